Source: an optimization exercise on an open RTL-to-GDS flow (aim: small area). Production flows keep margins and buffers that such runs may drop.
RTL that was checked went through simulation tests only; none was proved equivalent to the original.
Runs are listed by start time; runs that overlapped did not see each other's results, and the first one shown may already differ from the original design.
Some runs may be left out. An edit can pass the tests and still lose a function that they never use.
Function not checked in run 6: the RTL went through the layout flow alone.

$ cat design/flow/design.v
`timescale 1ns / 1ps
`default_nettype none
module pwm_module(cclk, rstb, duty_cycle, tick, pwm_out);
	input  wire cclk, rstb;
	input  wire [7:0] duty_cycle;
	input  wire tick;
	output wire pwm_out;
	reg [7:0] cycle_count;
	assign pwm_out = (cycle_count < duty_cycle);
	always @(posedge cclk) begin
		if (~rstb)
			cycle_count <= 8'd0;
		else if (tick)
			cycle_count <= cycle_count + 8'd1;
	end
endmodule
`default_nettype wire
`timescale 1ns / 1ps
`default_nettype none
module CharDraw(input wire [5:0] e, input wire [3:0] spix, output wire on);
	localparam [1023:0] ROM = 1024'h00000000000000000000003ff5aeffaa0000002b767896bc0000002b75adfffe0000003fc1eced9600000000129202000000002a25e7fdfe0000003fe0ebe5320000001bf71d4b660000003be0eff9fe0000003ce7e7ad1600000000101022000000003b93eff9fe0000003fe7ffafea0000003f741f82fe0000003fe7ffbbfe;
	assign on = ROM[{spix, e}];
endmodule
`default_nettype wire
`timescale 1ns / 1ps
`default_nettype none
`default_nettype wire
`timescale 1ns / 1ps
`default_nettype none
module CharReceiver(cclk, rstb, inputCharBit, slots);
	input  wire cclk;
	input  wire rstb;
	input  wire inputCharBit;
	output reg  [155:0] slots;
	reg [5:0]  counter;    
	reg [6:0]  currChar;   
	reg [13:0] clkCounter;
	localparam [77:0] ROWINIT = {6'd37, 6'd36, 6'd35, 6'd34, 6'd33, 6'd32, 6'd31,
	                             6'd27, 6'd4, 6'd3, 6'd2, 6'd1, 6'd0};
	wire [5:0] enc = (currChar != 7'd0 && currChar <= 7'd37) ? currChar[5:0] : 6'd0;
	wire [161:0] ext = {enc, slots};   
	wire shift = (clkCounter != 14'd1) && counter >= 6'd8 && counter < 6'd34 && inputCharBit;
	integer i;
	always @(posedge cclk) begin
		if (~rstb) begin
			slots <= {ROWINIT, ROWINIT};
			counter <= 6'd9;
			currChar <= 7'd27;
			clkCounter <= 14'd0;
		end
		else begin
			if (clkCounter == 14'd1) begin
				if (inputCharBit == 1'b0 && counter == 6'd34)
					counter <= 6'd0;
				else if (counter < 6'd8) begin
					if (counter != 6'd7) currChar[counter[2:0]] <= inputCharBit;
					counter <= counter + 6'd1;
				end
			end
			else if (shift) begin
				for (i = 0; i < 26; i = i + 1)
					if (counter == i + 8) slots[6*i +: 6] <= ext[6*(i+1) +: 6];
				counter <= counter + 6'd1;
			end
			if (clkCounter == (10417) - 1)
				clkCounter <= 14'd0;
			else
				clkCounter <= clkCounter + 14'd1;
		end
	end
endmodule
`default_nettype wire
`timescale 1ns / 1ps
`default_nettype none
module ScreenMux(cclk, rstb, x, y, slots, bg_red, bg_green, bg_blue, tft_red, tft_green, tft_blue);
	input  wire cclk, rstb;
	input  wire [9:0] x;
	input  wire [8:0] y;
	input  wire [155:0] slots;
	input  wire [7:0] bg_red, bg_green, bg_blue;
	output wire [7:0] tft_red, tft_green, tft_blue;
	integer i, s;
	reg [3:0] k;    
	reg [1:0] sc;   
	reg       cin;  
	always @* begin
		cin = 1'b0; k = 4'd0; sc = 2'd0;
		for (i = 0; i < 13; i = i + 1)
			for (s = 0; s < 3; s = s + 1)
				if (x >= 5 + 35*i + 10*s && x < 15 + 35*i + 10*s) begin
					cin = 1'b1; k = i; sc = s;
				end
	end
	wire r1 = (y >= 9'd5)  && (y < 9'd55);
	wire r2 = (y >= 9'd60) && (y < 9'd110);
	reg [2:0] sr;   
	always @* begin
		sr = 3'd0;
		for (i = 0; i < 5; i = i + 1)
			if ((y >= 5 + 10*i && y < 15 + 10*i) || (y >= 60 + 10*i && y < 70 + 10*i))
				sr = i;
	end
	wire [4:0] slot = r2 ? k + 5'd13 : {1'b0, k};
	wire [5:0] e = slots[6*slot +: 6];
	wire glyph_on;
	CharDraw rom(.e(e), .spix(sr * 3 + sc), .on(glyph_on));
	wire char_on = (r1 | r2) & cin & glyph_on;
	wire       lrow = (y >= 9'd184) && (y < 9'd224);
	wire [2:0] lsr  = y[5:3] - 3'd7;    
	reg  [4:0] lmask;
	always @* begin
		lmask = 5'd0;
		if (x >= 10'd7 && x < 10'd15) lmask = 5'b10111;
		if (x >= 10'd15 && x < 10'd23) lmask = 5'b10101;
		if (x >= 10'd23 && x < 10'd31) lmask = 5'b11101;
		if (x >= 10'd36 && x < 10'd44) lmask = 5'b11111;
		if (x >= 10'd44 && x < 10'd52) lmask = 5'b00101;
		if (x >= 10'd52 && x < 10'd60) lmask = 5'b00111;
		if (x >= 10'd65 && x < 10'd73) lmask = 5'b11111;
		if (x >= 10'd73 && x < 10'd81) lmask = 5'b00101;
		if (x >= 10'd81 && x < 10'd89) lmask = 5'b11111;
		if (x >= 10'd94 && x < 10'd102) lmask = 5'b11111;
		if (x >= 10'd102 && x < 10'd110) lmask = 5'b10001;
		if (x >= 10'd110 && x < 10'd118) lmask = 5'b10001;
		if (x >= 10'd123 && x < 10'd131) lmask = 5'b11111;
		if (x >= 10'd131 && x < 10'd139) lmask = 5'b10101;
		if (x >= 10'd139 && x < 10'd147) lmask = 5'b10101;
		if (x >= 10'd196 && x < 10'd204) lmask = 5'b00001;
		if (x >= 10'd204 && x < 10'd212) lmask = 5'b11111;
		if (x >= 10'd212 && x < 10'd220) lmask = 5'b00001;
		if (x >= 10'd225 && x < 10'd233) lmask = 5'b11111;
		if (x >= 10'd233 && x < 10'd241) lmask = 5'b00101;
		if (x >= 10'd241 && x < 10'd249) lmask = 5'b11111;
		if (x >= 10'd254 && x < 10'd262) lmask = 5'b11111;
		if (x >= 10'd262 && x < 10'd270) lmask = 5'b00101;
		if (x >= 10'd270 && x < 10'd278) lmask = 5'b00111;
		if (x >= 10'd342 && x < 10'd350) lmask = 5'b10111;
		if (x >= 10'd350 && x < 10'd358) lmask = 5'b10101;
		if (x >= 10'd358 && x < 10'd366) lmask = 5'b11101;
		if (x >= 10'd371 && x < 10'd379) lmask = 5'b11111;
		if (x >= 10'd379 && x < 10'd387) lmask = 5'b10101;
		if (x >= 10'd387 && x < 10'd395) lmask = 5'b10101;
		if (x >= 10'd400 && x < 10'd408) lmask = 5'b11110;
		if (x >= 10'd408 && x < 10'd416) lmask = 5'b00100;
		if (x >= 10'd416 && x < 10'd424) lmask = 5'b11100;
		if (x >= 10'd429 && x < 10'd437) lmask = 5'b11111;
		if (x >= 10'd437 && x < 10'd445) lmask = 5'b10001;
		if (x >= 10'd445 && x < 10'd453) lmask = 5'b01110;
	end
	wire label_on = lrow & lmask[lsr];
	wire morse_on = (y >= 9'd120) && (y < 9'd130) &&
	                ((x >= 10'd255 && x < 10'd275) || (x >= 10'd280 && x < 10'd300));
	reg pix;
	always @(posedge cclk) begin
		if (~rstb) pix <= 1'b0;
		else       pix <= char_on | label_on | morse_on;
	end
	wire in_box  = ((y >= 9'd5)   && (y < 9'd115) && (x >= 10'd5)   && (x < 10'd460)) ||
	               ((y >= 9'd120) && (y < 9'd130) && (x >= 10'd180) && (x < 10'd305)) ||
	               (lrow && ((x >= 10'd7   && x < 10'd152) ||
	                         (x >= 10'd196 && x < 10'd283) ||
	                         (x >= 10'd342 && x < 10'd458)));
	wire in_line = (y == 9'd136) ||
	               ((x == 10'd160 || x == 10'd320) && y >= 9'd136 && y < 9'd272);
	wire fg      = in_box | in_line;
	wire fgval   = in_box ? pix : 1'b1;
	assign tft_red   = fg ? {8{fgval}} : bg_red;
	assign tft_green = fg ? {8{fgval}} : bg_green;
	assign tft_blue  = fg ? {8{fgval}} : bg_blue;
endmodule
`default_nettype wire
`timescale 1ns / 1ps
`default_nettype none
module tft_driver(
	input wire cclk, rstb,
	input wire inputCharBit,
	input wire [7:0] switch,
	output wire tft_backlight, tft_data_ena,
	output wire tft_display, tft_vdd,
	output wire [7:0] tft_red, tft_green, tft_blue,
	input wire [7:0] bg_red, bg_green, bg_blue,
	output reg [(10-1):0] x,
	output reg [(9-1):0] y,
	output wire new_frame
);
wire [155:0] slots;
reg on;   
pwm_module PWM (.cclk(cclk), .rstb(rstb), .duty_cycle(switch), .tick(x[0]), .pwm_out(tft_backlight));
CharReceiver receiver(.cclk(cclk), .rstb(rstb), .inputCharBit(inputCharBit), .slots(slots));
ScreenMux screenMux(.cclk(cclk), .rstb(rstb), .x(x), .y(y), .slots(slots),
                    .bg_red(bg_red), .bg_green(bg_green), .bg_blue(bg_blue),
                    .tft_red(tft_red), .tft_green(tft_green), .tft_blue(tft_blue));
assign tft_data_ena = (x > 480 || y > 272) ? 0 : 1;
assign new_frame = (x == 0 && y == 0) ? 1 : 0;
assign tft_vdd = on;
assign tft_display = on;
always @(posedge cclk) begin
  if(~rstb) begin
    x <= 0;
    y <= 0;
    on <= 0;
  end
  else begin
    on <= 1;
    if (x == (480 + 45)) begin
      x <= 0;
      if (y == (272 + 16))
        y <= 0;
      else
        y <= y + 1;
    end
    else
      x <= x + 1;
  end
end
endmodule
`default_nettype wire
$ cat design/flow/run.sh
#!/bin/bash
# synth_recipe.tcl (not shown) runs the flow's synth.tcl, then flattens the netlist and writes it again
# the make line also repeats each setting of config.mk as NAME=value (left out here)
make -C /OpenROAD-flow-scripts/flow DESIGN_CONFIG=/design/flow/config.mk WORK_HOME=/design/flow/orfs CLKGATE_MAP_FILE= SYNTH_SCRIPT=/design/flow/synth_recipe.tcl finish
$ cat design/flow/config.mk
export PLATFORM = sky130hd
export DESIGN_NAME = tft_driver
export DESIGN_NICKNAME = tft_driver
export VERILOG_FILES = /design/flow/design.v
export SDC_FILE = /design/flow/constraint.sdc
export NUM_CORES = 4
export LEC_CHECK = 0
export CAP_MARGIN = 20
export CORE_MARGIN = 2
export CORE_UTILIZATION = 40
export PLACE_DENSITY = 0.6
export SLEW_MARGIN = 20
$ cat design/flow/constraint.sdc
create_clock -name core_clock -period 10.0 [get_ports {cclk}]
set_input_delay 2.0000 -clock core_clock [delete_from_list [all_inputs] [get_ports {cclk}]]
set_output_delay 2.0000 -clock core_clock [all_outputs]
set_load 0.01 [all_outputs]
==> results of run 1 <==
==> critical path, delay by kind of cell (launching register included) <==
family / cells / cell delay [ns]
flip-flops: 1 / 0.58
buffers and inverters: 2 / 0.98
AO/OA/AOI/OAI: 8 / 2.15
adder cells (fa/ha/maj): 2 / 0.75
AND/OR/NAND/NOR: 9 / 3.38
==> logic make-up after synthesis <==
kind of cell	share of synthesized area, %
DFF	28.1
AOI/OAI and AO/OA	20.5
muxes	9.60
buffers and inverters	5.58
and+or+nand+nor	30.3
adders and majority gates	3.49
xor gates and xnor gates	2.32
==> per-stage QoR <==
stage	worst slack (ns)	area, µm²	hold WS, ns
after floorplan	3.78	15100	0.451
after global placement	1.95	16100	0.467
after detailed placement	2.06	16100	0.477
after CTS	1.98	17000	0.482
after global routing	1.53	17000	0.502
final	2.02	17000	0.478
==> routing by layer <==
layer  share of wire, %  GRT usage (%)
met3                7.6           3.56
met2                 45           42.2
met1                 43           35.7
met5                  0              0
met4                4.2           10.9
==> sequential cells by signal (all words and copies together) (netlist names) <==
signal and cells:
PWM.cycle_count 8, on 1, receiver.clkCounter 14, receiver.counter 6, receiver.currChar 7, receiver.slots 156
screenMux.pix 1, x 10, y 9
==> worst max-delay path by stage <==
stage               startpoint       endpoint  cells past startpoint
global placement          x[7]  screenMux.pix                     21
CTS                       x[7]  screenMux.pix                     21
floorplan                 x[1]  screenMux.pix                     27
finish                    x[3]  screenMux.pix                     21
detailed placement        x[7]  screenMux.pix                     21
global route              x[1]  screenMux.pix                     23
==> cell usage after synthesis, types with 7 or more instances <==
| master | count | share of area [%] |
|---|---|---|
| nand2_1 | 277 | 6.9 |
| dfxtp_1 | 212 | 28 |
| nor2_1 | 160 | 4.0 |
| nand3_1 | 138 | 4.6 |
| mux2i_1 | 130 | 8.6 |
| nor2b_1 | 98 | 4.1 |
| clkbuf_1 | 84 | 2.1 |
| o21ai_0 | 72 | 2.4 |
| a21oi_1 | 60 | 2.0 |
| ha_1 | 38 | 3.2 |
| inv_1 | 38 | 0.95 |
| buf_2 | 34 | 1.1 |
| a211oi_1 | 30 | 1.5 |
| nand4_1 | 29 | 1.2 |
| a21boi_0 | 28 | 1.4 |
| nor3_1 | 28 | 0.93 |
| and3_1 | 27 | 1.1 |
| a311oi_1 | 26 | 1.5 |
| xnor2_1 | 22 | 1.3 |
| a2111oi_0 | 18 | 1.0 |
| nor4_1 | 18 | 0.75 |
| xor2_1 | 18 | 1.0 |
| a31oi_1 | 17 | 0.71 |
| a32oi_1 | 16 | 0.93 |
| nand2b_1 | 16 | 0.66 |
| o211ai_1 | 16 | 0.80 |
| and2_1 | 15 | 0.62 |
| nor4b_1 | 14 | 0.81 |
| buf_4 | 13 | 0.65 |
| o22ai_1 | 13 | 0.54 |
| or3_1 | 11 | 0.46 |
| buf_1 | 10 | 0.25 |
| o21ai_1 | 9 | 0.30 |
| o31ai_1 | 9 | 0.45 |
| or4_1 | 9 | 0.45 |
| a21o_1 | 8 | 0.40 |
| a211o_1 | 7 | 0.41 |
| a22oi_1 | 7 | 0.35 |
| and4_1 | 7 | 0.41 |
| nor3b_1 | 7 | 0.35 |
| o21a_1 | 7 | 0.35 |
==> cell type report <==
class | instances | area [µm²] | share of cell area, %
sequential | 212 | 4240 | 25.0
tap | 511 | 639 | 3.76
timing repair buffer | 113 | 1060 | 6.23
inverter | 41 | 154 | 0.906
multi-input combinational | 1540 | 10000 | 59.0
clock buffer | 33 | 738 | 4.34
clock inverter | 12 | 129 | 0.758
==> flow_summary.ini, run 1 <==
[setup_path]
critPathCaptureType = flop
arrival_ns = 8.38
crit_fanout = 41
path_cells = buf_4 > nand2_1 > and3_1 > nor3_1 > and4_1 > nand2_1 > ha_1 > nand2b_1 > o31a_1 > nor3_1 > a32oi_1 > a21oi_1 > or4_1 > inv_2 > ha_1 > o311a_1 > nor3_1 > a211oi_1 > a21oi_1 > a2111oi_1 > a311oi_2
worst-endpoint-required_ns = 10.40
worst-setup-path-type = reg2reg
critical_path_max_stage_delay_ns = 0.86
rr_endpoint = screenMux.pix
worst-r2r-setup-slack_ns = 2.02
rr_startpoint = x[3]
worst_setup_path_start_kind = flop
worst-r2r-cell-count = 21
worst_path_most_repeated_cell = nor3_1
crit_slowest_cell = or4_1

[clocking]
numCtsBuffers = 26
cts_tree = yes
ctsResizeCount = 0
cts_max_path_buffers = 3
h_tree_lvl_count = 1
clk_latency_ns = 0.54
clock_tree_root_driver_cell = clkbuf_16
cts.sink_count = 212
post_cts_hold_buffer_count = 0
setup_repair_bufs_after_cts = 0
clk_pin_slew_worst_paths_ns = 0.05

[floorplanning]
core-area_um2 = 37400
pin_count = 83
design.die.area_um2 = 39300
chipHeight_um = 198
initial_utilization_pct = 40.3
num_rows = 71
die_w_um = 198

[route]
drt-vias-per-instance = 6.14
post_drt_wl_per_cell_um = 21.3
drtAntennaViolNets = 0
detail_route.iter0.violations = 1532
routed-via-count = 15127
post-route-drc-count = 0
routed_wl_um = 52300
dr.pass1.iters = 5

[synth]
synth_edf_count = 0
dominantRegCellSynth = dfxtp_1
synth.yosys.seq_area_share_pct = 28.1
synth_nets = 2015
synth_seq_cells = 212
netlist_area_um2 = 15100
ys_async_sr_fraction_pct = 0
ys_warn_count = 5
synth_cell_type_count = 107
syn-mean-instance-area_um2 = 7.77
post_synth_inst_count = 1940

[sta]
drv_slew = 0
report.final.hold_viol_count = 0
slew_headroom_pct = 30.5
timing_worst_slew_pin_value_ns = 1.03
max_freq_ghz = 0.125
timing.clock.skew_ns = 0.0177
finalCritPeriodShare_pct = 79.8
rsz0062_at_grt = no
report.final.setup_viol = 0
final.min_clock_period_ns = 7.98
tns_ns = 0

[hold_path]
hold_path_startpoint = receiver.slots[146]
worstHoldEndpoint = receiver.slots[146]
worst_hold_path.num_cells = 2
hold_path_class = reg2reg

[grt]
global_route.overflow_total = 0
grt_first_pass_wirelength_um = 82400
antenna_violations_before_repair = 0
groute.usage.overall_pct = 26.4
grt_max_degree = 135
first_global_vias = 14069

[place]
post-place-cells = 2416
gp_congestion = 1.00
port_buffers = 82
hpwl_um = 37500

[cells_and_area]
layout_commonest_cell = nand2_1
finalNetCount = 2009
layout.filler_cells = 3763
flow.area_growth_from_synthesis_pct = 12.7
instances_no_fill = 2462
antenna_cells_inserted = 0
mostFrequentLayoutCells = nand2_1 (277), dfxtp_1 (212), nor2_1 (160)
layout-drive-gt1-share_pct = 7.12
postLayoutCoreUtil_pct = 45.4

[status]
run_status = complete, no violations

[flow_run]
drv_cap = 0
Power of run 1 is not shown: the default activity estimate is doubtful for this run.
==> inputs of run 2 (changes only) <==
==> design/flow/design.v (replaced) <==
`timescale 1ns / 1ps
`default_nettype none
module pwm_module(cclk, rstb, duty_cycle, tick, pwm_out);
	input  wire cclk, rstb;
	input  wire [7:0] duty_cycle;
	input  wire tick;
	output wire pwm_out;
	reg [7:0] cycle_count;
	assign pwm_out = (cycle_count < duty_cycle);
	always @(posedge cclk) begin
		if (~rstb)
			cycle_count <= 8'd0;
		else if (tick)
			cycle_count <= cycle_count + 8'd1;
	end
endmodule
`default_nettype wire
`timescale 1ns / 1ps
`default_nettype none
module CharDraw(input wire [5:0] e, input wire [3:0] spix, output wire on);
	localparam [1023:0] ROM = 1024'h00000000000000000000003ff5aeffaa0000002b767896bc0000002b75adfffe0000003fc1eced9600000000129202000000002a25e7fdfe0000003fe0ebe5320000001bf71d4b660000003be0eff9fe0000003ce7e7ad1600000000101022000000003b93eff9fe0000003fe7ffafea0000003f741f82fe0000003fe7ffbbfe;
	assign on = ROM[{spix, e}];
endmodule
`default_nettype wire
`timescale 1ns / 1ps
`default_nettype none
`default_nettype wire
`timescale 1ns / 1ps
`default_nettype none
module CharReceiver(cclk, rstb, inputCharBit, slots);
	input  wire cclk;
	input  wire rstb;
	input  wire inputCharBit;
	output reg  [155:0] slots;
	reg [5:0]  counter;    
	reg [6:0]  currChar;   
	reg [13:0] clkCounter;
	localparam [77:0] ROWINIT = {6'd37, 6'd36, 6'd35, 6'd34, 6'd33, 6'd32, 6'd31,
	                             6'd27, 6'd4, 6'd3, 6'd2, 6'd1, 6'd0};
	wire [5:0] enc = (currChar != 7'd0 && currChar <= 7'd37) ? currChar[5:0] : 6'd0;
	wire [161:0] ext = {enc, slots};   
	wire shift = (clkCounter != 14'd1) && counter >= 6'd8 && counter < 6'd34 && inputCharBit;
	localparam [155:0] INIT = {ROWINIT, ROWINIT};
	reg  [155:0] slots_d;
	integer i, b;
	always @* begin
		for (i = 0; i < 26; i = i + 1) begin : slot
			reg en, ld, hold;
			en   = shift && counter == i + 8;
			ld   = en & rstb;       
			hold = ~en & rstb;      
			for (b = 0; b < 6; b = b + 1)
				if (INIT[6*i+b])
					slots_d[6*i+b] = (~hold | slots[6*i+b]) & (~ld | ext[6*(i+1)+b]);
				else
					slots_d[6*i+b] = (ld & ext[6*(i+1)+b]) | (hold & slots[6*i+b]);
		end
	end
	always @(posedge cclk) slots <= slots_d;
	always @(posedge cclk) begin
		if (~rstb) begin
			counter <= 6'd9;
			currChar <= 7'd27;
			clkCounter <= 14'd0;
		end
		else begin
			if (clkCounter == 14'd1) begin
				if (inputCharBit == 1'b0 && counter == 6'd34)
					counter <= 6'd0;
				else if (counter < 6'd8) begin
					if (counter != 6'd7) currChar[counter[2:0]] <= inputCharBit;
					counter <= counter + 6'd1;
				end
			end
			else if (shift)
				counter <= counter + 6'd1;
			if (clkCounter == (10417) - 1)
				clkCounter <= 14'd0;
			else
				clkCounter <= clkCounter + 14'd1;
		end
	end
endmodule
`default_nettype wire
`timescale 1ns / 1ps
`default_nettype none
module ScreenMux(cclk, rstb, x, y, slots, bg_red, bg_green, bg_blue, tft_red, tft_green, tft_blue);
	input  wire cclk, rstb;
	input  wire [9:0] x;
	input  wire [8:0] y;
	input  wire [155:0] slots;
	input  wire [7:0] bg_red, bg_green, bg_blue;
	output wire [7:0] tft_red, tft_green, tft_blue;
	wire lmode = (y >= 9'd184);        
	reg [3:0] k;
	reg [1:0] sc;
	reg [3:0] sub;
	wire idle    = (sc == 2'd3) && (sub == 4'd5);
	wire colend  = (sc == 2'd3) ? (sub == 4'd4) : (sub == (lmode ? 4'd7 : 4'd9));
	wire last    = lmode ? (k == 4'd4 || k == 4'd7 || k == 4'd11 || k == 4'd12) : (k == 4'd12);
	wire load    = lmode ? (x == 10'd6 || x == 10'd195 || x == 10'd341) : (x == 10'd4);
	wire [3:0] k0 = x[8] ? 4'd8 : x[7] ? 4'd5 : 4'd0;
	always @(posedge cclk) begin
		if (~rstb) begin
			k <= 4'd12; sc <= 2'd3; sub <= 4'd5;
		end
		else if (load) begin
			k <= (lmode ? k0 : 4'd0); sc <= 2'd0; sub <= 4'd0;
		end
		else if (!idle) begin
			if (!colend)
				sub <= sub + 4'd1;
			else if (sc != 2'd3) begin
				sub <= 4'd0; sc <= sc + 2'd1;
			end
			else if (last)
				sub <= 4'd5;
			else begin
				sub <= 4'd0; sc <= 2'd0; k <= k + 4'd1;
			end
		end
	end
	wire r1 = (y >= 9'd5)  && (y < 9'd55);
	wire r2 = (y >= 9'd60) && (y < 9'd110);
	reg [2:0] csr;
	integer i;
	always @* begin
		csr = 3'd0;
		for (i = 0; i < 5; i = i + 1)
			if ((y >= 5 + 10*i && y < 15 + 10*i) || (y >= 60 + 10*i && y < 70 + 10*i))
				csr = i;
	end
	wire       lrow = (y >= 9'd184) && (y < 9'd224);
	wire [2:0] lsr  = y[5:3] - 3'd7;    
	reg [5:0] lcode;
	always @* begin
		case (k)
			4'd0: lcode = 6'd19;  4'd1: lcode = 6'd16;  4'd2: lcode = 6'd1;    
			4'd3: lcode = 6'd3;   4'd4: lcode = 6'd5;                          
			4'd5: lcode = 6'd20;  4'd6: lcode = 6'd1;   4'd7: lcode = 6'd16;   
			4'd8: lcode = 6'd19;  4'd9: lcode = 6'd5;   4'd10: lcode = 6'd14;  
			default: lcode = 6'd4;                                             
		endcase
	end
	reg [5:0] code;
	integer j;
	always @* begin
		code = 6'd0;
		for (j = 0; j < 26; j = j + 1)
			code = code | ({6{k == j % 13 && r2 == (j >= 13)}} & slots[6*j +: 6]);
	end
	wire [5:0] e    = lmode ? lcode : code;
	wire [2:0] sr   = lmode ? lsr : csr;
	wire glyph_on;
	CharDraw rom(.e(e), .spix(sr * 4'd3 + sc), .on(glyph_on));
	wire obj_on = (lmode ? lrow : (r1 | r2)) && sc != 2'd3 && glyph_on;
	wire mrow     = (y >= 9'd120) && (y < 9'd130);
	wire morse_on = mrow && ((x >= 10'd255 && x < 10'd275) || (x >= 10'd280 && x < 10'd300));
	reg pix;
	always @(posedge cclk) begin
		if (~rstb) pix <= 1'b0;
		else       pix <= obj_on | morse_on;
	end
	wire in_box  = (((y >= 9'd5) && (y < 9'd115)) || lrow) && !idle ||
	               (mrow && (x >= 10'd180) && (x < 10'd305));
	wire in_line = (y == 9'd136) ||
	               ((x == 10'd160 || x == 10'd320) && y >= 9'd136 && y < 9'd272);
	wire fg      = in_box | in_line;
	wire fgval   = in_box ? pix : 1'b1;
	assign tft_red   = fg ? {8{fgval}} : bg_red;
	assign tft_green = fg ? {8{fgval}} : bg_green;
	assign tft_blue  = fg ? {8{fgval}} : bg_blue;
endmodule
`default_nettype wire
`timescale 1ns / 1ps
`default_nettype none
module tft_driver(
	input wire cclk, rstb,
	input wire inputCharBit,
	input wire [7:0] switch,
	output wire tft_backlight, tft_data_ena,
	output wire tft_display, tft_vdd,
	output wire [7:0] tft_red, tft_green, tft_blue,
	input wire [7:0] bg_red, bg_green, bg_blue,
	output reg [(10-1):0] x,
	output reg [(9-1):0] y,
	output wire new_frame
);
wire [155:0] slots;
reg on;   
pwm_module PWM (.cclk(cclk), .rstb(rstb), .duty_cycle(switch), .tick(x[0]), .pwm_out(tft_backlight));
CharReceiver receiver(.cclk(cclk), .rstb(rstb), .inputCharBit(inputCharBit), .slots(slots));
ScreenMux screenMux(.cclk(cclk), .rstb(rstb), .x(x), .y(y), .slots(slots),
                    .bg_red(bg_red), .bg_green(bg_green), .bg_blue(bg_blue),
                    .tft_red(tft_red), .tft_green(tft_green), .tft_blue(tft_blue));
assign tft_data_ena = (x > 480 || y > 272) ? 0 : 1;
assign new_frame = (x == 0 && y == 0) ? 1 : 0;
assign tft_vdd = on;
assign tft_display = on;
always @(posedge cclk) begin
  if(~rstb) begin
    x <= 0;
    y <= 0;
    on <= 0;
  end
  else begin
    on <= 1;
    if (x == (480 + 45)) begin
      x <= 0;
      if (y == (272 + 16))
        y <= 0;
      else
        y <= y + 1;
    end
    else
      x <= x + 1;
  end
end
endmodule
`default_nettype wire
--- a/design/flow/config.mk
+++ b/design/flow/config.mk
@@ -5,6 +5,7 @@
 export SDC_FILE = /design/flow/constraint.sdc
 export NUM_CORES = 4
 export LEC_CHECK = 0
+export ABC_AREA = 1
 export CAP_MARGIN = 20
 export CORE_MARGIN = 2
 export CORE_UTILIZATION = 40
==> run 2 against run 1 <==
  * Still clean on timing, DRC and antenna
  * Flip-flop and latch count up 15
  * Sequential share of layout area up 5.5 points
  * Core utilization up 0.79 points
  * Via count down 13%
  * Synthesized cell count up 0.26%
  * Die area down 13%
==> flow_summary.ini, run 2 <==
[synth]
netlist_area_um2 = 13000
ys_async_sr_fraction_pct = 0
synth_common_cells = nand2_1 (349), inv_1 (328), nand3_1 (248), dfxtp_1 (227), nor2_1 (171)
ys_warn_count = 4
synth_top_area_cell = dfxtp_1
synthXorXnorAreaFrac_pct = 0.673
synth.yosys.seq_area_share_pct = 34.9
synth_top_family_by_area = simple AND/OR/NAND/NOR gates
muxShareOfSynthArea_pct = 0
syn-mean-instance-area_um2 = 6.69
synth_nets = 2031
post_synth_inst_count = 1945
synth-simple-area-share_pct = 31.4
synth_fa_ha_area_share_pct = 5.02
synth-compound-area-share_pct = 15.5
synth_cell_type_count = 53
synth_most_common_cell = nand2_1
yosys-top-cells-area = dfxtp_1 (35%), nand2_1 (10%), nand3_1 (9.5%)
synth_seq_cells = 227
synth_edf_count = 0
dominantRegCellSynth = dfxtp_1
post-synth-top-area-fraction_pct = 34.9

[sta]
fin_hold_ws_ns = 0.462
timing.clock.skew_ns = 0.0391
timing_worst_slew_pin_value_ns = 1.20
report.final.setup_viol = 0
report.final.hold_viol_count = 0
slew_headroom_pct = 19.8
tns_ns = 0
final.min_clock_period_ns = 6.19
drv_slew = 0
max_freq_ghz = 0.162
rsz0062_at_grt = no
finalCritPeriodShare_pct = 61.9
timing.final.ws_setup_ns = 3.81

[clocking]
setup_repair_bufs_after_cts = 0
cts.sink_count = 227
cts_tree = yes
post_cts_hold_buffer_count = 0
h_tree_lvl_count = 1
ctsResizeCount = 0
clk_pin_slew_worst_paths_ns = 0.06
cts_max_path_buffers = 3
numCtsBuffers = 26
clock_tree_root_driver_cell = clkbuf_16
clk_latency_ns = 0.56

[cells_and_area]
finalNetCount = 2083
layout-drive-gt1-share_pct = 4.42
antenna_cells_inserted = 0
layout_commonest_cell = nand2_1
largest_register_ff_count = 156
instances_no_fill = 2456
mostFrequentLayoutCells = nand2_1 (349), inv_1 (328), nand3_1 (248)
biggestRegsByFlops = receiver.slots: 156 flops, receiver.clkCounter: 14 flops, x: 10 flops
regMostFlops = receiver.slots
flow.area_growth_from_synthesis_pct = 14.7

[place]
port_buffers = 82
post-place-cells = 2411
preCtsSetupSlack_ns = 3.81
hpwl_um = 31700
gp_congestion = 0.960

[floorplanning]
initial_utilization_pct = 40.3
chipHeight_um = 184
core-area_um2 = 32300
design.die.area_um2 = 34000
die_w_um = 184
num_rows = 66
pin_count = 83

[setup_path]
critPathCaptureType = output pin
arrival_ns = 4.19
worst_setup_path_start_kind = primary input
worst-r2r-cell-count = 29
worst-r2r-setup-slack_ns = 4.63
worst-setup-path-type = in2out
critical_path_max_stage_delay_ns = 0.54
crit_fanout = 1
crit_slowest_cell = clkdlybuf4s50_1
rr_endpoint = screenMux.pix
path_cells = clkdlybuf4s50_1 > inv_1 > ha_1 > a21boi_0 > o211ai_1 > nand2_1 > a21oi_1 > nor2_1 > o21ai_0 > nand2_1 > a21oi_1 > clkdlybuf4s50_1
worst-endpoint-required_ns = 8.00
rr_startpoint = y[3]

[grt]
grt_max_degree = 93
groute.usage.overall_pct = 24.5
antenna_violations_before_repair = 0
first_global_vias = 12354
global_route.overflow_total = 0
grt_first_pass_wirelength_um = 66600

[route]
maxUsedRoutingLayer = met4
post_drt_wl_per_cell_um = 17.1
routed_wl_um = 42000
drt-vias-per-instance = 5.37
total_routed_wire_length_on_the_met1_layer_um = 18500
dr.pass1.iters = 5
post-route-drc-count = 0
wl_met3_um = 2500
drtAntennaViolNets = 0
detail_route.iter0.violations = 1164
wl_met2_um = 19100
routed-via-count = 13191

[hold_path]
worst_hold_path.num_cells = 1
hold_path_startpoint = PWM.cycle_count[7]
worstHoldEndpoint = PWM.cycle_count[7]
hold_path_class = reg2reg

[flow_run]
drv_cap = 0

[status]
run_status = complete, no violations
[run 2: cell count changes in the layout (fill, tap and decap cells not counted), moves of 24 or more]
cell,previous run,this run
a211oi_1,30,1
a21boi_0,28,3
a311oi_1,26,2
and3_1,27,0
buf_4,30,6
inv_1,38,328
mux2i_1,130,0
nand2_1,277,349
nand3_1,138,248
nand4_1,29,53
nor2b_1,98,0
o21ai_0,72,114
o22ai_1,13,118
[run 2: worst max-delay path by stage]
stage                   start            end  slack [ns]  cells after the start
finish              switch[1]  tft_backlight        3.81                     12
global route        switch[1]  tft_backlight        3.62                     12
CTS                      y[1]     tft_red[7]        3.77                     13
detailed placement  switch[1]  tft_backlight        3.81                     12
global placement    switch[1]  tft_backlight        3.77                     12
floorplan           switch[1]  tft_backlight        4.84                     10
[run 2: cell type report]
| type | count | area (µm²) |
|---|---|---|
| Inverter | 338 | 1270 |
| Timing Repair Buffer | 87 | 856 |
| Clock buffer | 34 | 691 |
| Fill cell | 3328 | 17400 |
| Tap cell | 442 | 553 |
| Multi-Input combinational cell | 1317 | 6870 |
| Sequential cell | 227 | 4540 |
| Clock inverter | 11 | 140 |
[run 2: kinds of logic (layout without fill, tap and decap cells)]
group	count (synthesis)	after routing
buf+inv	401	470
fa+ha+maj	51	51
xor+xnor	10	10
simple gates	911	911
flops	227	227
compound gates	345	345
[run 2: per-layer routing]
layer,vias up,global-route usage (%)
li1,6580,-
met1,6041,32.4
met2,482,40.3
met3,88,2.53
met4,0,10.7
met5,-,0
[run 2: worst max-delay path: cells and delay by family]
kind                       cells  cell delay (ns)
adders and majority gates      1             0.27
and+or+nand+nor                3             0.19
buffers and inverters          3             1.03
AOI/OAI and AO/OA              5             0.69
[run 2: per-stage QoR]
| stage | utilization [%] | cell area (µm²) |
|---|---|---|
| 6_report | 46.2 | 14900 |
| 5_1_grt | 46.2 | 14900 |
| 4_1_cts | 46.2 | 14900 |
| 3_5_place_dp | 43.6 | 14100 |
| 3_3_place_gp | 43.6 | 14100 |
| 2_1_floorplan | - | 13000 |
Power of run 2 is not shown: the default activity estimate is doubtful for this run.
==> inputs of run 3 (changes only) <==
==> design/flow/flow/run.sh (new file) <==
#!/bin/bash
# Standard layout, unchanged.
bash standard.sh > standard.log 2>&1
==> design/flow/standard.sh (new file) <==
#!/bin/bash
# synth_recipe.tcl (not shown) runs the flow's synth.tcl, then flattens the netlist and writes it again
# the make line also repeats each setting of config.mk as NAME=value (left out here)
make -C /OpenROAD-flow-scripts/flow DESIGN_CONFIG=/design/flow/config.mk WORK_HOME=/design/flow/orfs CLKGATE_MAP_FILE= SYNTH_SCRIPT=/design/flow/synth_recipe.tcl "${@:-finish}"
removed: design/flow/run.sh
==> run 3 against run 2 <==
  * Design area did not move
  * Clock skew did not move
  * Register-to-register slack barely moved
  * Critical path depth did not move
  * Flip-flop and latch count did not move
  * Largest cell class unchanged
  * Highest routed layer unchanged
==> flow_summary.ini, run 3 <==
[synth]
post_synth_inst_count = 1945
synth_edf_count = 0
synth_nets = 2031
ys_async_sr_fraction_pct = 0
synth_seq_cells = 227
netlist_area_um2 = 13000
synth.yosys.seq_area_share_pct = 34.9
post-synth-top-area-fraction_pct = 34.9
synth_common_cells = nand2_1 (349), inv_1 (328), nand3_1 (248), dfxtp_1 (227), nor2_1 (171)
synth_top_area_cell = dfxtp_1
synth_most_common_cell = nand2_1
yosys-top-cells-area = dfxtp_1 (35%), nand2_1 (10%), nand3_1 (9.5%)
syn-mean-instance-area_um2 = 6.69
ys_warn_count = 4
synth_cell_type_count = 53
dominantRegCellSynth = dfxtp_1

[hold_path]
hold_path_startpoint = PWM.cycle_count[7]
hold_path_class = reg2reg

[cells_and_area]
mostFrequentLayoutCells = nand2_1 (349), inv_1 (328), nand3_1 (248)
multiInputGateArea_um2 = 6870
layout_commonest_cell = nand2_1
biggestRegsByFlops = receiver.slots: 156 flops, receiver.clkCounter: 14 flops, x: 10 flops
antenna_cells_inserted = 0
final-seq-area_um2 = 4540
layout.filler_cells = 3328
layout-drive-gt1-share_pct = 4.42
flow.area_growth_from_synthesis_pct = 14.7
finalNetCount = 2083
regMostFlops = receiver.slots
largest_register_ff_count = 156

[clocking]
cts_tree = yes
cts_max_path_buffers = 3
ctsResizeCount = 0
clk_pin_slew_worst_paths_ns = 0.06
h_tree_lvl_count = 1
clk_latency_ns = 0.56
clock_tree_root_driver_cell = clkbuf_16
setup_repair_bufs_after_cts = 0
post_cts_hold_buffer_count = 0
cts.sink_count = 227
numCtsBuffers = 26

[grt]
met1_usage_pct = 32.4
globalRoute.busiestLayer = met2
routing_usage_on_met3_pct = 2.53
grt_first_pass_wirelength_um = 66600
antenna_violations_before_repair = 0
grt_max_degree = 93
groute.usage.overall_pct = 24.5
grt_use_met2_pct = 40.3
first_global_vias = 12354
global_route.overflow_total = 0

[floorplanning]
chipHeight_um = 184
die_w_um = 184
pin_count = 83
num_rows = 66
initial_utilization_pct = 40.3
design.die.area_um2 = 34000
core-area_um2 = 32300

[sta]
final.min_clock_period_ns = 6.19
timing_worst_slew_pin_value_ns = 1.20
drv_slew = 0
tns_ns = 0
slew_headroom_pct = 19.8
report.final.hold_viol_count = 0
report.final.setup_viol = 0
rsz0062_at_grt = no
timing.clock.skew_ns = 0.0391
timing.final.ws_setup_ns = 3.81
finalCritPeriodShare_pct = 61.9
max_freq_ghz = 0.162

[setup_path]
worst_setup_path_startpoint = switch[1]
rr_startpoint = y[3]
arrival_ns = 4.19
worst_setup_path_start_kind = primary input
worst-r2r-setup-slack_ns = 4.63
crit_fanout = 1
worst-setup-path-type = in2out
worst-endpoint-required_ns = 8.00
critPathCaptureType = output pin

[route]
drtAntennaViolNets = 0
detail_route.iter0.violations = 1164
routed_wl_um = 42000
dr.pass1.iters = 5
post_drt_wl_per_cell_um = 17.1
routed-via-count = 13191
post-route-drc-count = 0
drt-vias-per-instance = 5.37

[flow_run]
drv_cap = 0

[place]
preCtsSetupSlack_ns = 3.81
hpwl_um = 31700
gp_congestion = 0.960
port_buffers = 82

[status]
run_status = complete, no violations
-- run 3: cell counts after synthesis --
Identical to the previous run, type by type.
-- run 3: logic make-up after synthesis --
family	after synthesis	synth area share, %
adder cells (fa/ha/maj)	51	5.02
XOR/XNOR	10	0.673
buffers and inverters	401	12.5
flip-flops	227	34.9
AND/OR/NAND/NOR	911	31.4
AO/OA/AOI/OAI	345	15.5
-- run 3: worst max-delay path: stages --
cell,delay [ns]
clkdlybuf4s50_1,0.45
inv_1,0.04
ha_1,0.27
a21boi_0,0.12
o211ai_1,0.16
nand2_1,0.08
a21oi_1,0.15
nor2_1,0.05
o21ai_0,0.14
nand2_1,0.06
a21oi_1,0.12
clkdlybuf4s50_1,0.54
-- run 3: cell type report --
class | count | area share [%]
Clock buffer | 34 | 4.63
Clock inverter | 11 | 0.939
Inverter | 338 | 8.53
Multi-Input combinational cell | 1317 | 46.0
Sequential cell | 227 | 30.4
Tap cell | 442 | 3.70
Timing Repair Buffer | 87 | 5.73
-- run 3: per-stage QoR --
step,hold WS [ns],cell area (µm²),instances,util [%]
2_1_floorplan,0.427,13000,1945,-
3_3_place_gp,0.445,14100,2411,43.6
3_5_place_dp,0.460,14100,2411,43.6
4_1_cts,0.471,14900,2456,46.2
5_1_grt,0.485,14900,2456,46.2
6_report,0.462,14900,2456,46.2
-- run 3: layer usage --
layer / part of all wire, % / wire length [µm]
met2: 46 / 19100
met1: 44 / 18500
met4: 4.5 / 1870
met5: 0 / 0
met3: 5.9 / 2500
-- run 3: worst paths after layout --
| check | to | depth (start not counted) |
|---|---|---|
| max | tft_backlight | 12 |
| min reg2reg | PWM.cycle_count[7] | 1 |
| min | PWM.cycle_count[7] | 1 |
| max reg2reg | screenMux.pix | 29 |
Power of run 3 is not shown: the default activity estimate is doubtful for this run.
==> inputs of run 4 (changes only) <==
==> design/flow/flow/run.sh (replaced) <==
#!/bin/bash
# Standard synthesis, then the combinational logic re-mapped by ABC with an
# area-oriented script (flip-flops kept as the standard synthesis made them,
# same instances and names), then the standard layout with 1x port buffers.
set -euo pipefail
R=$PWD/orfs/results/$FLOW_PLATFORM/tft_driver/base
LIB=$FLOW_HOME/platforms/sky130hd/lib/sky130_fd_sc_hd__tt_025C_1v80.lib
YOSYS=$(command -v yosys || echo /OpenROAD-flow-scripts/tools/install/yosys/bin/yosys)

bash standard.sh $R/1_2_yosys.v > synth.log 2>&1
cp $R/1_2_yosys.v $R/1_2_yosys_standard.v

cat > remap.ys <<EOF
read_liberty -ignore_miss_func $LIB
read_verilog $R/1_2_yosys_standard.v
hierarchy -top $FLOW_TOP
setattr -mod -set keep_hierarchy 1 sky130_fd_sc_hd__dfxtp_*
flatten
delete t:\$scopeinfo
opt_clean
stat -liberty $LIB
opt -fast
abc -liberty $LIB -dont_use sky130_fd_sc_hd__lpflow_* -dont_use sky130_fd_sc_hd__probe* -script $PWD/flow/remap.abc
opt_clean -purge
hilomap -singleton -hicell sky130_fd_sc_hd__conb_1 HI -locell sky130_fd_sc_hd__conb_1 LO
insbuf -buf sky130_fd_sc_hd__buf_4 A X
splitnets
opt_clean -purge
stat -liberty $LIB
hierarchy -top $FLOW_TOP
blackbox sky130_fd_sc_hd__dfxtp_*
write_verilog -noattr -noexpr -nohex -nodec $R/1_2_yosys.v
EOF
$YOSYS -l remap.log remap.ys > /dev/null 2>&1
touch $R/1_2_yosys.v

bash standard.sh BUFFER_PORTS_ARGS="-buffer_cell sky130_fd_sc_hd__buf_1" finish > layout.log 2>&1
==> design/flow/flow/remap.abc (new file) <==
strash; ifraig; scorr; dc2; strash; &get -n; &dch -f; &nf -R 1000 -C 32; &put
==> run 4 against run 3 <==
  * Clock-buffer cell count is 4 lower
  * First-iteration DRC count is 25% higher
  * Register-to-register slack gained 0.36 ns
  * Area after synthesis down 18%
  * Clock skew is 0.025 ns lower
  * Non-clock buffer count rose by 18
  * Wire length down 18%
  * Critical path type is now reg2out
  * Highest routed layer unchanged
==> flow_summary.ini, run 4 <==
[sta]
max_freq_ghz = 0.171
rsz0062_at_grt = no
drv_slew = 0
timing.clock.skew_ns = 0.0143
slew_headroom_pct = 22.8
final.min_clock_period_ns = 5.83
tns_ns = 0
report.final.setup_viol = 0
finalCritPeriodShare_pct = 58.3
timing_worst_slew_pin_value_ns = 1.15
report.final.hold_viol_count = 0

[route]
drtAntennaViolNets = 0
post_drt_wl_per_cell_um = 20.5
dr.pass1.iters = 9
detail_route.iter0.violations = 1454
drt-vias-per-instance = 6.26
routed_wl_um = 34500
post-route-drc-count = 0
routed-via-count = 10569

[cells_and_area]
largest_register_ff_count = 156
layout.filler_cells = 2561
finalInstanceArea_um2 = 12400
postLayoutCoreUtil_pct = 47.5
flow.area_growth_from_synthesis_pct = 16.4
finalNetCount = 1370
mostFrequentLayoutCells = dfxtp_1 (227), nor2_1 (131), nand2_1 (102)
biggestRegsByFlops = receiver.slots: 156 flops, receiver.clkCounter: 14 flops, x: 10 flops
final-seq-area_um2 = 4540
multiInputGateArea_um2 = 5920
regMostFlops = receiver.slots
antenna_cells_inserted = 0
layout_commonest_cell = dfxtp_1
layout-drive-gt1-share_pct = 5.69

[setup_path]
critical_path_max_stage_delay_ns = 0.61
critPathCaptureType = output pin
worst_path_most_repeated_cell = a31oi_4
rr_startpoint = screenMux.k[0]
crit_slowest_cell = a31oi_4
worst_setup_path_start_kind = flop
path_cells = or3_1 > nor4b_1 > a311oi_1 > o21a_1 > a31oi_4 > nor2_1 > a31oi_4 > a41o_1 > buf_1
crit_fanout = 26
worst_setup_path_startpoint = y[8]
worst-r2r-setup-slack_ns = 4.99
worst-setup-path-type = reg2out
arrival_ns = 3.83
worst-endpoint-required_ns = 8.00

[floorplanning]
pin_count = 83
die_w_um = 167
initial_utilization_pct = 40.8
num_rows = 59
chipHeight_um = 167
design.die.area_um2 = 28000
core-area_um2 = 26100

[synth]
synth_nets = 1258
syn-mean-instance-area_um2 = 8.72
ys_warn_count = 4
netlist_area_um2 = 10700
post_synth_inst_count = 1223

[clocking]
h_tree_lvl_count = 1
ctsResizeCount = 0
cts_max_path_buffers = 3
clk_latency_ns = 0.55
clock_tree_root_driver_cell = clkbuf_16
setup_repair_bufs_after_cts = 0
post_cts_hold_buffer_count = 0
cts.sink_count = 227
clk_pin_slew_worst_paths_ns = 0.06
numCtsBuffers = 25
cts_tree = yes

[grt]
grt_max_degree = 55
first_global_vias = 9776
groute.usage.overall_pct = 23.8
global_route.overflow_total = 0
antenna_violations_before_repair = 0
grt_first_pass_wirelength_um = 54500

[status]
run_status = complete, no violations

[place]
port_buffers = 82
place_area_um2 = 11400
hpwl_um = 24600
gp_congestion = 0.932

[hold_path]
hold_path_startpoint = receiver.slots[104]
hold_path_class = reg2reg

[flow_run]
drv_cap = 0
run 4: metrics by stage:
| stage | worst slack (ns) | hold slack [ns] | instances |
|---|---|---|---|
| after floorplan | 4.22 | 0.423 | 1223 |
| after global placement | 4.34 | 0.451 | 1642 |
| after detailed placement | 4.19 | 0.454 | 1642 |
| after CTS | 3.61 | 0.463 | 1687 |
| after global routing | 3.91 | 0.478 | 1688 |
| final | 4.17 | 0.464 | 1688 |
run 4: path summary, 6_finish.rpt:
kind / end / cells past startpoint
max: tft_red[0] / 9
min: receiver.slots[104] / 2
max reg2reg: screenMux.pix / 19
min reg2reg: receiver.slots[104] / 2
run 4: final cells by class:
class,count,share of cell area (%)
Tap cell,335,3.38
Clock inverter,15,1.80
Sequential cell,227,36.6
Clock buffer,30,5.52
Timing Repair Buffer,105,3.88
Multi-Input combinational cell,941,47.7
Inverter,35,1.06
run 4: worst max-delay path: cells and delay by family (launching register included):
family                 cells  cell delay, ns
flip-flops                 1            0.41
AND/OR/NAND/NOR            3            1.03
AO/OA/AOI/OAI              5            1.69
buffers and inverters      1            0.17
run 4: per-layer routing:
metal,global-route usage (%),vias to the layer above,wire (µm)
met4,6.81,0,913
li1,-,5042,-
met1,33.1,4985,15300
met2,38.2,475,15600
met3,4.09,67,2710
met5,0,-,0
Power of run 4 is not shown: the default activity estimate is doubtful for this run.
==> inputs of run 5 (changes only) <==
--- a/design/flow/design.v
+++ b/design/flow/design.v
@@ -17,51 +17,88 @@
 `default_nettype wire
 `timescale 1ns / 1ps
 `default_nettype none
-module CharDraw(input wire [5:0] e, input wire [3:0] spix, output wire on);
-	localparam [1023:0] ROM = 1024'h00000000000000000000003ff5aeffaa0000002b767896bc0000002b75adfffe0000003fc1eced9600000000129202000000002a25e7fdfe0000003fe0ebe5320000001bf71d4b660000003be0eff9fe0000003ce7e7ad1600000000101022000000003b93eff9fe0000003fe7ffafea0000003f741f82fe0000003fe7ffbbfe;
-	assign on = ROM[{spix, e}];
-endmodule
-`default_nettype wire
-`timescale 1ns / 1ps
-`default_nettype none
-`default_nettype wire
-`timescale 1ns / 1ps
-`default_nettype none
-module CharReceiver(cclk, rstb, inputCharBit, slots);
+module CharDraw(input wire [5:0] e, input wire [2:0] row, input wire [1:0] col, output wire on);
+	localparam [2047:0] ROM = 2048'h00000000000000000000000000000000000000000000000000000000000000000000000000000000000000000000000000000000000000000000000000000000000000000000000000000000000000000000000000000000000000000000000000000000000000000000003ff5aeffaa0000002b767896bc0000002b75adfffe00000000000000000000003fc1eced9600000000129202000000002a25e7fdfe00000000000000000000003fe0ebe5320000001bf71d4b660000003be0eff9fe00000000000000000000003ce7e7ad1600000000101022000000003b93eff9fe00000000000000000000003fe7ffafea0000003f741f82fe0000003fe7ffbbfe;
+	assign on = ROM[{row, col, e}];
+endmodule
+`default_nettype wire
+`timescale 1ns / 1ps
+`default_nettype none
+`default_nettype wire
+`timescale 1ns / 1ps
+`default_nettype none
+module CharReceiver(cclk, rstb, inputCharBit, d, code);
 	input  wire cclk;
 	input  wire rstb;
 	input  wire inputCharBit;
-	output reg  [155:0] slots;
+	input  wire [4:0] d;       
+	output wire [5:0] code;    
 	reg [5:0]  counter;    
 	reg [6:0]  currChar;   
 	reg [13:0] clkCounter;
-	localparam [77:0] ROWINIT = {6'd37, 6'd36, 6'd35, 6'd34, 6'd33, 6'd32, 6'd31,
-	                             6'd27, 6'd4, 6'd3, 6'd2, 6'd1, 6'd0};
+	reg [155:0] ring;      
+	reg [4:0]  q;
+	reg        fill;       
+	reg        z0;         
+	wire step     = (clkCounter != 14'd1) && counter >= 6'd8 && counter < 6'd34 && inputCharBit;
+	wire complete = step && counter == 6'd33;
+	wire shifting = counter >= 6'd9 && counter <= 6'd33;    
 	wire [5:0] enc = (currChar != 7'd0 && currChar <= 7'd37) ? currChar[5:0] : 6'd0;
-	wire [161:0] ext = {enc, slots};   
-	wire shift = (clkCounter != 14'd1) && counter >= 6'd8 && counter < 6'd34 && inputCharBit;
-	localparam [155:0] INIT = {ROWINIT, ROWINIT};
-	reg  [155:0] slots_d;
-	integer i, b;
+	reg [5:0] init;
 	always @* begin
-		for (i = 0; i < 26; i = i + 1) begin : slot
-			reg en, ld, hold;
-			en   = shift && counter == i + 8;
-			ld   = en & rstb;       
-			hold = ~en & rstb;      
-			for (b = 0; b < 6; b = b + 1)
-				if (INIT[6*i+b])
-					slots_d[6*i+b] = (~hold | slots[6*i+b]) & (~ld | ext[6*(i+1)+b]);
-				else
-					slots_d[6*i+b] = (ld & ext[6*(i+1)+b]) | (hold & slots[6*i+b]);
-		end
-	end
-	always @(posedge cclk) slots <= slots_d;
+		case (q)
+			5'd0:  init = 6'd0;    
+			5'd1:  init = 6'd37;   
+			5'd2:  init = 6'd36;
+			5'd3:  init = 6'd35;
+			5'd4:  init = 6'd34;
+			5'd5:  init = 6'd33;
+			5'd6:  init = 6'd32;
+			5'd7:  init = 6'd31;
+			5'd8:  init = 6'd27;
+			5'd9:  init = 6'd4;
+			5'd10: init = 6'd3;
+			5'd11: init = 6'd2;
+			5'd12: init = 6'd1;
+			5'd13: init = 6'd0;    
+			5'd14: init = 6'd37;   
+			5'd15: init = 6'd36;
+			5'd16: init = 6'd35;
+			5'd17: init = 6'd34;
+			5'd18: init = 6'd33;
+			5'd19: init = 6'd32;
+			5'd20: init = 6'd31;
+			5'd21: init = 6'd27;
+			5'd22: init = 6'd4;
+			5'd23: init = 6'd3;
+			5'd24: init = 6'd2;
+			default: init = 6'd1;  
+		endcase
+	end
+	wire [5:0] ring_in = fill ? init :
+	                     ((q == 5'd0) && (shifting || (counter == 6'd8 && step))) ? enc :
+	                     ring[5:0];
+	always @(posedge cclk)
+		ring <= {ring_in, ring[155:6]};
+	wire       adj = shifting && ({1'b0, d} + 6'd9 <= counter);
+	wire [6:0] sum = d + adj + q;
+	wire [4:0] pos = (sum >= 7'd52) ? sum - 7'd52 : (sum >= 7'd26) ? sum - 7'd26 : sum[4:0];
+	reg  [5:0] rd;
+	integer i;
+	always @* begin
+		rd = 6'd0;
+		for (i = 0; i < 26; i = i + 1)
+			rd = rd | ({6{pos == i}} & ring[6*i +: 6]);
+	end
+	assign code = (z0 && d == 5'd0) ? 6'd0 : rd;
 	always @(posedge cclk) begin
 		if (~rstb) begin
 			counter <= 6'd9;
 			currChar <= 7'd27;
 			clkCounter <= 14'd0;
+			q <= 5'd0;
+			fill <= 1'b1;
+			z0 <= 1'b1;
 		end
 		else begin
 			if (clkCounter == 14'd1) begin
@@ -72,23 +109,28 @@
 					counter <= counter + 6'd1;
 				end
 			end
-			else if (shift)
+			else if (step)
 				counter <= counter + 6'd1;
 			if (clkCounter == (10417) - 1)
 				clkCounter <= 14'd0;
 			else
 				clkCounter <= clkCounter + 14'd1;
-		end
-	end
-endmodule
-`default_nettype wire
-`timescale 1ns / 1ps
-`default_nettype none
-module ScreenMux(cclk, rstb, x, y, slots, bg_red, bg_green, bg_blue, tft_red, tft_green, tft_blue);
-	input  wire cclk, rstb;
+			if (!complete)
+				q <= (q == 5'd0) ? 5'd25 : q - 5'd1;
+			if (clkCounter == 14'd25)
+				fill <= 1'b0;
+			if (counter == 6'd8 && step)
+				z0 <= 1'b0;
+		end
+	end
+endmodule
+`default_nettype wire
+`timescale 1ns / 1ps
+`default_nettype none
+module ScreenMux(cclk, rstb, inputCharBit, x, y, bg_red, bg_green, bg_blue, tft_red, tft_green, tft_blue);
+	input  wire cclk, rstb, inputCharBit;
 	input  wire [9:0] x;
 	input  wire [8:0] y;
-	input  wire [155:0] slots;
 	input  wire [7:0] bg_red, bg_green, bg_blue;
 	output wire [7:0] tft_red, tft_green, tft_blue;
 	wire lmode = (y >= 9'd184);        
@@ -132,28 +174,22 @@
 	end
 	wire       lrow = (y >= 9'd184) && (y < 9'd224);
 	wire [2:0] lsr  = y[5:3] - 3'd7;    
-	reg [5:0] lcode;
-	always @* begin
-		case (k)
-			4'd0: lcode = 6'd19;  4'd1: lcode = 6'd16;  4'd2: lcode = 6'd1;    
-			4'd3: lcode = 6'd3;   4'd4: lcode = 6'd5;                          
-			4'd5: lcode = 6'd20;  4'd6: lcode = 6'd1;   4'd7: lcode = 6'd16;   
-			4'd8: lcode = 6'd19;  4'd9: lcode = 6'd5;   4'd10: lcode = 6'd14;  
-			default: lcode = 6'd4;                                             
-		endcase
-	end
-	reg [5:0] code;
-	integer j;
-	always @* begin
-		code = 6'd0;
-		for (j = 0; j < 26; j = j + 1)
-			code = code | ({6{k == j % 13 && r2 == (j >= 13)}} & slots[6*j +: 6]);
-	end
+	wire [5:0] lcode = (k == 4'd0 || k == 4'd8) ? 6'd19 :    
+	                   (k == 4'd1 || k == 4'd7) ? 6'd16 :    
+	                   (k == 4'd2 || k == 4'd6) ? 6'd1  :    
+	                   (k == 4'd3)              ? 6'd3  :    
+	                   (k == 4'd4 || k == 4'd9) ? 6'd5  :    
+	                   (k == 4'd5)              ? 6'd20 :    
+	                   (k == 4'd10)             ? 6'd14 :    
+	                                              6'd4;      
+	wire [4:0] slot = r2 ? k + 5'd13 : {1'b0, k};
+	wire [5:0] code;
+	CharReceiver receiver(.cclk(cclk), .rstb(rstb), .inputCharBit(inputCharBit), .d(slot), .code(code));
 	wire [5:0] e    = lmode ? lcode : code;
 	wire [2:0] sr   = lmode ? lsr : csr;
 	wire glyph_on;
-	CharDraw rom(.e(e), .spix(sr * 4'd3 + sc), .on(glyph_on));
-	wire obj_on = (lmode ? lrow : (r1 | r2)) && sc != 2'd3 && glyph_on;
+	CharDraw rom(.e(e), .row(sr), .col(sc), .on(glyph_on));
+	wire obj_on = (lmode ? lrow : (r1 | r2)) && glyph_on;    
 	wire mrow     = (y >= 9'd120) && (y < 9'd130);
 	wire morse_on = mrow && ((x >= 10'd255 && x < 10'd275) || (x >= 10'd280 && x < 10'd300));
 	reg pix;
@@ -186,11 +222,9 @@
 	output reg [(9-1):0] y,
 	output wire new_frame
 );
-wire [155:0] slots;
 reg on;   
 pwm_module PWM (.cclk(cclk), .rstb(rstb), .duty_cycle(switch), .tick(x[0]), .pwm_out(tft_backlight));
-CharReceiver receiver(.cclk(cclk), .rstb(rstb), .inputCharBit(inputCharBit), .slots(slots));
-ScreenMux screenMux(.cclk(cclk), .rstb(rstb), .x(x), .y(y), .slots(slots),
+ScreenMux screenMux(.cclk(cclk), .rstb(rstb), .inputCharBit(inputCharBit), .x(x), .y(y),
                     .bg_red(bg_red), .bg_green(bg_green), .bg_blue(bg_blue),
                     .tft_red(tft_red), .tft_green(tft_green), .tft_blue(tft_blue));
 assign tft_data_ena = (x > 480 || y > 272) ? 0 : 1;
==> run 5 against run 4 <==
  * Still clean
  * Maximum frequency down 36%
  * Die area down 8.8%
  * Via count down 15%
  * Critical path type is now reg2reg
==> flow_summary.ini, run 5 <==
[setup_path]
crit_fanout = 12
worst-setup-path-type = reg2reg
worst-r2r-setup-slack_ns = 0.84
worst-r2r-cell-count = 46
critPathCaptureType = flop
rr_endpoint = screenMux.pix
critical_path_max_stage_delay_ns = 0.54
rr_startpoint = y[2]
crit_slowest_cell = dfxtp_1
worst-endpoint-required_ns = 10.41
arrival_ns = 9.56
worst_setup_path_start_kind = flop

[cells_and_area]
layout_commonest_cell = dfxtp_1
layout-drive-gt1-share_pct = 5.99
finalNetCount = 1236
multiInputGateArea_um2 = 4810
final-seq-area_um2 = 4690
antenna_cells_inserted = 0
largest_register_ff_count = 156
instances_no_fill = 1542
flow.area_growth_from_synthesis_pct = 16.5
layout.filler_cells = 2299
regMostFlops = screenMux.receiver.ring
mostFrequentLayoutCells = dfxtp_1 (230), nor2_1 (137), nand2_1 (98)
biggestRegsByFlops = screenMux.receiver.ring: 156 flops, screenMux.receiver.clkCounter: 14 flops, x: 10 flops

[hold_path]
worst_hold_path.num_cells = 0
worstHoldEndpoint = screenMux.receiver.ring[16]
hold_path_class = reg2reg
hold_path_startpoint = screenMux.receiver.ring[22]

[clocking]
cts_tree = yes
cts.sink_count = 234
clk_latency_ns = 0.53
numCtsBuffers = 24
post_cts_hold_buffer_count = 0
cts_max_path_buffers = 3
clock_tree_root_driver_cell = clkbuf_16
clk_pin_slew_worst_paths_ns = 0.06
h_tree_lvl_count = 1

[sta]
timing_worst_slew_pin_value_ns = 0.912
report.final.setup_viol = 0
tns_ns = 0
slew_headroom_pct = 39.0
timing.clock.skew_ns = 0.0192
finalCritPeriodShare_pct = 91.6
report.final.hold_viol_count = 0
drv_slew = 0
rsz0062_at_grt = no
fin_hold_ws_ns = 0.343
final.min_clock_period_ns = 9.16
max_freq_ghz = 0.109

[synth]
ys_warn_count = 4
netlist_area_um2 = 9710
syn-mean-instance-area_um2 = 8.86
synth_nets = 1131
post_synth_inst_count = 1096

[grt]
groute.usage.overall_pct = 20.3
global_route.overflow_total = 0
antenna_violations_before_repair = 0
grt_first_pass_wirelength_um = 43100
grt_max_degree = 42
first_global_vias = 8238

[route]
post_drt_wl_per_cell_um = 17.4
drtAntennaViolNets = 0
drt-vias-per-instance = 5.84
detail_route.iter0.violations = 1000
dr.pass1.iters = 6
routed-via-count = 9012
post-route-drc-count = 0
routed_wl_um = 26800

[floorplanning]
chipHeight_um = 160
pin_count = 83
core-area_um2 = 24000
design.die.area_um2 = 25500
initial_utilization_pct = 40.4
die_w_um = 160
num_rows = 57

[place]
port_buffers = 82
post-place-cells = 1496
hpwl_um = 18800
gp_congestion = 0.935

[flow_run]
drv_cap = 0

[status]
run_status = complete, no violations
-- run 5: worst max-delay path by stage --
stage,from,endpoint,slack [ns],cells after the start
floorplan,y[4],screenMux.pix,1.17,39
global placement,y[8],screenMux.pix,-0.1,43
detailed placement,y[8],screenMux.pix,-0.12,44
CTS,y[8],screenMux.pix,0.08,46
global route,y[8],screenMux.pix,0.004,48
finish,y[2],screenMux.pix,0.84,46
-- run 5: layer usage --
metal | GRT usage, % | vias to the layer above | part of all wire, %
met4 | 5.77 | 0 | 2.3
met5 | 0 | - | 0
met1 | 28.8 | 4209 | 46
met3 | 3.14 | 55 | 7.7
met2 | 32.0 | 378 | 44
li1 | - | 4370 | -
-- run 5: area by class of cell --
type                            count  area share (%)
Clock inverter                     11            1.54
Sequential cell                   234            41.5
Tap cell                          324            3.59
Timing Repair Buffer               99            3.90
Clock buffer                       32            5.84
Inverter                           33            1.10
Multi-Input combinational cell    809            42.6
-- run 5: critical path: cells and delay by family, from the launching register on --
kind	cells	cell delay (ns)
AO/OA/AOI/OAI	22	4.28
AND/OR/NAND/NOR	16	2.36
adder cells (fa/ha/maj)	2	0.81
XOR/XNOR	3	0.56
flip-flops	1	0.54
buffers and inverters	3	0.47
-- run 5: what timing repair did --
item | in CTS | in global routing
resized for setup | 2 | 23
setup buffers | 0 | 2
setup endpoints to repair | 1 | 1
pin swaps | 0 | 1
-- run 5: per-stage QoR --
stage,area (µm²),util (%),setup WS [ns]
after detailed placement,10400,43.2,-0.123
after CTS,11200,46.7,0.0757
after global placement,10400,43.2,-0.0950
after floorplan,9710,-,1.17
final,11300,47.0,0.845
after global routing,11300,47.0,0.00375
Power of run 5 is not shown: the default activity estimate is doubtful for this run.
==> inputs of run 6 (changes only) <==
--- a/design/flow/design.v
+++ b/design/flow/design.v
@@ -34,7 +34,7 @@
 	input  wire [4:0] d;       
 	output wire [5:0] code;    
 	reg [5:0]  counter;    
-	reg [6:0]  currChar;   
+	reg [5:0]  currChar;   
 	reg [13:0] clkCounter;
 	reg [155:0] ring;      
 	reg [4:0]  q;
@@ -43,40 +43,10 @@
 	wire step     = (clkCounter != 14'd1) && counter >= 6'd8 && counter < 6'd34 && inputCharBit;
 	wire complete = step && counter == 6'd33;
 	wire shifting = counter >= 6'd9 && counter <= 6'd33;    
-	wire [5:0] enc = (currChar != 7'd0 && currChar <= 7'd37) ? currChar[5:0] : 6'd0;
-	reg [5:0] init;
-	always @* begin
-		case (q)
-			5'd0:  init = 6'd0;    
-			5'd1:  init = 6'd37;   
-			5'd2:  init = 6'd36;
-			5'd3:  init = 6'd35;
-			5'd4:  init = 6'd34;
-			5'd5:  init = 6'd33;
-			5'd6:  init = 6'd32;
-			5'd7:  init = 6'd31;
-			5'd8:  init = 6'd27;
-			5'd9:  init = 6'd4;
-			5'd10: init = 6'd3;
-			5'd11: init = 6'd2;
-			5'd12: init = 6'd1;
-			5'd13: init = 6'd0;    
-			5'd14: init = 6'd37;   
-			5'd15: init = 6'd36;
-			5'd16: init = 6'd35;
-			5'd17: init = 6'd34;
-			5'd18: init = 6'd33;
-			5'd19: init = 6'd32;
-			5'd20: init = 6'd31;
-			5'd21: init = 6'd27;
-			5'd22: init = 6'd4;
-			5'd23: init = 6'd3;
-			5'd24: init = 6'd2;
-			default: init = 6'd1;  
-		endcase
-	end
+	localparam [155:0] INITV = 156'b000001000010000011000100011011011111100000100001100010100011100100100101000000000001000010000011000100011011011111100000100001100010100011100100100101000000;
+	wire [5:0] init = INITV[6*q +: 6];
 	wire [5:0] ring_in = fill ? init :
-	                     ((q == 5'd0) && (shifting || (counter == 6'd8 && step))) ? enc :
+	                     ((q == 5'd0) && (shifting || (counter == 6'd8 && step))) ? currChar :
 	                     ring[5:0];
 	always @(posedge cclk)
 		ring <= {ring_in, ring[155:6]};
@@ -94,7 +64,7 @@
 	always @(posedge cclk) begin
 		if (~rstb) begin
 			counter <= 6'd9;
-			currChar <= 7'd27;
+			currChar <= 6'd27;
 			clkCounter <= 14'd0;
 			q <= 5'd0;
 			fill <= 1'b1;
@@ -105,7 +75,11 @@
 				if (inputCharBit == 1'b0 && counter == 6'd34)
 					counter <= 6'd0;
 				else if (counter < 6'd8) begin
-					if (counter != 6'd7) currChar[counter[2:0]] <= inputCharBit;
+					if (counter == 6'd6) begin
+						if (inputCharBit) currChar <= 6'd0;
+					end
+					else if (counter != 6'd7)
+						currChar[counter[2:0]] <= inputCharBit;
 					counter <= counter + 6'd1;
 				end
 			end
--- a/design/flow/config.mk
+++ b/design/flow/config.mk
@@ -8,6 +8,7 @@
 export ABC_AREA = 1
 export CAP_MARGIN = 20
 export CORE_MARGIN = 2
-export CORE_UTILIZATION = 40
-export PLACE_DENSITY = 0.6
+export CORE_UTILIZATION = 60
+export CTS_BUF_LIST = sky130_fd_sc_hd__clkbuf_4
+export PLACE_DENSITY = 0.75
 export SLEW_MARGIN = 20
==> run 6 against run 5 <==
  * Core utilization rose by 22 points
  * Area after synthesis fell by 0.75%
  * Critical endpoint unchanged
  * Still clean
  * Maximum frequency fell by 2.0%
==> flow_summary.ini, run 6 <==
[status]
run_status = complete, no violations

[sta]
drv_slew = 0
timing_worst_slew_pin_value_ns = 1.08
report.final.setup_viol = 0
slew_headroom_pct = 27.2
finalCritPeriodShare_pct = 93.5
max_freq_ghz = 0.107
fin_hold_ws_ns = 0.296
timing.clock.skew_ns = 0.0697
tns_ns = 0
final.min_clock_period_ns = 9.35
report.final.hold_viol_count = 0

[clocking]
clk_pin_slew_worst_paths_ns = 0.07
setup_repair_bufs_after_cts = 0
clock_tree_root_driver_cell = clkbuf_4
post_cts_hold_buffer_count = 0
clk_latency_ns = 0.71
cts.sink_count = 228
numCtsBuffers = 55
h_tree_lvl_count = 2
cts_max_path_buffers = 3
cts_tree = yes

[grt]
antenna_violations_before_repair = 0
groute.usage.overall_pct = 30.2
first_global_vias = 8265
grt_first_pass_wirelength_um = 40900
grt_max_degree = 42
global_route.overflow_total = 0

[setup_path]
critPathCaptureType = flop
crit_fanout = 10
worst_setup_path_start_kind = flop
critical_path_max_stage_delay_ns = 0.48
worst-setup-path-type = reg2reg
crit_slowest_cell = or4_1
worst-endpoint-required_ns = 10.56
arrival_ns = 9.91
worst_path_most_repeated_cell = nand2_1

[cells_and_area]
biggestRegsByFlops = screenMux.receiver.ring: 156 flops, screenMux.receiver.clkCounter: 14 flops, x: 10 flops
finalInstanceArea_um2 = 10900
layout-drive-gt1-share_pct = 8.43
layout_commonest_cell = dfxtp_1
flow.area_growth_from_synthesis_pct = 12.7
regMostFlops = screenMux.receiver.ring
instances_no_fill = 1474
finalNetCount = 1259
antenna_cells_inserted = 0
mostFrequentLayoutCells = dfxtp_1 (226), nor2_1 (124), nand2_1 (108)
largest_register_ff_count = 156

[floorplanning]
chipHeight_um = 131
core-area_um2 = 15800
die_w_um = 131
initial_utilization_pct = 61.1
design.die.area_um2 = 17100
num_rows = 46
pin_count = 83

[place]
place_area_um2 = 10200
gp_congestion = 0.974
hpwl_um = 18200
port_buffers = 82
post-place-cells = 1382

[synth]
syn-mean-instance-area_um2 = 8.81
post_synth_inst_count = 1093
netlist_area_um2 = 9630
ys_warn_count = 4
synth_nets = 1128

[route]
routed_wl_um = 26600
drt-vias-per-instance = 6.23
drtAntennaViolNets = 0
routed-via-count = 9186
post_drt_wl_per_cell_um = 18.1
detail_route.iter0.violations = 1301
dr.pass1.iters = 6
post-route-drc-count = 0

[hold_path]
hold_path_class = reg2reg

[flow_run]
drv_cap = 0
run 6: path summary, 6_finish.rpt:
check,start,end,slack (ns),cells after the start
worst max-delay path,y[8],screenMux.pix,0.65,47
worst min register to register,screenMux.receiver.ring[92],screenMux.receiver.ring[86],0.30,0
worst max register to register,y[8],screenMux.pix,0.65,47
worst min-delay path,screenMux.receiver.ring[92],screenMux.receiver.ring[86],0.30,0
run 6: area by class of cell:
| cell class | instances | area [µm²] |
|---|---|---|
| timing repair buffer | 94 | 403 |
| clock inverter | 19 | 91.3 |
| clock buffer | 72 | 541 |
| multi-input combinational | 813 | 4860 |
| inverter | 32 | 124 |
| sequential | 228 | 4570 |
| tap | 216 | 270 |
| fill | 1337 | 4910 |
run 6: through the flow:
step	util [%]	setup slack (ns)
finish	68.9	0.655
global route	68.9	-0.0428
detailed placement	64.4	0.411
global placement	64.4	0.795
floorplan	-	1.14
CTS	68.4	0.347
run 6: repair_timing:
| action | CTS | global route |
|---|---|---|
| resized for setup | 0 | 15 |
| setup endpoints to repair | 0 | 1 |
| endpoints found under the hold margin | 0 | 0 |
run 6: routing by layer:
| metal | GRT usage, % | vias up | share of wire [%] |
|---|---|---|---|
| met5 | 0 | - | 0 |
| met4 | 13.7 | 0 | 3.7 |
| met3 | 7.29 | 82 | 8.7 |
| met2 | 48.6 | 467 | 46 |
| met1 | 38.7 | 4217 | 41 |
| li1 | - | 4420 | - |
run 6: critical path: cells and delay by family, from the launching register on:
| kind | cells | cell delay (ns) |
|---|---|---|
| XOR/XNOR | 4 | 0.99 |
| AO/OA/AOI/OAI | 16 | 2.59 |
| adder cells (fa/ha/maj) | 3 | 1.07 |
| buffers and inverters | 4 | 0.51 |
| flip-flops | 1 | 0.41 |
| AND/OR/NAND/NOR | 20 | 3.65 |
Power of run 6 is not shown: the default activity estimate is doubtful for this run.
==> inputs of run 7 (changes only) <==
--- a/design/flow/design.v
+++ b/design/flow/design.v
@@ -27,51 +27,63 @@
 `default_nettype wire
 `timescale 1ns / 1ps
 `default_nettype none
-module CharReceiver(cclk, rstb, inputCharBit, d, code);
+module CharReceiver(cclk, rstb, inputCharBit, k, r2, code);
 	input  wire cclk;
 	input  wire rstb;
 	input  wire inputCharBit;
-	input  wire [4:0] d;       
+	input  wire [3:0] k;       
+	input  wire r2;            
 	output wire [5:0] code;    
 	reg [5:0]  counter;    
 	reg [5:0]  currChar;   
 	reg [13:0] clkCounter;
-	reg [155:0] ring;      
-	reg [4:0]  q;
+	localparam [13:0] CNT1 = 14'd1, CNT25 = 14'd3854, CNTLAST = 14'd2538;
+	reg [77:0] ring1;      
+	reg [77:0] ring2;
+	reg [3:0]  q;
 	reg        fill;       
 	reg        z0;         
-	wire step     = (clkCounter != 14'd1) && counter >= 6'd8 && counter < 6'd34 && inputCharBit;
+	wire step     = (clkCounter != CNT1) && counter >= 6'd8 && counter < 6'd34 && inputCharBit;
 	wire complete = step && counter == 6'd33;
 	wire shifting = counter >= 6'd9 && counter <= 6'd33;    
-	localparam [155:0] INITV = 156'b000001000010000011000100011011011111100000100001100010100011100100100101000000000001000010000011000100011011011111100000100001100010100011100100100101000000;
+	localparam [77:0] INITV = 78'b000001000010000011000100011011011111100000100001100010100011100100100101000000;
 	wire [5:0] init = INITV[6*q +: 6];
-	wire [5:0] ring_in = fill ? init :
-	                     ((q == 5'd0) && (shifting || (counter == 6'd8 && step))) ? currChar :
-	                     ring[5:0];
-	always @(posedge cclk)
-		ring <= {ring_in, ring[155:6]};
-	wire       adj = shifting && ({1'b0, d} + 6'd9 <= counter);
-	wire [6:0] sum = d + adj + q;
-	wire [4:0] pos = (sum >= 7'd52) ? sum - 7'd52 : (sum >= 7'd26) ? sum - 7'd26 : sum[4:0];
-	reg  [5:0] rd;
+	wire at0 = (q == 4'd0);
+	wire w1  = at0 && ((counter == 6'd8 && step) || (counter >= 6'd9 && counter <= 6'd20));
+	wire w2  = at0 && ((counter == 6'd21 && step) || (counter >= 6'd22 && counter <= 6'd33));
+	wire [5:0] in1 = fill ? init : w1 ? ring2[5:0] : ring1[5:0];
+	wire [5:0] in2 = fill ? init : w2 ? currChar   : ring2[5:0];
+	always @(posedge cclk) begin
+		ring1 <= {in1, ring1[77:6]};
+		ring2 <= {in2, ring2[77:6]};
+	end
+	wire       adj  = shifting && ({1'b0, r2 ? k + 5'd13 : {1'b0, k}} + 6'd9 <= counter);
+	wire [3:0] idx  = k + adj;                  
+	wire       row2 = r2 || (idx == 4'd13 && counter <= 6'd20);
+	wire [3:0] c    = (idx == 4'd13) ? 4'd0 : idx;
+	wire [4:0] sum  = c + q;
+	wire [3:0] pos  = (sum >= 5'd13) ? sum - 5'd13 : sum[3:0];
+	reg  [5:0] rd1, rd2;
 	integer i;
 	always @* begin
-		rd = 6'd0;
-		for (i = 0; i < 26; i = i + 1)
-			rd = rd | ({6{pos == i}} & ring[6*i +: 6]);
-	end
-	assign code = (z0 && d == 5'd0) ? 6'd0 : rd;
+		rd1 = 6'd0; rd2 = 6'd0;
+		for (i = 0; i < 13; i = i + 1) begin
+			rd1 = rd1 | ({6{pos == i}} & ring1[6*i +: 6]);
+			rd2 = rd2 | ({6{pos == i}} & ring2[6*i +: 6]);
+		end
+	end
+	assign code = (z0 && !r2 && k == 4'd0) ? 6'd0 : row2 ? rd2 : rd1;
 	always @(posedge cclk) begin
 		if (~rstb) begin
 			counter <= 6'd9;
 			currChar <= 6'd27;
 			clkCounter <= 14'd0;
-			q <= 5'd0;
+			q <= 4'd0;
 			fill <= 1'b1;
 			z0 <= 1'b1;
 		end
 		else begin
-			if (clkCounter == 14'd1) begin
+			if (clkCounter == CNT1) begin
 				if (inputCharBit == 1'b0 && counter == 6'd34)
 					counter <= 6'd0;
 				else if (counter < 6'd8) begin
@@ -85,13 +97,13 @@
 			end
 			else if (step)
 				counter <= counter + 6'd1;
-			if (clkCounter == (10417) - 1)
+			if (clkCounter == CNTLAST)
 				clkCounter <= 14'd0;
 			else
-				clkCounter <= clkCounter + 14'd1;
+				clkCounter <= {clkCounter[12:0], ~^{clkCounter[13], clkCounter[12], clkCounter[11], clkCounter[1]}};
 			if (!complete)
-				q <= (q == 5'd0) ? 5'd25 : q - 5'd1;
-			if (clkCounter == 14'd25)
+				q <= at0 ? 4'd12 : q - 4'd1;
+			if (clkCounter == CNT25)
 				fill <= 1'b0;
 			if (counter == 6'd8 && step)
 				z0 <= 1'b0;
@@ -156,9 +168,8 @@
 	                   (k == 4'd5)              ? 6'd20 :    
 	                   (k == 4'd10)             ? 6'd14 :    
 	                                              6'd4;      
-	wire [4:0] slot = r2 ? k + 5'd13 : {1'b0, k};
 	wire [5:0] code;
-	CharReceiver receiver(.cclk(cclk), .rstb(rstb), .inputCharBit(inputCharBit), .d(slot), .code(code));
+	CharReceiver receiver(.cclk(cclk), .rstb(rstb), .inputCharBit(inputCharBit), .k(k), .r2(r2), .code(code));
 	wire [5:0] e    = lmode ? lcode : code;
 	wire [2:0] sr   = lmode ? lsr : csr;
 	wire glyph_on;
==> design/flow/flow/remap.abc (replaced) <==
strash; ifraig; scorr; dc2; balance -l; resub -K 6 -l; rewrite -l; resub -K 6 -N 2 -l; refactor -l; resub -K 8 -l; balance -l; resub -K 8 -N 2 -l; rewrite -l; resub -K 10 -l; rewrite -z -l; resub -K 10 -N 2 -l; balance -l; resub -K 12 -l; refactor -z -l; resub -K 12 -N 2 -l; rewrite -z -l; balance -l; dc2; balance -l; resub -K 6 -l; rewrite -l; resub -K 6 -N 2 -l; refactor -l; resub -K 8 -l; balance -l; resub -K 8 -N 2 -l; rewrite -l; resub -K 10 -l; rewrite -z -l; resub -K 10 -N 2 -l; balance -l; resub -K 12 -l; refactor -z -l; resub -K 12 -N 2 -l; rewrite -z -l; balance -l; dc2; balance -l; resub -K 6 -l; rewrite -l; resub -K 6 -N 2 -l; refactor -l; resub -K 8 -l; balance -l; resub -K 8 -N 2 -l; rewrite -l; resub -K 10 -l; rewrite -z -l; resub -K 10 -N 2 -l; balance -l; resub -K 12 -l; refactor -z -l; resub -K 12 -N 2 -l; rewrite -z -l; balance -l; strash; &get -n; &dch -f; &nf -R 1000 -C 32; &put
--- a/design/flow/config.mk
+++ b/design/flow/config.mk
@@ -9,6 +9,8 @@
 export CAP_MARGIN = 20
 export CORE_MARGIN = 2
 export CORE_UTILIZATION = 60
-export CTS_BUF_LIST = sky130_fd_sc_hd__clkbuf_4
+export CTS_BUF_LIST = sky130_fd_sc_hd__clkbuf_8
+export CTS_CLUSTER_DIAMETER = 60
+export CTS_CLUSTER_SIZE = 16
 export PLACE_DENSITY = 0.75
 export SLEW_MARGIN = 20
==> run 7 against run 6 <==
  * Maximum frequency grew 2.7%
  * Core utilization shrank 2.0 points
  * Synthesized cell count shrank 3.4%
  * Cell count shrank 8.5%
  * Sequential share of layout area grew 2.9 points
  * Global-route usage shrank 1.1 points
  * Flip-flop and latch count shrank 1
  * Design area shrank 6.8%
  * Clock skew shrank 0.040 ns
==> flow_summary.ini, run 7 <==
[status]
run_status = complete, no violations

[clocking]
setup_repair_bufs_after_cts = 0
h_tree_lvl_count = 1
cts_max_path_buffers = 3
clk_latency_ns = 0.54
post_cts_hold_buffer_count = 0
cts_tree = yes
clk_pin_slew_worst_paths_ns = 0.11
numCtsBuffers = 19
cts.sink_count = 227
ctsResizeCount = 0
clock_tree_root_driver_cell = clkbuf_8

[synth]
post_synth_inst_count = 1056
ys_warn_count = 4
synth_nets = 1091
syn-mean-instance-area_um2 = 8.75
netlist_area_um2 = 9240

[cells_and_area]
antenna_cells_inserted = 0
finalNetCount = 1191
layout-drive-gt1-share_pct = 4.40
flow.area_growth_from_synthesis_pct = 9.52
finalInstanceArea_um2 = 10100
mostFrequentLayoutCells = dfxtp_1 (226), nor2_1 (152), nand2_1 (118)
layout_commonest_cell = dfxtp_1
biggestRegsByFlops = screenMux.receiver.ring1: 78 flops, screenMux.receiver.ring2: 78 flops, screenMux.receiver.clkCounter: 14 flops

[grt]
first_global_vias = 7426
groute.usage.overall_pct = 29.0
antenna_violations_before_repair = 0
grt_first_pass_wirelength_um = 38600
grt_max_degree = 44
global_route.overflow_total = 0

[route]
drtAntennaViolNets = 0
drt-vias-per-instance = 6.19
detail_route.iter0.violations = 1044
post_drt_wl_per_cell_um = 18.2
routed_wl_um = 24500
post-route-drc-count = 0
dr.pass1.iters = 5
routed-via-count = 8338

[floorplanning]
num_rows = 45
core-area_um2 = 15100
design.die.area_um2 = 16400
chipHeight_um = 128
die_w_um = 128
initial_utilization_pct = 61.0
pin_count = 83

[setup_path]
critical_path_max_stage_delay_ns = 0.92
worst-setup-path-type = reg2reg
path_delay_family = simple AND/OR/NAND/NOR gates
worst-endpoint-required_ns = 10.45
worst_setup_path_start_kind = flop
critical_path_buf_inv_count = 2
arrival_ns = 9.55
critPathCaptureType = flop
crit_fanout = 15
worst_path_most_repeated_cell = nor2_1
crit_slowest_cell = nor2_1

[sta]
timing_worst_slew_pin_value_ns = 1.17
finalCritPeriodShare_pct = 91.0
final.min_clock_period_ns = 9.10
rsz0062_at_grt = no
report.final.hold_viol_count = 0
tns_ns = 0
report.final.setup_viol = 0
slew_headroom_pct = 21.4
max_freq_ghz = 0.110
drv_slew = 0
timing.clock.skew_ns = 0.0300

[flow_run]
drv_cap = 0

[place]
gp_congestion = 0.980
hpwl_um = 17100
port_buffers = 82
place_area_um2 = 9770

[hold_path]
hold_path_class = reg2reg
## run 7: routing by layer
| layer | global-route usage [%] | wire (µm) |
|---|---|---|
| met1 | 43.1 | 11100 |
| met2 | 42.8 | 10500 |
| met3 | 5.47 | 2210 |
| met4 | 9.05 | 654 |
| met5 | 0 | 0 |
## run 7: layout make-up
cell class	count	area, µm²
Fill cell	1273	5030
Clock inverter	6	51.3
Timing Repair Buffer	99	437
Inverter	24	90.1
Sequential cell	227	4550
Tap cell	188	235
Clock buffer	19	262
Multi-Input combinational cell	785	4500
## run 7: final timing paths
check | startpoint | endpoint | slack, ns | depth (start not counted)
max reg2reg | y[3] | screenMux.pix | 0.90 | 41
max | y[3] | screenMux.pix | 0.90 | 41
min | screenMux.receiver.ring1[61] | screenMux.receiver.ring1[55] | 0.35 | 0
min reg2reg | screenMux.receiver.ring1[61] | screenMux.receiver.ring1[55] | 0.35 | 0
## run 7: metrics by stage
step	utilization, %	setup WS (ns)	hold slack, ns	instances
after floorplan	-	1.87	0.330	1056
after global placement	64.5	1.16	0.333	1323
after detailed placement	64.5	0.816	0.338	1323
after CTS	66.6	0.748	0.342	1348
after global routing	66.8	0.0301	0.348	1348
final	66.8	0.903	0.348	1348
Power of run 7 is not shown: the default activity estimate is doubtful for this run.
==> inputs of run 8 (changes only) <==
==> design/flow/config.mk (replaced) <==
export PLATFORM = sky130hd
export DESIGN_NAME = tft_driver
export DESIGN_NICKNAME = tft_driver
export VERILOG_FILES = /design/flow/design.v
export SDC_FILE = /design/flow/constraint.sdc
export NUM_CORES = 4
export LEC_CHECK = 0
export ABC_AREA = 1
export CAP_MARGIN = 0
export CORE_MARGIN = 2
export CORE_UTILIZATION = 70
export CTS_BUF_LIST = sky130_fd_sc_hd__clkbuf_8
export CTS_CLUSTER_DIAMETER = 60
export CTS_CLUSTER_SIZE = 16
export PLACE_DENSITY = 0.8
export SLEW_MARGIN = 0
==> run 8 against run 7 <==
  * Synthesized cell count unchanged
  * First-iteration DRC count rose by 28%
  * Maximum frequency grew 1.0%
==> flow_summary.ini, run 8 <==
[cells_and_area]
finalInstanceArea_um2 = 10100
finalNetCount = 1196
layout.filler_cells = 788
biggestRegsByFlops = screenMux.receiver.ring1: 78 flops, screenMux.receiver.ring2: 78 flops, screenMux.receiver.clkCounter: 14 flops
layout-drive-gt1-share_pct = 4.47
layout_commonest_cell = dfxtp_1
mostFrequentLayoutCells = dfxtp_1 (227), nor2_1 (154), nand2_1 (118)
antenna_cells_inserted = 0
flow.area_growth_from_synthesis_pct = 9.52

[setup_path]
worst-endpoint-required_ns = 10.48
arrival_ns = 9.48
critical_path_max_stage_delay_ns = 0.64
worst-setup-path-type = reg2reg
crit_slowest_cell = dfxtp_1
crit_fanout = 17
critPathCaptureType = flop
worst_path_most_repeated_cell = nor2_1
worst_setup_path_start_kind = flop

[sta]
drv_slew = 0
slew_headroom_pct = 48.0
report.final.hold_viol_count = 0
max_freq_ghz = 0.111
rsz0062_at_grt = no
tns_ns = 0
final.min_clock_period_ns = 9.00
report.final.setup_viol = 0
timing_worst_slew_pin_value_ns = 0.772
timing.clock.skew_ns = 0.0285
fin_hold_ws_ns = 0.345
finalCritPeriodShare_pct = 90.0

[synth]
synth_nets = 1091
post_synth_inst_count = 1056
ys_warn_count = 4
netlist_area_um2 = 9240
syn-mean-instance-area_um2 = 8.75

[clocking]
numCtsBuffers = 19
cts_max_path_buffers = 3
post_cts_hold_buffer_count = 0
h_tree_lvl_count = 1
cts.sink_count = 227
clk_pin_slew_worst_paths_ns = 0.11
setup_repair_bufs_after_cts = 0
clock_tree_root_driver_cell = clkbuf_8
clk_latency_ns = 0.53
cts_tree = yes

[status]
run_status = complete, no violations

[route]
post_drt_wl_per_cell_um = 19.2
routed-via-count = 8766
drt-vias-per-instance = 6.56
detail_route.iter0.violations = 1334
post-route-drc-count = 0
drtAntennaViolNets = 0
dr.pass1.iters = 8
routed_wl_um = 25700

[floorplanning]
core-area_um2 = 12800
die_w_um = 119
chipHeight_um = 119
design.die.area_um2 = 14100
num_rows = 41
initial_utilization_pct = 72.3
pin_count = 83

[place]
place_area_um2 = 9790
hpwl_um = 18300
port_buffers = 82
gp_congestion = 1.00

[hold_path]
hold_path_class = reg2reg

[grt]
global_route.overflow_total = 0
antenna_violations_before_repair = 1
first_global_vias = 8173
grt_max_degree = 44
groute.usage.overall_pct = 35.4
grt_first_pass_wirelength_um = 40900

[flow_run]
drv_cap = 0
==> run 8: what timing repair did <==
action | 4_1_cts | 5_1_grt
endpoints found under the hold margin | 0 | 0
endpoints found under the setup margin | 0 | 1
resized for setup | 0 | 4
==> run 8: worst paths after layout <==
kind	from	to	slack (ns)	cells past startpoint
setup reg to reg	y[4]	screenMux.pix	1.0	44
hold reg to reg	screenMux.receiver.ring1[61]	screenMux.receiver.ring1[55]	0.35	0
hold / removal	screenMux.receiver.ring1[61]	screenMux.receiver.ring1[55]	0.35	0
setup / recovery	y[4]	screenMux.pix	1.0	44
==> run 8: final cells by class <==
cell class | instances | area (µm²) | share of cell area [%]
Timing Repair Buffer | 104 | 474 | 4.69
Sequential cell | 227 | 4540 | 44.9
Clock inverter | 4 | 42.5 | 0.420
Clock buffer | 20 | 275 | 2.72
Inverter | 24 | 90.1 | 0.890
Multi-Input combinational cell | 785 | 4480 | 44.3
Tap cell | 172 | 215 | 2.13
==> run 8: through the flow <==
step,setup slack [ns],instances,util [%]
2_1_floorplan,1.87,1056,-
3_3_place_gp,1.19,1312,76.6
3_5_place_dp,0.966,1312,76.6
4_1_cts,0.901,1336,79.1
5_1_grt,0.119,1336,79.2
6_report,0.996,1336,79.2
==> run 8: worst max-delay path: cells and delay by family, from the launching register on <==
family                   cells  cell delay [ns]
XOR/XNOR                     3             0.74
AND/OR/NAND/NOR             19             3.15
AO/OA/AOI/OAI               18             3.23
flip-flops                   1             0.64
buffers and inverters        2             0.41
adder cells (fa/ha/maj)      2             0.79
==> run 8: layer usage <==
metal  part of all wire (%)  GRT usage (%)  vias up
met5                  0.051              0        -
met4                    2.9           10.9        2
met3                     12           8.52       91
met2                     45           56.7      559
met1                     40           47.6     4047
li1                       -              -     4067
Power of run 8 is not shown: the default activity estimate is doubtful for this run.
==> inputs of run 9 (changes only) <==
--- a/design/flow/design.v
+++ b/design/flow/design.v
@@ -50,7 +50,7 @@
 	wire [5:0] init = INITV[6*q +: 6];
 	wire at0 = (q == 4'd0);
 	wire w1  = at0 && ((counter == 6'd8 && step) || (counter >= 6'd9 && counter <= 6'd20));
-	wire w2  = at0 && ((counter == 6'd21 && step) || (counter >= 6'd22 && counter <= 6'd33));
+	wire w2  = at0 && !z0 && ((counter == 6'd21 && step) || (counter >= 6'd22 && counter <= 6'd33));
 	wire [5:0] in1 = fill ? init : w1 ? ring2[5:0] : ring1[5:0];
 	wire [5:0] in2 = fill ? init : w2 ? currChar   : ring2[5:0];
 	always @(posedge cclk) begin
@@ -76,7 +76,6 @@
 	always @(posedge cclk) begin
 		if (~rstb) begin
 			counter <= 6'd9;
-			currChar <= 6'd27;
 			clkCounter <= 14'd0;
 			q <= 4'd0;
 			fill <= 1'b1;
@@ -129,10 +128,7 @@
 	wire load    = lmode ? (x == 10'd6 || x == 10'd195 || x == 10'd341) : (x == 10'd4);
 	wire [3:0] k0 = x[8] ? 4'd8 : x[7] ? 4'd5 : 4'd0;
 	always @(posedge cclk) begin
-		if (~rstb) begin
-			k <= 4'd12; sc <= 2'd3; sub <= 4'd5;
-		end
-		else if (load) begin
+		if (load) begin
 			k <= (lmode ? k0 : 4'd0); sc <= 2'd0; sub <= 4'd0;
 		end
 		else if (!idle) begin
@@ -178,10 +174,8 @@
 	wire mrow     = (y >= 9'd120) && (y < 9'd130);
 	wire morse_on = mrow && ((x >= 10'd255 && x < 10'd275) || (x >= 10'd280 && x < 10'd300));
 	reg pix;
-	always @(posedge cclk) begin
-		if (~rstb) pix <= 1'b0;
-		else       pix <= obj_on | morse_on;
-	end
+	always @(posedge cclk)
+		pix <= obj_on | morse_on;
 	wire in_box  = (((y >= 9'd5) && (y < 9'd115)) || lrow) && !idle ||
 	               (mrow && (x >= 10'd180) && (x < 10'd305));
 	wire in_line = (y == 9'd136) ||
==> design/flow/config.mk (replaced) <==
export PLATFORM = sky130hd
export DESIGN_NAME = tft_driver
export DESIGN_NICKNAME = tft_driver
export VERILOG_FILES = /design/flow/design.v
export SDC_FILE = /design/flow/constraint.sdc
export NUM_CORES = 4
export LEC_CHECK = 0
export ABC_AREA = 1
export CAP_MARGIN = 20
export CORE_MARGIN = 2
export CORE_UTILIZATION = 60
export CTS_BUF_LIST = sky130_fd_sc_hd__clkbuf_8
export CTS_CLUSTER_DIAMETER = 60
export CTS_CLUSTER_SIZE = 16
export PLACE_DENSITY = 0.75
export SLEW_MARGIN = 20
==> run 9 against run 8 <==
  * The flow now stops in netlist read-in after synthesis
==> flow_summary.ini, run 9 <==
[status]
run_status = aborted with a tool error
stop_stage = netlist read-in after synthesis
error_message = [ERROR ORD-2013] instance _1410_.A_reg LEF master $_DFF_P_ not found.

[synth]
ys_warn_count = 4
==> inputs of run 10 (changes only) <==
--- a/design/flow/config.mk
+++ b/design/flow/config.mk
@@ -10,7 +10,7 @@
 export CORE_MARGIN = 2
 export CORE_UTILIZATION = 60
 export CTS_BUF_LIST = sky130_fd_sc_hd__clkbuf_8
-export CTS_CLUSTER_DIAMETER = 60
-export CTS_CLUSTER_SIZE = 16
+export CTS_CLUSTER_DIAMETER = 50
+export CTS_CLUSTER_SIZE = 20
 export PLACE_DENSITY = 0.75
 export SLEW_MARGIN = 20
==> run 10 against run 9 <==
  * The run again fails in netlist read-in after synthesis
==> flow_summary.ini, run 10 <==
[status]
run_status = aborted with a tool error
stop_stage = netlist read-in after synthesis
error_message = [ERROR ORD-2013] instance _1410_.A_reg LEF master $_DFF_P_ not found.

[synth]
ys_warn_count = 4
==> inputs of run 11 (changes only) <==
--- a/design/flow/design.v
+++ b/design/flow/design.v
@@ -50,7 +50,7 @@
 	wire [5:0] init = INITV[6*q +: 6];
 	wire at0 = (q == 4'd0);
 	wire w1  = at0 && ((counter == 6'd8 && step) || (counter >= 6'd9 && counter <= 6'd20));
-	wire w2  = at0 && !z0 && ((counter == 6'd21 && step) || (counter >= 6'd22 && counter <= 6'd33));
+	wire w2  = at0 && ((counter == 6'd21 && step) || (counter >= 6'd22 && counter <= 6'd33));
 	wire [5:0] in1 = fill ? init : w1 ? ring2[5:0] : ring1[5:0];
 	wire [5:0] in2 = fill ? init : w2 ? currChar   : ring2[5:0];
 	always @(posedge cclk) begin
@@ -76,6 +76,7 @@
 	always @(posedge cclk) begin
 		if (~rstb) begin
 			counter <= 6'd9;
+			currChar <= 6'd27;
 			clkCounter <= 14'd0;
 			q <= 4'd0;
 			fill <= 1'b1;
@@ -128,7 +129,10 @@
 	wire load    = lmode ? (x == 10'd6 || x == 10'd195 || x == 10'd341) : (x == 10'd4);
 	wire [3:0] k0 = x[8] ? 4'd8 : x[7] ? 4'd5 : 4'd0;
 	always @(posedge cclk) begin
-		if (load) begin
+		if (~rstb) begin
+			k <= 4'd12; sc <= 2'd3; sub <= 4'd5;
+		end
+		else if (load) begin
 			k <= (lmode ? k0 : 4'd0); sc <= 2'd0; sub <= 4'd0;
 		end
 		else if (!idle) begin
@@ -174,8 +178,10 @@
 	wire mrow     = (y >= 9'd120) && (y < 9'd130);
 	wire morse_on = mrow && ((x >= 10'd255 && x < 10'd275) || (x >= 10'd280 && x < 10'd300));
 	reg pix;
-	always @(posedge cclk)
-		pix <= obj_on | morse_on;
+	always @(posedge cclk) begin
+		if (~rstb) pix <= 1'b0;
+		else       pix <= obj_on | morse_on;
+	end
 	wire in_box  = (((y >= 9'd5) && (y < 9'd115)) || lrow) && !idle ||
 	               (mrow && (x >= 10'd180) && (x < 10'd305));
 	wire in_line = (y == 9'd136) ||
--- a/design/flow/flow/run.sh
+++ b/design/flow/flow/run.sh
@@ -14,7 +14,7 @@
 read_liberty -ignore_miss_func $LIB
 read_verilog $R/1_2_yosys_standard.v
 hierarchy -top $FLOW_TOP
-setattr -mod -set keep_hierarchy 1 sky130_fd_sc_hd__dfxtp_*
+setattr -mod -set keep_hierarchy 1 sky130_fd_sc_hd__*df* sky130_fd_sc_hd__dl*
 flatten
 delete t:\$scopeinfo
 opt_clean
@@ -28,7 +28,7 @@
 opt_clean -purge
 stat -liberty $LIB
 hierarchy -top $FLOW_TOP
-blackbox sky130_fd_sc_hd__dfxtp_*
+blackbox sky130_fd_sc_hd__*df* sky130_fd_sc_hd__dl*
 write_verilog -noattr -noexpr -nohex -nodec $R/1_2_yosys.v
 EOF
 $YOSYS -l remap.log remap.ys > /dev/null 2>&1
--- a/design/flow/config.mk
+++ b/design/flow/config.mk
@@ -10,7 +10,8 @@
 export CORE_MARGIN = 2
 export CORE_UTILIZATION = 60
 export CTS_BUF_LIST = sky130_fd_sc_hd__clkbuf_8
-export CTS_CLUSTER_DIAMETER = 50
-export CTS_CLUSTER_SIZE = 20
+export CTS_CLUSTER_DIAMETER = 60
+export CTS_CLUSTER_SIZE = 16
+export GPL_TIMING_DRIVEN = 0
 export PLACE_DENSITY = 0.75
 export SLEW_MARGIN = 20
==> run 11 against run 10 <==
  * The run now finishes clean
==> flow_summary.ini, run 11 <==
[setup_path]
arrival_ns = 9.67
crit_slowest_cell = dfxtp_1
rr_startpoint = y[5]
critical_path_max_stage_delay_ns = 0.67
worst-endpoint-required_ns = 10.49
worst-r2r-setup-slack_ns = 0.82
worst_setup_path_startpoint = y[5]
rr_endpoint = screenMux.pix
critPathCaptureType = flop
worst-r2r-cell-count = 39
worst-setup-path-type = reg2reg
worst_setup_path_start_kind = flop
worst_path_most_repeated_cell = nand2_1
crit_fanout = 17
worst_setup_path_endpoint = screenMux.pix

[sta]
report.final.hold_viol_count = 0
final.min_clock_period_ns = 9.18
max_freq_ghz = 0.109
timing_worst_slew_pin_value_ns = 1.14
timing.clock.skew_ns = 0.0210
drv_slew = 0
slew_headroom_pct = 23.7
rsz0062_at_grt = no
report.final.setup_viol = 0
fin_hold_ws_ns = 0.339
finalCritPeriodShare_pct = 91.8

[place]
gp_congestion = 0.936
hpwl_um = 16000
post-place-cells = 1330
port_buffers = 82

[floorplanning]
design.die.area_um2 = 16400
num_rows = 45
initial_utilization_pct = 61.0
pin_count = 83
chipHeight_um = 128
die_w_um = 128
core-area_um2 = 15100

[cells_and_area]
flow.area_growth_from_synthesis_pct = 11.1
postLayoutCoreUtil_pct = 67.8
antenna_cells_inserted = 0
mostFrequentLayoutCells = dfxtp_1 (224), nor2_1 (147), nand2_1 (117)
layout-drive-gt1-share_pct = 6.32
layout.filler_cells = 1258
biggestRegsByFlops = screenMux.receiver.ring1: 78 flops, screenMux.receiver.ring2: 78 flops, screenMux.receiver.clkCounter: 14 flops
finalNetCount = 1201
layout_commonest_cell = dfxtp_1
instances_no_fill = 1359

[synth]
netlist_area_um2 = 9240
syn-mean-instance-area_um2 = 8.75
post_synth_inst_count = 1056
synth_nets = 1091
ys_warn_count = 4

[route]
routed-via-count = 8238
post-route-drc-count = 0
drtAntennaViolNets = 0
dr.pass1.iters = 7
detail_route.iter0.violations = 965
routed_wl_um = 23200
drt-vias-per-instance = 6.06
post_drt_wl_per_cell_um = 17.1

[grt]
groute.usage.overall_pct = 27.8
antenna_violations_before_repair = 0
global_route.overflow_total = 0
grt_first_pass_wirelength_um = 37100
first_global_vias = 7221
grt_max_degree = 44

[clocking]
post_cts_hold_buffer_count = 0
cts.sink_count = 227
numCtsBuffers = 19
clock_tree_root_driver_cell = clkbuf_8
cts_tree = yes
h_tree_lvl_count = 1
cts_max_path_buffers = 3
clk_latency_ns = 0.54
clk_pin_slew_worst_paths_ns = 0.10

[flow_run]
drv_cap = 0

[hold_path]
hold_path_class = reg2reg
hold_path_startpoint = screenMux.receiver.ring2[16]

[status]
run_status = complete, no violations
run 11: stage by stage:
stage               worst slack (ns)  TNS, ns  cell area, µm²
global placement              -0.894   -0.894            9780
finish                         0.818        0           10300
floorplan                       1.87        0            9240
CTS                            0.105        0           10200
global route                  0.0279        0           10300
detailed placement            -0.249   -0.249            9850
run 11: worst max-delay path: cells and delay by family, from the launching register on:
family	cells	cell delay [ns]
DFF	1	0.67
and+or+nand+nor	17	3.18
buffers and inverters	2	0.50
AOI/OAI and AO/OA	15	3.29
adders and majority gates	2	0.78
xor gates and xnor gates	3	0.70
run 11: how the worst min path moves through the flow:
stage / to / slack (ns) / depth (start not counted)
2_1_floorplan: screenMux.receiver.ring1[12] / 0.33 / 0
3_3_place_gp: screenMux.receiver.ring1[17] / 0.33 / 0
3_5_place_dp: screenMux.receiver.ring1[16] / 0.34 / 0
4_1_cts: screenMux.receiver.ring2[10] / 0.34 / 0
5_1_grt: screenMux.receiver.ring2[10] / 0.34 / 0
6_report: screenMux.receiver.ring2[10] / 0.34 / 0
run 11: timing repair:
| action | CTS | global route |
|---|---|---|
| cloned | 0 | 0 |
| endpoints found under the setup margin | 1 | 1 |
| buffers inserted | 0 | 2 |
| gates resized for setup | 1 | 11 |
| pin swaps | 0 | 1 |
run 11: layout make-up:
type	instances	area, µm²	area share (%)
repair buffers	89	369	3.60
inverters	24	90.1	0.878
clock buffers	19	262	2.55
well taps	188	235	2.29
plain buffers	20	150	1.46
clock inverters	7	77.6	0.756
multi-input cells	785	4530	44.2
flip-flops and latches	227	4550	44.3
run 11: routing by layer:
layer	vias to the layer above	global-route usage [%]	wire length (µm)	share of wire, %
met1	3780	41.5	11000	47
met5	-	0	0	0
met2	346	41.0	10000	43
met3	31	5.47	1860	8.0
li1	4081	-	-	-
met4	0	7.56	335	1.4
Power of run 11 is not shown: the default activity estimate is doubtful for this run.
==> inputs of run 12 (changes only) <==
--- a/design/flow/flow/run.sh
+++ b/design/flow/flow/run.sh
@@ -17,13 +17,15 @@
 setattr -mod -set keep_hierarchy 1 sky130_fd_sc_hd__*df* sky130_fd_sc_hd__dl*
 flatten
 delete t:\$scopeinfo
+# internal net names only: ports keep their own nets, with no pass-through copies
+rename -hide w:* i:* o:* %u %d
 opt_clean
 stat -liberty $LIB
 opt -fast
 abc -liberty $LIB -dont_use sky130_fd_sc_hd__lpflow_* -dont_use sky130_fd_sc_hd__probe* -script $PWD/flow/remap.abc
 opt_clean -purge
 hilomap -singleton -hicell sky130_fd_sc_hd__conb_1 HI -locell sky130_fd_sc_hd__conb_1 LO
-insbuf -buf sky130_fd_sc_hd__buf_4 A X
+insbuf -buf sky130_fd_sc_hd__buf_1 A X
 splitnets
 opt_clean -purge
 stat -liberty $LIB
==> run 12 against run 11 <==
  * Largest cell class is now multi-input combinational cells
  * Flip-flop and latch count unchanged
  * Still clean
  * Non-clock buffer count is 18 lower
  * First-iteration DRC count fell by 9.2%
  * Critical path type unchanged
  * Via count grew 0.64%
  * Hold slack lost 0.0025 ns
==> flow_summary.ini, run 12 <==
[setup_path]
arrival_ns = 9.80
worst-endpoint-required_ns = 10.46
rr_endpoint = screenMux.pix
worst_path_most_repeated_cell = nand2_1
critical_path_max_stage_delay_ns = 0.53
worst_setup_path_startpoint = y[8]
worst-r2r-setup-slack_ns = 0.66
crit_fanout = 9
critPathCaptureType = flop
crit_slowest_cell = dfxtp_1
worst-setup-path-type = reg2reg
path_delay_family = simple AND/OR/NAND/NOR gates
critical_path_buf_inv_count = 2
rr_startpoint = y[8]
worst_setup_path_start_kind = flop
worst-r2r-cell-count = 40

[sta]
max_freq_ghz = 0.107
report.final.hold_viol_count = 0
drv_slew = 0
final.min_clock_period_ns = 9.34
slew_headroom_pct = 23.8
finalCritPeriodShare_pct = 93.4
timing_worst_slew_pin_value_ns = 1.14
timing.clock.skew_ns = 0.0277
report.final.setup_viol = 0
fin_hold_ws_ns = 0.337

[floorplanning]
die_w_um = 127
core-area_um2 = 14600
pin_count = 83
design.die.area_um2 = 16200
initial_utilization_pct = 62.1
chipHeight_um = 127
num_rows = 44

[place]
hpwl_um = 15900
post-place-cells = 1305
port_buffers = 82
gp_congestion = 0.926

[grt]
grt_max_degree = 44
grt_first_pass_wirelength_um = 37400
groute.usage.overall_pct = 28.1
first_global_vias = 7289
global_route.overflow_total = 0
antenna_violations_before_repair = 0

[route]
routed_wl_um = 23200
dr.pass1.iters = 7
drt-vias-per-instance = 6.20
drtAntennaViolNets = 0
detail_route.iter0.violations = 876
post_drt_wl_per_cell_um = 17.3
routed-via-count = 8291
post-route-drc-count = 0

[hold_path]
hold_path_class = reg2reg
worst_hold_path.num_cells = 0
worstHoldEndpoint = screenMux.receiver.ring2[48]
hold_path_startpoint = screenMux.receiver.ring2[54]

[status]
run_status = complete, no violations

[synth]
post_synth_inst_count = 1037
ys_warn_count = 4
syn-mean-instance-area_um2 = 8.77
netlist_area_um2 = 9090
synth_nets = 1072

[clocking]
post_cts_hold_buffer_count = 0
h_tree_lvl_count = 1
numCtsBuffers = 19
clock_tree_root_driver_cell = clkbuf_8
cts_tree = yes
clk_latency_ns = 0.54
cts.sink_count = 227
clk_pin_slew_worst_paths_ns = 0.09
cts_max_path_buffers = 3

[cells_and_area]
biggestRegsByFlops = screenMux.receiver.ring1: 78 flops, screenMux.receiver.ring2: 78 flops, screenMux.receiver.clkCounter: 14 flops
layout_commonest_cell = dfxtp_1
mostFrequentLayoutCells = dfxtp_1 (224), nor2_1 (147), nand2_1 (118)
finalNetCount = 1183
layout-drive-gt1-share_pct = 4.77
flow.area_growth_from_synthesis_pct = 11.7
instances_no_fill = 1337
antenna_cells_inserted = 0

[flow_run]
drv_cap = 0
-- run 12: through the flow --
stage                     instance area (µm²)  utilization, %  TNS, ns  worst slack (ns)
after floorplan                          9090               -        0              1.83
after global placement                   9630            65.8   -0.681            -0.681
after detailed placement                 9680            66.1   -0.380            -0.380
after CTS                               10000            68.6        0             0.256
after global routing                    10200            69.4  -0.0434           -0.0434
final                                   10200            69.4        0             0.660
-- run 12: timing repair --
item                       CTS  global route
setup buffers                0             4
setup endpoints to repair    1             1
resized for setup            2            14
pin swaps                    0             1
-- run 12: cell type report --
class	count	area (µm²)
Timing Repair Buffer	90	370
Fill cell	1222	4480
Clock buffer	19	262
Sequential cell	227	4550
Multi-Input combinational cell	785	4550
Inverter	24	93.8
Buffer	1	3.75
Tap cell	184	230
Clock inverter	7	100
-- run 12: how the worst max path moves through the flow --
stage | cells past startpoint | slack, ns | end
5_1_grt | 44 | -0.04 | screenMux.pix
6_report | 40 | 0.66 | screenMux.pix
4_1_cts | 39 | 0.26 | screenMux.pix
3_5_place_dp | 39 | -0.38 | screenMux.pix
2_1_floorplan | 42 | 1.83 | screenMux.pix
3_3_place_gp | 41 | -0.68 | screenMux.pix
-- run 12: routing by layer --
layer  vias to the layer above  track usage (%)  wire length, µm
met5                         -                0                0
met4                         0             6.08              417
met2                       327             42.2            10100
met1                      3876             42.9            10800
met3                        34             4.44             1830
li1                       4054                -                -
Power of run 12 is not shown: the default activity estimate is doubtful for this run.
==> inputs of run 13 (changes only) <==
--- a/design/flow/config.mk
+++ b/design/flow/config.mk
@@ -12,6 +12,5 @@
 export CTS_BUF_LIST = sky130_fd_sc_hd__clkbuf_8
 export CTS_CLUSTER_DIAMETER = 60
 export CTS_CLUSTER_SIZE = 16
-export GPL_TIMING_DRIVEN = 0
 export PLACE_DENSITY = 0.75
 export SLEW_MARGIN = 20
==> run 13 against run 12 <==
  * Still clean
  * Synthesized cell count did not move
  * First-iteration DRC count fell by 8.1%
  * Wire length rose by 4.3%
  * Non-clock buffer count rose by 11
  * Register-to-register slack improved by 0.27 ns
==> flow_summary.ini, run 13 <==
[route]
drtAntennaViolNets = 0
drt-vias-per-instance = 6.20
dr.pass1.iters = 7
detail_route.iter0.violations = 805
post-route-drc-count = 0
post_drt_wl_per_cell_um = 18.0
routed-via-count = 8342
routed_wl_um = 24200

[sta]
final.min_clock_period_ns = 9.07
max_freq_ghz = 0.110
finalCritPeriodShare_pct = 90.7
drv_slew = 0
tns_ns = 0
rsz0062_at_grt = no
timing_worst_slew_pin_value_ns = 0.859
report.final.hold_viol_count = 0
slew_headroom_pct = 42.6
timing.clock.skew_ns = 0.0317
fin_hold_ws_ns = 0.354
report.final.setup_viol = 0

[floorplanning]
chipHeight_um = 127
die_w_um = 127
design.die.area_um2 = 16200
initial_utilization_pct = 62.1
pin_count = 83
num_rows = 44
core-area_um2 = 14600

[cells_and_area]
layout-drive-gt1-share_pct = 4.13
flow.area_growth_from_synthesis_pct = 11.0
postLayoutCoreUtil_pct = 68.9
finalNetCount = 1194
antenna_cells_inserted = 0
finalInstanceArea_um2 = 10100
biggestRegsByFlops = screenMux.receiver.ring1: 78 flops, screenMux.receiver.ring2: 78 flops, screenMux.receiver.clkCounter: 14 flops
mostFrequentLayoutCells = dfxtp_1 (227), nor2_1 (154), nand2_1 (118)
layout_commonest_cell = dfxtp_1

[hold_path]
worstHoldEndpoint = screenMux.receiver.ring2[51]
hold_path_class = reg2reg
worst_hold_path.num_cells = 0
hold_path_startpoint = screenMux.receiver.ring2[57]

[place]
hpwl_um = 17000
place_area_um2 = 9790
port_buffers = 82
gp_congestion = 0.962

[grt]
first_global_vias = 7590
grt_first_pass_wirelength_um = 39000
global_route.overflow_total = 0
antenna_violations_before_repair = 0
groute.usage.overall_pct = 29.3
grt_max_degree = 44

[setup_path]
rr_startpoint = y[5]
worst-r2r-cell-count = 41
worst-endpoint-required_ns = 10.45
worst-r2r-setup-slack_ns = 0.93
critPathCaptureType = flop
arrival_ns = 9.52
crit_fanout = 17
crit_slowest_cell = dfxtp_1
critical_path_max_stage_delay_ns = 0.69
worst-setup-path-type = reg2reg
worst_setup_path_start_kind = flop
worst_path_most_repeated_cell = nor2_1
rr_endpoint = screenMux.pix

[clocking]
setup_repair_bufs_after_cts = 0
clock_tree_root_driver_cell = clkbuf_8
clk_latency_ns = 0.53
cts_tree = yes
cts_max_path_buffers = 3
post_cts_hold_buffer_count = 0
cts.sink_count = 227
clk_pin_slew_worst_paths_ns = 0.10
ctsResizeCount = 0
h_tree_lvl_count = 1
numCtsBuffers = 19

[synth]
ys_warn_count = 4
syn-mean-instance-area_um2 = 8.77
post_synth_inst_count = 1037
netlist_area_um2 = 9090
synth_nets = 1072

[status]
run_status = complete, no violations

[flow_run]
drv_cap = 0
==> run 13: changes by cell type in the layout (fill, tap and decap cells not counted), sizes merged <==
cell | previous run | this run
clkinvlp | 2 | 1
clkbuf | 19 | 20
buf | 91 | 101
bufinv | 2 | 0
==> run 13: through the flow <==
step / instances / setup WS [ns]
2_1_floorplan: 1037 / 1.83
3_3_place_gp: 1322 / 1.21
3_5_place_dp: 1322 / 1.05
4_1_cts: 1345 / 0.975
5_1_grt: 1345 / 0.0430
6_report: 1345 / 0.933
==> run 13: worst max path at each step <==
stage | start | endpoint | cells past startpoint
2_1_floorplan | y[4] | screenMux.pix | 42
3_3_place_gp | y[8] | screenMux.pix | 41
3_5_place_dp | y[8] | screenMux.pix | 41
4_1_cts | y[8] | screenMux.pix | 41
5_1_grt | y[5] | screenMux.pix | 44
6_report | y[5] | screenMux.pix | 41
==> run 13: cell type report <==
type	count	area, µm²
Fill cell	1239	4550
Timing Repair Buffer	102	459
Clock buffer	19	262
Sequential cell	227	4540
Multi-Input combinational cell	785	4470
Tap cell	184	230
Clock inverter	4	37.5
Inverter	24	90.1
==> run 13: critical path, delay by kind of cell (launching register included) <==
kind,cells,cell delay (ns)
DFF,1,0.69
buffers and inverters,2,0.35
adders and majority gates,1,0.37
and+or+nand+nor,20,4.13
xor gates and xnor gates,2,0.40
muxes,1,0.35
AOI/OAI and AO/OA,15,2.68
==> run 13: per-layer routing <==
layer / part of all wire, % / wire, µm / track usage [%]
met2: 44 / 10700 / 44.4
met5: 0 / 0 / 0
met1: 47 / 11300 / 43.6
met3: 7.1 / 1720 / 5.23
met4: 2.1 / 501 / 7.30
Power of run 13 is not shown: the default activity estimate is doubtful for this run.
==> inputs of run 14 (changes only) <==
--- a/design/flow/config.mk
+++ b/design/flow/config.mk
@@ -6,11 +6,11 @@
 export NUM_CORES = 4
 export LEC_CHECK = 0
 export ABC_AREA = 1
-export CAP_MARGIN = 20
+export CAP_MARGIN = 0
 export CORE_MARGIN = 2
 export CORE_UTILIZATION = 60
 export CTS_BUF_LIST = sky130_fd_sc_hd__clkbuf_8
 export CTS_CLUSTER_DIAMETER = 60
 export CTS_CLUSTER_SIZE = 16
 export PLACE_DENSITY = 0.75
-export SLEW_MARGIN = 20
+export SLEW_MARGIN = 0
==> run 14 against run 13 <==
  * Core utilization up 0.36 points
  * Design area is 0.52% higher
  * Register-to-register slack got worse by 0.15 ns
  * Maximum frequency shrank 1.6%
  * Non-clock buffer count stayed put
  * Flip-flop and latch count unchanged
  * Sequential share of layout area fell by 0.23 points
  * Clock skew fell by 0.012 ns
  * Setup slack lost 0.15 ns
  * Synthesized cell count unchanged
  * Critical path depth unchanged
==> flow_summary.ini, run 14 <==
[status]
run_status = complete, no violations

[synth]
post_synth_inst_count = 1037
synth_nets = 1072
syn-mean-instance-area_um2 = 8.77
ys_warn_count = 4
netlist_area_um2 = 9090

[sta]
final.min_clock_period_ns = 9.21
tns_ns = 0
timing.clock.skew_ns = 0.0201
drv_slew = 0
max_freq_ghz = 0.109
slew_headroom_pct = 22.5
timing_worst_slew_pin_value_ns = 1.16
rsz0062_at_grt = no
report.final.hold_viol_count = 0
report.final.setup_viol = 0
finalCritPeriodShare_pct = 92.1

[setup_path]
critical_path_max_stage_delay_ns = 0.90
crit_fanout = 12
worst_setup_path_startpoint = y[8]
worst-r2r-setup-slack_ns = 0.79
worst-endpoint-required_ns = 10.46
rr_endpoint = screenMux.pix
worst_path_most_repeated_cell = nor2_1
crit_slowest_cell = nor2_1
worst_setup_path_endpoint = screenMux.pix
worst_setup_path_start_kind = flop
worst-r2r-cell-count = 41
rr_startpoint = y[8]
worst-setup-path-type = reg2reg
arrival_ns = 9.67
critPathCaptureType = flop

[clocking]
cts_max_path_buffers = 3
cts_tree = yes
h_tree_lvl_count = 1
numCtsBuffers = 19
clk_pin_slew_worst_paths_ns = 0.09
clk_latency_ns = 0.53
clock_tree_root_driver_cell = clkbuf_8
cts.sink_count = 227
post_cts_hold_buffer_count = 0

[cells_and_area]
flow.area_growth_from_synthesis_pct = 11.6
postLayoutCoreUtil_pct = 69.3
biggestRegsByFlops = screenMux.receiver.ring1: 78 flops, screenMux.receiver.ring2: 78 flops, screenMux.receiver.clkCounter: 14 flops
antenna_cells_inserted = 0
finalNetCount = 1194
mostFrequentLayoutCells = dfxtp_1 (227), nor2_1 (155), nand2_1 (118)
layout-drive-gt1-share_pct = 4.13
layout.filler_cells = 1260
layout_commonest_cell = dfxtp_1

[floorplanning]
pin_count = 83
design.die.area_um2 = 16200
chipHeight_um = 127
num_rows = 44
core-area_um2 = 14600
initial_utilization_pct = 62.1
die_w_um = 127

[grt]
grt_first_pass_wirelength_um = 39100
global_route.overflow_total = 0
antenna_violations_before_repair = 0
first_global_vias = 7624
groute.usage.overall_pct = 29.4
grt_max_degree = 44

[route]
post_drt_wl_per_cell_um = 18.1
routed_wl_um = 24400
drt-vias-per-instance = 6.22
detail_route.iter0.violations = 883
drtAntennaViolNets = 0
dr.pass1.iters = 6
post-route-drc-count = 0
routed-via-count = 8370

[place]
gp_congestion = 0.962
port_buffers = 82
hpwl_um = 17000

[flow_run]
drv_cap = 0

[hold_path]
hold_path_class = reg2reg
-- run 14: routing by layer --
layer / wire (µm) / vias to the layer above / track usage [%]
met5: 0 / - / 0
li1: - / 4066 / -
met1: 11200 / 3878 / 43.6
met3: 2020 / 48 / 4.73
met2: 10600 / 378 / 45.2
met4: 584 / 0 / 7.24
-- run 14: stage by stage --
stage          setup slack (ns)  cell area (µm²)  hold WS [ns]  cells
3_3_place_gp               1.21             9790         0.334   1322
4_1_cts                    1.00            10100         0.352   1346
2_1_floorplan              1.83             9090         0.330   1037
5_1_grt                  0.0205            10100         0.349   1346
3_5_place_dp               1.07             9790         0.338   1322
6_report                  0.787            10100         0.346   1346
-- run 14: worst max-delay path: cells and delay by family (launching register included) --
family,cells,cell delay (ns)
and+or+nand+nor,21,4.86
xor gates and xnor gates,3,0.71
adders and majority gates,1,0.37
buffers and inverters,2,0.35
DFF,1,0.51
AOI/OAI and AO/OA,14,2.35
-- run 14: timing repair --
item	in CTS	in global routing
resized for setup	0	1
endpoints found under the setup margin	0	1
setup buffers	0	0
-- run 14: cell type report --
class                      instances  area [µm²]  share of cell area [%]
sequential                       227        4540                    44.8
multi-input combinational        785        4470                    44.1
timing repair buffer             102         459                    4.52
clock buffer                      19         262                    2.58
tap                              184         230                    2.27
clock inverter                     5        92.6                   0.912
inverter                          24        90.1                   0.888
-- run 14: worst min path at each step --
| stage | depth (start not counted) | startpoint | end |
|---|---|---|---|
| 2_1_floorplan | 0 | screenMux.receiver.ring1[18] | screenMux.receiver.ring1[12] |
| 4_1_cts | 0 | screenMux.receiver.ring1[47] | screenMux.receiver.ring1[41] |
| 3_5_place_dp | 0 | screenMux.receiver.ring2[57] | screenMux.receiver.ring2[51] |
| 3_3_place_gp | 0 | screenMux.receiver.ring2[22] | screenMux.receiver.ring2[16] |
| 5_1_grt | 0 | screenMux.receiver.ring2[59] | screenMux.receiver.ring2[53] |
| 6_report | 0 | screenMux.receiver.ring2[30] | screenMux.receiver.ring2[24] |
Power of run 14 is not shown: the default activity estimate is doubtful for this run.
==> inputs of run 15 (changes only) <==
==> design/flow/config.mk (replaced) <==
export PLATFORM = sky130hd
export DESIGN_NAME = tft_driver
export DESIGN_NICKNAME = tft_driver
export VERILOG_FILES = /design/flow/design.v
export SDC_FILE = /design/flow/constraint.sdc
export NUM_CORES = 4
export LEC_CHECK = 0
export ABC_AREA = 1
export CAP_MARGIN = 20
export CORE_MARGIN = 2
export CORE_UTILIZATION = 50
export CTS_BUF_LIST = sky130_fd_sc_hd__clkbuf_8
export CTS_CLUSTER_DIAMETER = 60
export CTS_CLUSTER_SIZE = 16
export PLACE_DENSITY = 0.65
export SLEW_MARGIN = 20
==> run 15 against run 14 <==
  * Still clean
  * Register-to-register slack better by 0.16 ns
  * Flip-flop and latch count is the same
  * Core utilization decreased by 12 points
  * Sequential share of layout area decreased by 0.18 points
  * Global-route usage shrank 4.9 points
  * Hold slack improved by 0.0049 ns
  * Setup slack improved by 0.16 ns
  * Critical path type unchanged
  * Highest routed layer unchanged
==> flow_summary.ini, run 15 <==
[status]
run_status = complete, no violations

[place]
post-place-cells = 1370
port_buffers = 82
gp_congestion = 0.933
hpwl_um = 17300

[sta]
report.final.setup_viol = 0
tns_ns = 0
finalCritPeriodShare_pct = 90.5
max_freq_ghz = 0.110
rsz0062_at_grt = no
timing_worst_slew_pin_value_ns = 0.816
timing.clock.skew_ns = 0.0280
final.min_clock_period_ns = 9.05
drv_slew = 0
slew_headroom_pct = 45.3
report.final.hold_viol_count = 0

[setup_path]
arrival_ns = 9.51
worst_setup_path_start_kind = flop
crit_slowest_cell = nor4_1
critical_path_max_stage_delay_ns = 0.48
worst-setup-path-type = reg2reg
worst-endpoint-required_ns = 10.46
worst_path_most_repeated_cell = nor2_1
crit_fanout = 17
critPathCaptureType = flop

[route]
drtAntennaViolNets = 0
dr.pass1.iters = 6
routed_wl_um = 24100
post_drt_wl_per_cell_um = 17.3
detail_route.iter0.violations = 751
drt-vias-per-instance = 5.95
routed-via-count = 8304
post-route-drc-count = 0

[synth]
post_synth_inst_count = 1037
synth_nets = 1072
syn-mean-instance-area_um2 = 8.77
ys_warn_count = 4
netlist_area_um2 = 9090

[clocking]
clock_tree_root_driver_cell = clkbuf_8
clk_latency_ns = 0.53
clk_pin_slew_worst_paths_ns = 0.09
numCtsBuffers = 19
h_tree_lvl_count = 1
cts.sink_count = 227
cts_tree = yes
cts_max_path_buffers = 3
setup_repair_bufs_after_cts = 0

[floorplanning]
design.die.area_um2 = 19300
chipHeight_um = 139
core-area_um2 = 17900
die_w_um = 139
pin_count = 83
num_rows = 49
initial_utilization_pct = 50.8

[grt]
grt_max_degree = 44
antenna_violations_before_repair = 0
global_route.overflow_total = 0
groute.usage.overall_pct = 24.5
grt_first_pass_wirelength_um = 39500
first_global_vias = 7642

[flow_run]
drv_cap = 0

[cells_and_area]
layout-drive-gt1-share_pct = 4.37
biggestRegsByFlops = screenMux.receiver.ring1: 78 flops, screenMux.receiver.ring2: 78 flops, screenMux.receiver.clkCounter: 14 flops
instances_no_fill = 1395
flow.area_growth_from_synthesis_pct = 12.1
finalNetCount = 1197
layout_commonest_cell = dfxtp_1
mostFrequentLayoutCells = dfxtp_1 (227), nor2_1 (155), nand2_1 (118)
antenna_cells_inserted = 0

[hold_path]
hold_path_class = reg2reg
## run 15: cell type report
type                    instances  area (µm²)
clock buffers                  19         262
clock inverters                 6        50.0
fillers                      1694        7710
inverters                      24        90.1
multi-input cells             785        4480
flip-flops and latches        227        4540
well taps                     229         287
repair buffers                105         482
## run 15: worst paths after layout
check | startpoint | endpoint | slack (ns) | cells after the start
setup / recovery | y[4] | screenMux.pix | 0.95 | 40
hold reg to reg | screenMux.receiver.ring2[62] | screenMux.receiver.ring2[56] | 0.35 | 0
hold / removal | screenMux.receiver.ring2[62] | screenMux.receiver.ring2[56] | 0.35 | 0
setup reg to reg | y[4] | screenMux.pix | 0.95 | 40
## run 15: critical path: cells and delay by family (launching register included)
kind                     cells  cell delay (ns)
flip-flops                   1             0.46
AND/OR/NAND/NOR             18             3.37
adder cells (fa/ha/maj)      1             0.36
XOR/XNOR                     3             0.88
buffers and inverters        2             0.55
AO/OA/AOI/OAI               16             3.37
## run 15: layer usage
metal | track usage (%) | vias up | part of all wire [%]
li1 | - | 4079 | -
met1 | 37.1 | 3858 | 48
met2 | 36.8 | 331 | 42
met3 | 3.56 | 36 | 7.6
met4 | 5.90 | 0 | 1.8
met5 | 0 | - | 0
## run 15: repair_timing
item / 4_1_cts / 5_1_grt
hold buffers: 0 / 0
endpoints found under the setup margin: 0 / 1
resized for setup: 0 / 3
## run 15: through the flow
step	hold slack, ns	instance area (µm²)	util (%)	setup slack (ns)
global placement	0.332	9860	55.1	1.01
CTS	0.354	10200	56.9	0.746
finish	0.351	10200	56.9	0.948
detailed placement	0.337	9870	55.1	0.802
floorplan	0.330	9090	-	1.83
global route	0.348	10200	56.9	0.0236
Power of run 15 is not shown: the default activity estimate is doubtful for this run.

-- what the ideal ports hide --
The results above use ideal ports. As a check the final layouts listed here were re-extracted and re-timed, cells and wires unchanged. Step 1: set_driving_cell puts a clkbuf_16 on cclk and a buf_2 on each other input, an assumption about the parent block. Step 2 adds t to the input delays and takes it off the output delays; t is the mean of the earliest and latest rising clock arrival at the registers after step 1. Input paths then give back, and output paths get back, about the clock's delay inside the block. Slacks: ideal / step 1 / step 2; pairs: ideal / step 1.
| run | shift t [ns] | setup slack, ns | latest minus earliest clock arrival (ns) | worst data-port slew with drivers (ns) |
|---|---|---|---|---|
| run 1 | 0.589 | 2.022 / 2.022 / 2.022 | 0.018 / 0.017 | 0.07 |
| run 2 | 0.597 | 3.812 / 3.788 / 3.788 | 0.041 / 0.041 | 0.04 |
| run 3 | 0.597 | 3.812 / 3.788 / 3.788 | 0.041 / 0.041 | 0.04 |
| run 4 | 0.585 | 4.165 / 4.116 / 4.702 | 0.017 / 0.017 | 0.04 |
| run 5 | 0.565 | 0.845 / 0.845 / 0.845 | 0.020 / 0.020 | 0.04 |
| run 6 | 0.716 | 0.655 / 0.655 / 0.655 | 0.073 / 0.072 | 0.04 |
| run 7 | 0.559 | 0.903 / 0.903 / 0.903 | 0.030 / 0.030 | 0.04 |
| run 8 | 0.553 | 0.996 / 0.996 / 0.996 | 0.030 / 0.030 | 0.03 |
| run 11 | 0.572 | 0.818 / 0.818 / 0.818 | 0.025 / 0.024 | 0.04 |
| run 12 | 0.560 | 0.660 / 0.660 / 0.660 | 0.029 / 0.029 | 0.04 |
| run 13 | 0.557 | 0.933 / 0.933 / 0.933 | 0.032 / 0.031 | 0.04 |
| run 14 | 0.556 | 0.787 / 0.787 / 0.787 | 0.020 / 0.020 | 0.04 |
| run 15 | 0.557 | 0.948 / 0.948 / 0.948 | 0.028 / 0.028 | 0.03 |
After both steps every run listed still meets setup and hold.
